This is an optimization exercise on Yosys and OpenROAD, whose aim is a short achievable clock period and few clock cycles, not a production implementation.
Function was checked by simulation only, so behaviour that the tests miss may differ from the original.
Order is by start time. A run may have started before the one above it ended, and the first run may already hold edits.
Some runs may be left out. An edit can pass the tests and still lose a function that they never use.

[run.sh]
#!/bin/bash
# synth_recipe.tcl (not shown) runs the flow's synth.tcl, then flattens the netlist and writes it again
# the make line also repeats each setting of config.mk as NAME=value (left out here)
make -C /OpenROAD-flow-scripts/flow DESIGN_CONFIG=/design/flow/config.mk WORK_HOME=/design/flow/orfs CLKGATE_MAP_FILE= SYNTH_SCRIPT=/design/flow/synth_recipe.tcl finish
[config.mk]
export PLATFORM = sky130hd
export DESIGN_NAME = rv_core
export DESIGN_NICKNAME = rv_core
export VERILOG_FILES = /design/flow/design.v
export SDC_FILE = /design/flow/constraint.sdc
export NUM_CORES = 4
export LEC_CHECK = 0
export CAP_MARGIN = 30
export CORE_MARGIN = 2
export CORE_UTILIZATION = 40
export SLEW_MARGIN = 30
[constraint.sdc]
create_clock -name core_clock -period 14.5 [get_ports {clk}]
set_input_delay 2.9000 -clock core_clock [delete_from_list [all_inputs] [get_ports {clk}]]
set_output_delay 2.9000 -clock core_clock [all_outputs]
set_load 0.01 [all_outputs]
[design.v]
module muldiv (
    input  logic        clk,
    input  logic        rst,
    input  logic        start,    
    input  logic        hold,     
    input  logic [2:0]  f3,
    input  logic [31:0] a,
    input  logic [31:0] b,
    output logic        idle,
    output logic        done,
    output logic [31:0] res
);
localparam logic [2:0] S_IDLE = 3'd0, S_M2 = 3'd1, S_M3 = 3'd2,
                       S_DN = 3'd3, S_DI = 3'd4, S_DD = 3'd5;
logic [2:0] st;
logic [31:0] ma, mb;
logic        msa, msb, mhi;
logic [47:0] p_lo, p_hi;
logic [32:0] corr;
logic        mhi2;
logic [31:0] da, db;
logic        negq, negr, bz, isrem;
logic [31:0] rr, xx, qq;
logic [33:0] db3;
logic [4:0]  cnt;
assign idle = (st == S_IDLE);
assign done = (st == S_M3) | (st == S_DD);
function automatic [5:0] clz32(input [31:0] v);
    logic [31:0] x;
    logic [4:0]  n;
    begin
        x = v;
        n = 5'd0;
        if (x[31:16] == 16'd0) begin n[4] = 1'b1; x = {x[15:0], 16'd0}; end
        if (x[31:24] == 8'd0)  begin n[3] = 1'b1; x = {x[23:0], 8'd0};  end
        if (x[31:28] == 4'd0)  begin n[2] = 1'b1; x = {x[27:0], 4'd0};  end
        if (x[31:30] == 2'd0)  begin n[1] = 1'b1; x = {x[29:0], 2'd0};  end
        if (x[31] == 1'b0)     n[0] = 1'b1;
        clz32 = (v == 32'd0) ? 6'd32 : {1'b0, n};
    end
endfunction
logic [5:0] ca, cb;
logic       nega;
logic [6:0] nq;
logic       nq_le0;
logic [5:0] n2;
assign nq     = {1'b0, cb} - {1'b0, ca} + 7'd1 + {6'd0, nega};
assign nq_le0 = nq[6] | (nq == 7'd0);
assign n2     = (nq[6:5] != 2'b00) ? 6'd32 : (nq[5:0] + {5'd0, nq[0]});    
logic [33:0] r4;
logic [34:0] t1, t2, t3;
assign r4 = {rr, xx[31:30]};
assign t1 = {1'b0, r4} - {1'b0, {2'b00, db}};
assign t2 = {1'b0, r4} - {1'b0, {1'b0, db, 1'b0}};
assign t3 = {1'b0, r4} - {1'b0, db3};
logic [63:0] prod;
assign prod = {16'd0, p_lo} + {p_hi, 16'd0} - {corr[31:0], 32'd0};
always_comb begin
    if (st == S_M3)
        res = mhi2 ? prod[63:32] : prod[31:0];
    else if (isrem)
        res = negr ? (32'd0 - rr) : rr;
    else if (bz)
        res = 32'hffffffff;
    else
        res = negq ? (32'd0 - qq) : qq;
end
always_ff @(posedge clk) begin
    if (rst) begin
        st <= S_IDLE;
    end else begin
        case (st)
            S_IDLE: if (start) st <= f3[2] ? S_DN : S_M2;
            S_M2:   st <= S_M3;
            S_M3:   if (!hold) st <= S_IDLE;
            S_DN: begin
                if (bz || nq_le0) st <= S_DD;
                else st <= S_DI;
            end
            S_DI:   if (cnt == 5'd1) st <= S_DD;
            S_DD:   if (!hold) st <= S_IDLE;
            default: st <= S_IDLE;
        endcase
    end
end
always_ff @(posedge clk) begin
    case (st)
        S_IDLE: begin
            ma  <= a;
            mb  <= b;
            msa <= (f3[1:0] == 2'b01) | (f3[1:0] == 2'b10);
            msb <= (f3[1:0] == 2'b01);
            mhi <= (f3[1:0] != 2'b00);
            da    <= (!f3[0] && a[31]) ? (32'd0 - a) : a;
            db    <= (!f3[0] && b[31]) ? (32'd0 - b) : b;
            negq  <= !f3[0] && (a[31] ^ b[31]);
            negr  <= !f3[0] && a[31];
            bz    <= (b == 32'd0);
            ca    <= clz32(a ^ {32{!f3[0] & a[31]}});
            cb    <= clz32(b ^ {32{!f3[0] & b[31]}});
            nega  <= !f3[0] & a[31];
            isrem <= f3[1] & f3[2];
        end
        S_M2: begin
            p_lo <= ma * mb[15:0];
            p_hi <= ma * mb[31:16];
            corr <= ((msa & ma[31]) ? {1'b0, mb} : 33'd0) + ((msb & mb[31]) ? {1'b0, ma} : 33'd0);
            mhi2 <= mhi;
        end
        S_DN: begin
            db3 <= {2'b00, db} + {1'b0, db, 1'b0};
            qq  <= 32'd0;
            cnt <= n2[5:1];
            if (bz || nq_le0) begin
                rr <= da;
            end else begin
                rr <= da >> n2;
                xx <= da << (6'd32 - n2);
            end
        end
        S_DI: begin
            xx  <= {xx[29:0], 2'b00};
            cnt <= cnt - 5'd1;
            if (!t3[34]) begin
                rr <= t3[31:0];
                qq <= {qq[29:0], 2'b11};
            end else if (!t2[34]) begin
                rr <= t2[31:0];
                qq <= {qq[29:0], 2'b10};
            end else if (!t1[34]) begin
                rr <= t1[31:0];
                qq <= {qq[29:0], 2'b01};
            end else begin
                rr <= r4[31:0];
                qq <= {qq[29:0], 2'b00};
            end
        end
        default: ;
    endcase
end
endmodule
module rv_core (
    input  logic        clk,
    input  logic        rst,
    output logic [31:0] imem_addr,
    input  logic [31:0] imem_rdata,
    input  logic        imem_resp,
    output logic [31:0] dmem_addr,
    output logic        dmem_read,
    output logic        dmem_write,
    output logic [3:0]  dmem_wmask,
    output logic [31:0] dmem_wdata,
    input  logic [31:0] dmem_rdata,
    input  logic        dmem_resp
);
logic [31:0] fa;               
logic        pv;               
logic [31:0] ppc;              
logic        pp_hit, pp_tk;    
logic [31:0] q_ins [0:3];
logic [31:0] q_pc  [0:3];
logic [3:0]  q_hit, q_tk;
logic [1:0]  q_head, q_tail;
logic [2:0]  q_cnt;
logic        d_redone;         
logic        btb_v   [0:15];
logic [25:0] btb_tag [0:15];
logic [31:0] btb_tgt [0:15];
logic [1:0]  btb_ctr [0:15];
logic        bu_v, bu_tk, bu_jal;
logic [31:0] bu_pc, bu_tgt;
logic        e_v;
logic [31:0] e_pc, e_pc4, e_tgt, e_a, e_b, e_c;
logic [4:0]  e_rd;
logic        e_wen, e_load, e_store, e_br, e_jal, e_jalr, e_md, e_pred;
logic [2:0]  e_f3;
logic        e_fam, e_faw, e_fbm, e_fbw, e_fcm, e_fcw;
logic        e_sub, e_sra;
logic [9:0]  e_rsel;           
logic        m_v, m_wen, m_load, m_store;
logic [4:0]  m_rd;
logic [31:0] m_res, m_wdata;
logic [3:0]  m_wmask;
logic [3:0]  m_bsel, m_ssel;
logic        m_b1hi, m_isb, m_isw;
logic        w_wen;
logic [4:0]  w_rd;
logic [31:0] w_res;
logic [31:0] rf [1:31];
logic md_idle, md_done;
logic [31:0] md_res;
logic mem_wait, md_stall, stall;
assign mem_wait = (m_load | m_store) & ~dmem_resp;
assign md_stall = e_v & e_md & ~md_done;
assign stall    = mem_wait | md_stall;
logic [31:0] xa, xb, xc;
assign xa = e_fam ? m_res : (e_faw ? w_res : e_a);
assign xb = e_fbm ? m_res : (e_fbw ? w_res : e_b);
assign xc = e_fcm ? m_res : (e_fcw ? w_res : e_c);
logic [31:0] sum, sll_r, sr_r;
logic        eq, lt, ltu;
assign sum   = xa + (xb ^ {32{e_sub}}) + {31'd0, e_sub};
assign eq    = (xa == xb);
assign ltu   = (xa < xb);
assign lt    = (xa[31] ^ xb[31]) ? xa[31] : ltu;
assign sll_r = xa << xb[4:0];
logic [32:0] sr_tmp;
assign sr_tmp = $signed({e_sra & xa[31], xa}) >>> xb[4:0];
assign sr_r  = sr_tmp[31:0];
logic [31:0] e_res;
assign e_res = ({32{e_rsel[0]}} & sum)
             | ({32{e_rsel[1]}} & {31'd0, lt})
             | ({32{e_rsel[2]}} & {31'd0, ltu})
             | ({32{e_rsel[3]}} & sll_r)
             | ({32{e_rsel[4]}} & sr_r)
             | ({32{e_rsel[5]}} & (xa ^ xb))
             | ({32{e_rsel[6]}} & (xa | xb))
             | ({32{e_rsel[7]}} & (xa & xb))
             | ({32{e_rsel[8]}} & e_pc4)
             | ({32{e_rsel[9]}} & md_res);
logic taken;
always_comb begin
    case (e_f3)
        3'b000:  taken = eq;
        3'b001:  taken = ~eq;
        3'b100:  taken = lt;
        3'b101:  taken = ~lt;
        3'b110:  taken = ltu;
        default: taken = ~ltu;
    endcase
end
logic        e_red;
logic [31:0] e_rtgt;
assign e_red  = e_v & (e_jalr | (e_br & (taken ^ e_pred)));
assign e_rtgt = e_jalr ? {sum[31:1], 1'b0} : (taken ? e_tgt : e_pc4);
muldiv MD (
    .clk   (clk),
    .rst   (rst),
    .start (e_v & e_md & md_idle),
    .hold  (mem_wait),
    .f3    (e_f3),
    .a     (xa),
    .b     (xb),
    .idle  (md_idle),
    .done  (md_done),
    .res   (md_res)
);
logic [1:0]  lo2;
logic [3:0]  lo_oh;
assign lo2   = xa[1:0] + xb[1:0];
assign lo_oh = 4'b0001 << lo2;
logic [31:0] ins, dpc;
logic        dv, dhit, dtk;
assign ins  = q_ins[q_head];
assign dpc  = q_pc[q_head];
assign dhit = q_hit[q_head];
assign dtk  = q_tk[q_head];
assign dv   = (q_cnt != 3'd0);
logic [6:0] op;
logic [2:0] f3;
logic [4:0] rs1, rs2, rd;
assign op  = ins[6:0];
assign f3  = ins[14:12];
assign rs1 = ins[19:15];
assign rs2 = ins[24:20];
assign rd  = ins[11:7];
logic is_lui, is_auipc, is_jal, is_jalr, is_br, is_load, is_store, is_opi, is_op, is_md, is_alu;
assign is_lui   = (op == 7'b0110111);
assign is_auipc = (op == 7'b0010111);
assign is_jal   = (op == 7'b1101111);
assign is_jalr  = (op == 7'b1100111);
assign is_br    = (op == 7'b1100011);
assign is_load  = (op == 7'b0000011);
assign is_store = (op == 7'b0100011);
assign is_opi   = (op == 7'b0010011);
assign is_op    = (op == 7'b0110011);
assign is_md    = is_op & ins[25];
assign is_alu   = is_opi | (is_op & ~ins[25]);
logic [31:0] imm_i, imm_s, imm_b, imm_u, imm_j;
assign imm_i = {{20{ins[31]}}, ins[31:20]};
assign imm_s = {{20{ins[31]}}, ins[31:25], ins[11:7]};
assign imm_b = {{19{ins[31]}}, ins[31], ins[7], ins[30:25], ins[11:8], 1'b0};
assign imm_u = {ins[31:12], 12'd0};
assign imm_j = {{11{ins[31]}}, ins[31], ins[19:12], ins[20], ins[30:21], 1'b0};
logic use1, use2, d_wen;
assign use1  = ~(is_lui | is_auipc | is_jal) & (rs1 != 5'd0);
assign use2  = (is_op | is_br | is_store) & (rs2 != 5'd0);
assign d_wen = (is_lui | is_auipc | is_jal | is_jalr | is_load | is_opi | is_op) & (rd != 5'd0);
logic [31:0] rv1, rv2;
always_comb begin
    if (w_wen && w_rd == rs1) rv1 = w_res;
    else if (rs1 == 5'd0)     rv1 = 32'd0;
    else                      rv1 = rf[rs1];
    if (w_wen && w_rd == rs2) rv2 = w_res;
    else if (rs2 == 5'd0)     rv2 = 32'd0;
    else                      rv2 = rf[rs2];
end
logic h1e, h1m, h2e, h2m;
assign h1e = e_v & e_wen & (e_rd == rs1);
assign h1m = m_v & m_wen & (m_rd == rs1);
assign h2e = e_v & e_wen & (e_rd == rs2);
assign h2m = m_v & m_wen & (m_rd == rs2);
logic luse;
assign luse = e_v & e_load & e_wen & ((use1 & (e_rd == rs1)) | (use2 & (e_rd == rs2)));
logic        st_tk, fin_pred, d_need, d_red, d_go;
logic [31:0] d_tgt, d_pc4, d_rtgt;
assign st_tk    = ins[31] | (f3 == 3'b001);
assign fin_pred = is_jal | (is_br & (dhit ? dtk : st_tk));
assign d_need   = (is_jal & ~dtk) | (is_br & ~dhit & st_tk) | (~is_jal & ~is_br & dtk);
assign d_tgt    = dpc + (is_jal ? imm_j : imm_b);
assign d_pc4    = dpc + 32'd4;
assign d_rtgt   = (is_jal | is_br) ? d_tgt : d_pc4;
assign d_red    = dv & d_need & ~d_redone & ~e_red;
assign d_go     = dv & ~stall & ~luse & ~e_red;
logic [9:0] d_rsel;
always_comb begin
    d_rsel = 10'd0;
    if (is_md)                 d_rsel[9] = 1'b1;
    else if (is_jal | is_jalr) d_rsel[8] = 1'b1;
    else if (is_alu) begin
        case (f3)
            3'b000: d_rsel[0] = 1'b1;
            3'b010: d_rsel[1] = 1'b1;
            3'b011: d_rsel[2] = 1'b1;
            3'b001: d_rsel[3] = 1'b1;
            3'b101: d_rsel[4] = 1'b1;
            3'b100: d_rsel[5] = 1'b1;
            3'b110: d_rsel[6] = 1'b1;
            default: d_rsel[7] = 1'b1;
        endcase
    end else                   d_rsel[0] = 1'b1;
end
logic [3:0]  f_idx;
logic        f_hit, f_tk;
logic [31:0] f_pred;
assign f_idx  = fa[5:2];
assign f_hit  = btb_v[f_idx] & (btb_tag[f_idx] == fa[31:6]);
assign f_tk   = f_hit & btb_ctr[f_idx][1];
assign f_pred = f_tk ? btb_tgt[f_idx] : fa + 32'd4;
logic enq, refetch, issue;
assign enq     = pv & imem_resp & ~e_red & ~d_red;
assign refetch = pv & ~imem_resp & ~e_red & ~d_red;
assign issue   = ({1'b0, q_cnt} + {3'd0, pv}) <= 4'd2;
assign imem_addr = fa;
always_ff @(posedge clk) begin
    if (rst) begin
        fa <= 32'h40000000;
        pv <= 1'b0;
    end else begin
        if (e_red)        fa <= e_rtgt;
        else if (d_red)   fa <= d_rtgt;
        else if (refetch) fa <= ppc;
        else if (issue)   fa <= f_pred;
        pv <= issue & ~e_red & ~d_red & ~refetch;
    end
    ppc    <= fa;
    pp_hit <= f_hit;
    pp_tk  <= f_tk;
end
always_ff @(posedge clk) begin
    if (rst) begin
        q_cnt    <= 3'd0;
        q_head   <= 2'd0;
        q_tail   <= 2'd0;
        d_redone <= 1'b0;
    end else begin
        if (e_red) begin
            q_cnt  <= 3'd0;
            q_tail <= q_head;
        end else if (d_red) begin
            if (d_go) begin
                q_cnt  <= 3'd0;
                q_head <= q_head + 2'd1;
                q_tail <= q_head + 2'd1;
            end else begin
                q_cnt  <= 3'd1;
                q_tail <= q_head + 2'd1;
            end
        end else begin
            q_cnt  <= q_cnt + {2'd0, enq} - {2'd0, d_go};
            q_head <= q_head + {1'b0, d_go};
            q_tail <= q_tail + {1'b0, enq};
        end
        if (e_red | d_go)  d_redone <= 1'b0;
        else if (d_red)    d_redone <= 1'b1;
    end
end
always_ff @(posedge clk) begin
    if (enq) begin
        q_ins[q_tail] <= imem_rdata;
        q_pc[q_tail]  <= ppc;
        q_hit[q_tail] <= pp_hit;
        q_tk[q_tail]  <= pp_tk;
    end
end
logic [3:0] bu_idx;
logic       bu_hit;
assign bu_idx = bu_pc[5:2];
assign bu_hit = btb_v[bu_idx] & (btb_tag[bu_idx] == bu_pc[31:6]);
always_ff @(posedge clk) begin
    if (rst) begin
        bu_v <= 1'b0;
        for (int k = 0; k < 16; k++) btb_v[k] <= 1'b0;
    end else begin
        bu_v <= e_v & ~stall & (e_br | e_jal);
        if (bu_v) begin
            if (bu_hit) begin
                if (bu_tk) begin
                    if (btb_ctr[bu_idx] != 2'b11) btb_ctr[bu_idx] <= btb_ctr[bu_idx] + 2'd1;
                end else begin
                    if (btb_ctr[bu_idx] != 2'b00) btb_ctr[bu_idx] <= btb_ctr[bu_idx] - 2'd1;
                end
            end else if (bu_tk) begin
                btb_v[bu_idx]   <= 1'b1;
                btb_tag[bu_idx] <= bu_pc[31:6];
                btb_tgt[bu_idx] <= bu_tgt;
                btb_ctr[bu_idx] <= bu_jal ? 2'b11 : 2'b10;
            end
        end
    end
    bu_pc  <= e_pc;
    bu_tgt <= e_tgt;
    bu_tk  <= e_jal | taken;
    bu_jal <= e_jal;
end
always_ff @(posedge clk) begin
    if (rst) begin
        e_v <= 1'b0;
    end else if (!stall) begin
        e_v <= d_go;
    end
    if (!stall) begin
        e_pc    <= dpc;
        e_pc4   <= d_pc4;
        e_tgt   <= d_tgt;
        e_a     <= is_auipc ? dpc : (is_lui ? 32'd0 : rv1);
        e_b     <= (is_op | is_br) ? rv2 :
                   is_store ? imm_s :
                   (is_lui | is_auipc) ? imm_u : imm_i;
        e_c     <= rv2;
        e_rd    <= rd;
        e_wen   <= d_wen;
        e_load  <= is_load;
        e_store <= is_store;
        e_br    <= is_br;
        e_jal   <= is_jal;
        e_jalr  <= is_jalr;
        e_md    <= is_md;
        e_pred  <= fin_pred;
        e_f3    <= f3;
        e_sub   <= is_op & ~ins[25] & ins[30] & (f3 == 3'b000);
        e_sra   <= ins[30];
        e_rsel  <= d_rsel;
        e_fam   <= use1 & h1e;
        e_faw   <= use1 & ~h1e & h1m;
        e_fbm   <= (is_op | is_br) & use2 & h2e;
        e_fbw   <= (is_op | is_br) & use2 & ~h2e & h2m;
        e_fcm   <= is_store & use2 & h2e;
        e_fcw   <= is_store & use2 & ~h2e & h2m;
    end
end
always_ff @(posedge clk) begin
    if (rst) begin
        m_v     <= 1'b0;
        m_load  <= 1'b0;
        m_store <= 1'b0;
    end else if (!stall) begin
        m_v     <= e_v;
        m_load  <= e_v & e_load;
        m_store <= e_v & e_store;
    end
    if (!stall) begin
        m_wen   <= e_wen;
        m_rd    <= e_rd;
        m_res   <= e_res;
        m_wdata <= xc << {lo2, 3'b000};
        case (e_f3[1:0])
            2'b00:   m_wmask <= lo_oh;
            2'b01:   m_wmask <= lo2[1] ? 4'b1100 : 4'b0011;
            default: m_wmask <= 4'b1111;
        endcase
        case (e_f3[1:0])
            2'b00:   m_bsel <= lo_oh;
            2'b01:   m_bsel <= lo2[1] ? 4'b0100 : 4'b0001;
            default: m_bsel <= 4'b0001;
        endcase
        m_b1hi <= (e_f3[1:0] == 2'b01) & lo2[1];
        m_isb  <= (e_f3[1:0] == 2'b00);
        m_isw  <= (e_f3[1:0] == 2'b10);
        if (e_f3[2] || e_f3[1])    m_ssel <= 4'b0000;
        else if (e_f3[0])          m_ssel <= lo2[1] ? 4'b1000 : 4'b0010;
        else                       m_ssel <= lo_oh;
    end
end
assign dmem_addr  = m_res;
assign dmem_read  = m_load;
assign dmem_write = m_store;
assign dmem_wmask = m_wmask;
assign dmem_wdata = m_wdata;
logic [31:0] ld;
logic        lsign;
logic [7:0]  lb0, lb1;
assign lsign = |(m_ssel & {dmem_rdata[31], dmem_rdata[23], dmem_rdata[15], dmem_rdata[7]});
assign lb0   = ({8{m_bsel[0]}} & dmem_rdata[7:0])   | ({8{m_bsel[1]}} & dmem_rdata[15:8])
             | ({8{m_bsel[2]}} & dmem_rdata[23:16]) | ({8{m_bsel[3]}} & dmem_rdata[31:24]);
assign lb1   = m_isb ? {8{lsign}} : (m_b1hi ? dmem_rdata[31:24] : dmem_rdata[15:8]);
assign ld    = {m_isw ? dmem_rdata[31:16] : {16{lsign}}, lb1, lb0};
always_ff @(posedge clk) begin
    if (rst) begin
        w_wen <= 1'b0;
    end else if (!stall) begin
        w_wen <= m_v & m_wen;
    end
    if (!stall) begin
        w_rd  <= m_rd;
        w_res <= m_load ? ld : m_res;
    end
end
always_ff @(posedge clk) begin
    if (rst) begin
        for (int k = 1; k < 32; k++) rf[k] <= 32'd0;
    end else if (w_wen) begin
        rf[w_rd] <= w_res;
    end
end
endmodule
==> impl_metrics.csv, run 1 <==
group,metric,value,unit
run_status,outcome,"complete, no violations",
drt,drt_iter0_drc,19800,
finish,fin_area,0.227,mm^2
setup_path,rrSetupSlack,6550,ps
hold_path,hold_depth,0,
sta,setup_viol_count_final,0,
finish,drive_above_1_share,0.139,
cts,post_cts_resized,0,
synthesis,synth-seq-cells,3170,
cts,clk-insertion-delay-late,1030,ps
floorplanning,initial_core_util,0.402,
sta,rsz0062_at_grt,"false",
synthesis,synth-seq-area-share,0.457,
cts,cts_num_sinks,3170,
setup_path,setup.worst_path.class,"reg -> reg",
floorplanning,die_w,719,um
sta,fin_tns_setup,0,ps
sta,worst_pin_slew,1170,ps
sta,slew_headroom,0.223,
setup_path,worstSetupStartpointType,"flop",
sta,fin_crit_sh,0.548,
synthesis,synth_top_family_by_area,"multiplexers",
setup_path,crit_family,"adder cells",
cts,h-tree-depth,5,
synthesis,yosysWarnings,2,
drt,num_vias,144000,
synthesis,synthArstFlopShare,0,
synthesis,post_synth_most_frequent_cells,"3000 x edfxtp_1, 1500 x and2_1, 1463 x nand2_1",
setup_path,cp_slowest_cell,"edfxtp_1",
synthesis,synth_top_area_share,0.440,
setup_path,worstPathArrival,8640,ps
grt,gr-total-overflow,0,
cts,tritoncts,"built",
hold_path,min_path_type,"reg -> reg",
sta,finalHoldViolations,0,
synthesis,synth_compound_area_frac,0.0838,
finish,fin_cells,23600,
finish,syn2layout_area_growth,10.7,%
setup_path,slowest_delay,780,ps
grt,grt_util_all_layers,0.281,
synthesis,synth_enable_flop_cells,3000,
synthesis,synth_area,0.205,mm^2
synthesis,synth.most_common_cell,"edfxtp_1",
grt,grt_pass1_vias,141000,
cts,cts_made_buffers,354,
hold_path,min_to,"bu_pc[4]",
setup_path,ff2ff_path_depth,24,
sta,skew,93.5,ps
floorplanning,row_count,262,
placement,postPlaceCellArea,0.215,mm^2
drt,viasPerCell,6.11,
placement,gp_congestion,1.07,
setup_path,worstPathMaxFanout,17,
placement,io_buffers,169,
hold_path,min_from,"e_pc[4]",
synthesis,synth_simple_gate_area_frac,0.116,
placement,hpwlAfterDp,498000,um
drt,post_drt_wl_per_cell,31.4,um
setup_path,cp_num_buf_inv,6,
placement,dp.cells,23000,
synthesis,synth_xor_xnor_area_share,0.0264,
sta,period_needed,7950,ps
synthesis,muxShareOfSynthArea,0.143,
grt,grt_antenna_before_repair,72,
finish,nFillCells,46300,
drt,routed_wl,743000,um
cts,clockRootBuffer,"clkbuf_16",
setup_path,crit_top_cell,"fa_1",
synthesis,syn_nets,18400,
setup_path,end_kind,"flop",
cts,post_cts_buffers,0,
synthesis,ys_types,97,
floorplanning,dieArea,0.517,mm^2
finish,fin_nets,18200,
drt,drc,0,
synthesis,synthCells,16700,
grt,grt_pass1_wl,1060000,um
synthesis,yosys-top-cells-area,"edfxtp_1 44%, mux4_2 12%, fa_1 8.4%, and2_1 4.6%, ha_1 4.2%",
cts,hold_buffers,0,
grt,grt_max_degree,145,
setup_path,reg2reg_from,"MD.ma[7]",
setup_path,crit_chain,"buf_4, nand2_1, fa_1, inv_1, fa_1, inv_1, fa_1, inv_1, fa_1, fa_1, inv_1, fa_1, inv_1, ha_1, o21a_1, o211ai_1, nor2_1, o2bb2ai_1, a21oi_1, a31oi_1, a41oi_1, o41ai_1, a221oi_1, xnor2_1",
floorplanning,core-area,0.509,mm^2
setup_path,required,15200,ps
drt,drtPass1Iterations,8,
drt,final_antenna_net_count,0,
cts,clk_pin_slew_worst_paths,60,ps
sta,slew_viol_final,0,
synthesis,synth_top_cell_by_area,"edfxtp_1",
setup_path,r2r_end,"MD.p_hi[47]",
floorplanning,die_h,719,um
synthesis,avgSynthCellArea,12.2,um^2
cts,clock_path_buffers,4,
floorplanning,io_pins,170,
synthesis,synth_adder_area_share,0.126,
synthesis,yosys_most_used_dff,"edfxtp_1",
sta,max_freq,0.126,GHz
job,drv_cap,0,
cells in the final DEF, fill, tap and decap left out, types with 69 or more instances in the layout:
| cell | count |
|---|---|
| and3_1 | 160 |
| nand4_1 | 94 |
| mux2_2 | 83 |
| nand3_1 | 262 |
| buf_4 | 440 |
| a21o_1 | 213 |
| a22oi_1 | 85 |
| inv_1 | 1343 |
| or3_1 | 69 |
| clkinv_1 | 85 |
| nor3_1 | 146 |
| dfxtp_1 | 159 |
| and2_1 | 1495 |
| a31oi_1 | 95 |
| mux2i_1 | 423 |
| xor2_1 | 191 |
| edfxtp_1 | 3000 |
| clkbuf_16 | 360 |
| o21a_1 | 116 |
| nand2b_1 | 87 |
| nand2_1 | 1463 |
| clkdlybuf4s50_1 | 168 |
| o21ai_0 | 498 |
| xnor2_1 | 419 |
| ha_1 | 689 |
| mux4_2 | 1055 |
| o211ai_1 | 119 |
| fa_1 | 862 |
| a21oi_1 | 653 |
| a211oi_1 | 137 |
| clkbuf_1 | 89 |
| nor2_1 | 599 |
logic make-up after synthesis:
group                    count (synthesis)
buffers and inverters                 2528
flip-flops                            3170
multiplexers                          1582
AND/OR/NAND/NOR                       4682
AO/OA/AOI/OAI                         2617
XOR/XNOR                               617
adder cells (fa/ha/maj)               1552
worst reg2reg max path: cells and delay by family, from the launching register on:
kind / cells / cell delay [ps]
simple gates: 2 / 270
xor+xnor: 1 / 160
compound gates: 8 / 2410
flops: 1 / 780
buf+inv: 6 / 660
fa+ha+maj: 7 / 3400
worst max-delay path by stage:
stage,startpoint,end,depth (start not counted)
2_1_floorplan,dmem_resp,q_cnt[2],14
3_3_place_gp,dmem_resp,w_res[26],7
4_1_cts,MD.ma[7],MD.p_hi[47],24
6_report,MD.ma[7],MD.p_hi[47],24
5_1_grt,MD.ma[7],MD.p_hi[47],24
3_5_place_dp,dmem_resp,m_wdata[1],7
layer usage:
layer  vias to the layer above  routed length [um]  global-route usage
li1                      60500                   -                   -
met1                     73700              287000               0.372
met2                      8213              331000               0.429
met3                      1885               76900              0.0659
met4                        54               47900               0.152
met5                         -                 329                   0
cell type report:
type	instances	area, um^2	share of cell area
antenna	25	62.6	0.000276
clock buffer	479	9760	0.0431
clock inverter	176	1630	0.00718
inverter	1374	5170	0.0228
multi-input combinational	11100	103000	0.453
sequential	3170	93500	0.413
tap	6732	8420	0.0372
timing repair buffer	640	5430	0.0240
stage by stage:
step | utilization | hold slack (ps) | worst slack, ps
3_3_place_gp | 0.421 | 329 | 6300
4_1_cts | 0.444 | 343 | 6540
2_1_floorplan | - | 323 | 2730
3_5_place_dp | 0.422 | 333 | 6300
6_report | 0.445 | 346 | 6550
5_1_grt | 0.445 | 362 | 6070
registers in the layout, indices dropped and copies added, names as in the netlist, 34 cells and up, named ones only:
signal	count
btb_tag	416
btb_tgt	512
rf	1024
MD.p_hi	48
q_ins	128
MD.p_lo	48
q_pc	128
MD.db3	34
Testbench counts, summed over its fixed seeds: cycles 9,046.
Power of run 1 is left out: the tool's default activity adds up to more than one toggle a clock period on the data nets, which glitch-free logic cannot reach.
==> run 2, diff against run 1 <==
--- a/design.v
+++ b/design.v
@@ -15,8 +15,7 @@
 logic [2:0] st;
 logic [31:0] ma, mb;
 logic        msa, msb, mhi;
-logic [47:0] p_lo, p_hi;
-logic [32:0] corr;
+logic [63:0] mq [0:3];      
 logic        mhi2;
 logic [31:0] da, db;
 logic        negq, negr, bz, isrem;
@@ -53,8 +52,125 @@
 assign t1 = {1'b0, r4} - {1'b0, {2'b00, db}};
 assign t2 = {1'b0, r4} - {1'b0, {1'b0, db, 1'b0}};
 assign t3 = {1'b0, r4} - {1'b0, db3};
+logic [63:0] pp [0:34];
+logic [31:0] cx, cy;
+assign cx = (msa & ma[31]) ? mb : 32'd0;
+assign cy = (msb & mb[31]) ? ma : 32'd0;
+always_comb begin
+    for (int i = 0; i < 32; i++) pp[i] = mb[i] ? ({32'd0, ma} << i) : 64'd0;
+    pp[32] = {~cx, 32'd0};
+    pp[33] = {~cy, 32'd0};
+    pp[34] = 64'h0000_0002_0000_0000;
+end
+logic [63:0] m2_o [0:3];
+logic [63:0] m2_l0_s0, m2_l0_c0;
+logic [63:0] m2_l0_s1, m2_l0_c1;
+logic [63:0] m2_l0_s2, m2_l0_c2;
+logic [63:0] m2_l0_s3, m2_l0_c3;
+logic [63:0] m2_l0_s4, m2_l0_c4;
+logic [63:0] m2_l0_s5, m2_l0_c5;
+logic [63:0] m2_l0_s6, m2_l0_c6;
+logic [63:0] m2_l0_s7, m2_l0_c7;
+logic [63:0] m2_l0_s8, m2_l0_c8;
+logic [63:0] m2_l0_s9, m2_l0_c9;
+logic [63:0] m2_l0_s10, m2_l0_c10;
+logic [63:0] m2_l1_s0, m2_l1_c0;
+logic [63:0] m2_l1_s1, m2_l1_c1;
+logic [63:0] m2_l1_s2, m2_l1_c2;
+logic [63:0] m2_l1_s3, m2_l1_c3;
+logic [63:0] m2_l1_s4, m2_l1_c4;
+logic [63:0] m2_l1_s5, m2_l1_c5;
+logic [63:0] m2_l1_s6, m2_l1_c6;
+logic [63:0] m2_l1_s7, m2_l1_c7;
+logic [63:0] m2_l2_s0, m2_l2_c0;
+logic [63:0] m2_l2_s1, m2_l2_c1;
+logic [63:0] m2_l2_s2, m2_l2_c2;
+logic [63:0] m2_l2_s3, m2_l2_c3;
+logic [63:0] m2_l2_s4, m2_l2_c4;
+logic [63:0] m2_l3_s0, m2_l3_c0;
+logic [63:0] m2_l3_s1, m2_l3_c1;
+logic [63:0] m2_l3_s2, m2_l3_c2;
+logic [63:0] m2_l4_s0, m2_l4_c0;
+logic [63:0] m2_l4_s1, m2_l4_c1;
+logic [63:0] m2_l5_s0, m2_l5_c0;
+logic [63:0] m2_l5_s1, m2_l5_c1;
+assign m2_l0_s0 = pp[0] ^ pp[1] ^ pp[2];
+assign m2_l0_c0 = ((pp[0] & pp[1]) | (pp[0] & pp[2]) | (pp[1] & pp[2])) << 1;
+assign m2_l0_s1 = pp[3] ^ pp[4] ^ pp[5];
+assign m2_l0_c1 = ((pp[3] & pp[4]) | (pp[3] & pp[5]) | (pp[4] & pp[5])) << 1;
+assign m2_l0_s2 = pp[6] ^ pp[7] ^ pp[8];
+assign m2_l0_c2 = ((pp[6] & pp[7]) | (pp[6] & pp[8]) | (pp[7] & pp[8])) << 1;
+assign m2_l0_s3 = pp[9] ^ pp[10] ^ pp[11];
+assign m2_l0_c3 = ((pp[9] & pp[10]) | (pp[9] & pp[11]) | (pp[10] & pp[11])) << 1;
+assign m2_l0_s4 = pp[12] ^ pp[13] ^ pp[14];
+assign m2_l0_c4 = ((pp[12] & pp[13]) | (pp[12] & pp[14]) | (pp[13] & pp[14])) << 1;
+assign m2_l0_s5 = pp[15] ^ pp[16] ^ pp[17];
+assign m2_l0_c5 = ((pp[15] & pp[16]) | (pp[15] & pp[17]) | (pp[16] & pp[17])) << 1;
+assign m2_l0_s6 = pp[18] ^ pp[19] ^ pp[20];
+assign m2_l0_c6 = ((pp[18] & pp[19]) | (pp[18] & pp[20]) | (pp[19] & pp[20])) << 1;
+assign m2_l0_s7 = pp[21] ^ pp[22] ^ pp[23];
+assign m2_l0_c7 = ((pp[21] & pp[22]) | (pp[21] & pp[23]) | (pp[22] & pp[23])) << 1;
+assign m2_l0_s8 = pp[24] ^ pp[25] ^ pp[26];
+assign m2_l0_c8 = ((pp[24] & pp[25]) | (pp[24] & pp[26]) | (pp[25] & pp[26])) << 1;
+assign m2_l0_s9 = pp[27] ^ pp[28] ^ pp[29];
+assign m2_l0_c9 = ((pp[27] & pp[28]) | (pp[27] & pp[29]) | (pp[28] & pp[29])) << 1;
+assign m2_l0_s10 = pp[30] ^ pp[31] ^ pp[32];
+assign m2_l0_c10 = ((pp[30] & pp[31]) | (pp[30] & pp[32]) | (pp[31] & pp[32])) << 1;
+assign m2_l1_s0 = m2_l0_s0 ^ m2_l0_c0 ^ m2_l0_s1;
+assign m2_l1_c0 = ((m2_l0_s0 & m2_l0_c0) | (m2_l0_s0 & m2_l0_s1) | (m2_l0_c0 & m2_l0_s1)) << 1;
+assign m2_l1_s1 = m2_l0_c1 ^ m2_l0_s2 ^ m2_l0_c2;
+assign m2_l1_c1 = ((m2_l0_c1 & m2_l0_s2) | (m2_l0_c1 & m2_l0_c2) | (m2_l0_s2 & m2_l0_c2)) << 1;
+assign m2_l1_s2 = m2_l0_s3 ^ m2_l0_c3 ^ m2_l0_s4;
+assign m2_l1_c2 = ((m2_l0_s3 & m2_l0_c3) | (m2_l0_s3 & m2_l0_s4) | (m2_l0_c3 & m2_l0_s4)) << 1;
+assign m2_l1_s3 = m2_l0_c4 ^ m2_l0_s5 ^ m2_l0_c5;
+assign m2_l1_c3 = ((m2_l0_c4 & m2_l0_s5) | (m2_l0_c4 & m2_l0_c5) | (m2_l0_s5 & m2_l0_c5)) << 1;
+assign m2_l1_s4 = m2_l0_s6 ^ m2_l0_c6 ^ m2_l0_s7;
+assign m2_l1_c4 = ((m2_l0_s6 & m2_l0_c6) | (m2_l0_s6 & m2_l0_s7) | (m2_l0_c6 & m2_l0_s7)) << 1;
+assign m2_l1_s5 = m2_l0_c7 ^ m2_l0_s8 ^ m2_l0_c8;
+assign m2_l1_c5 = ((m2_l0_c7 & m2_l0_s8) | (m2_l0_c7 & m2_l0_c8) | (m2_l0_s8 & m2_l0_c8)) << 1;
+assign m2_l1_s6 = m2_l0_s9 ^ m2_l0_c9 ^ m2_l0_s10;
+assign m2_l1_c6 = ((m2_l0_s9 & m2_l0_c9) | (m2_l0_s9 & m2_l0_s10) | (m2_l0_c9 & m2_l0_s10)) << 1;
+assign m2_l1_s7 = m2_l0_c10 ^ pp[33] ^ pp[34];
+assign m2_l1_c7 = ((m2_l0_c10 & pp[33]) | (m2_l0_c10 & pp[34]) | (pp[33] & pp[34])) << 1;
+assign m2_l2_s0 = m2_l1_s0 ^ m2_l1_c0 ^ m2_l1_s1;
+assign m2_l2_c0 = ((m2_l1_s0 & m2_l1_c0) | (m2_l1_s0 & m2_l1_s1) | (m2_l1_c0 & m2_l1_s1)) << 1;
+assign m2_l2_s1 = m2_l1_c1 ^ m2_l1_s2 ^ m2_l1_c2;
+assign m2_l2_c1 = ((m2_l1_c1 & m2_l1_s2) | (m2_l1_c1 & m2_l1_c2) | (m2_l1_s2 & m2_l1_c2)) << 1;
+assign m2_l2_s2 = m2_l1_s3 ^ m2_l1_c3 ^ m2_l1_s4;
+assign m2_l2_c2 = ((m2_l1_s3 & m2_l1_c3) | (m2_l1_s3 & m2_l1_s4) | (m2_l1_c3 & m2_l1_s4)) << 1;
+assign m2_l2_s3 = m2_l1_c4 ^ m2_l1_s5 ^ m2_l1_c5;
+assign m2_l2_c3 = ((m2_l1_c4 & m2_l1_s5) | (m2_l1_c4 & m2_l1_c5) | (m2_l1_s5 & m2_l1_c5)) << 1;
+assign m2_l2_s4 = m2_l1_s6 ^ m2_l1_c6 ^ m2_l1_s7;
+assign m2_l2_c4 = ((m2_l1_s6 & m2_l1_c6) | (m2_l1_s6 & m2_l1_s7) | (m2_l1_c6 & m2_l1_s7)) << 1;
+assign m2_l3_s0 = m2_l2_s0 ^ m2_l2_c0 ^ m2_l2_s1;
+assign m2_l3_c0 = ((m2_l2_s0 & m2_l2_c0) | (m2_l2_s0 & m2_l2_s1) | (m2_l2_c0 & m2_l2_s1)) << 1;
+assign m2_l3_s1 = m2_l2_c1 ^ m2_l2_s2 ^ m2_l2_c2;
+assign m2_l3_c1 = ((m2_l2_c1 & m2_l2_s2) | (m2_l2_c1 & m2_l2_c2) | (m2_l2_s2 & m2_l2_c2)) << 1;
+assign m2_l3_s2 = m2_l2_s3 ^ m2_l2_c3 ^ m2_l2_s4;
+assign m2_l3_c2 = ((m2_l2_s3 & m2_l2_c3) | (m2_l2_s3 & m2_l2_s4) | (m2_l2_c3 & m2_l2_s4)) << 1;
+assign m2_l4_s0 = m2_l3_s0 ^ m2_l3_c0 ^ m2_l3_s1;
+assign m2_l4_c0 = ((m2_l3_s0 & m2_l3_c0) | (m2_l3_s0 & m2_l3_s1) | (m2_l3_c0 & m2_l3_s1)) << 1;
+assign m2_l4_s1 = m2_l3_c1 ^ m2_l3_s2 ^ m2_l3_c2;
+assign m2_l4_c1 = ((m2_l3_c1 & m2_l3_s2) | (m2_l3_c1 & m2_l3_c2) | (m2_l3_s2 & m2_l3_c2)) << 1;
+assign m2_l5_s0 = m2_l4_s0 ^ m2_l4_c0 ^ m2_l4_s1;
+assign m2_l5_c0 = ((m2_l4_s0 & m2_l4_c0) | (m2_l4_s0 & m2_l4_s1) | (m2_l4_c0 & m2_l4_s1)) << 1;
+assign m2_l5_s1 = m2_l4_c1 ^ m2_l2_c4 ^ m2_l1_c7;
+assign m2_l5_c1 = ((m2_l4_c1 & m2_l2_c4) | (m2_l4_c1 & m2_l1_c7) | (m2_l2_c4 & m2_l1_c7)) << 1;
+assign m2_o[0] = m2_l5_s0;
+assign m2_o[1] = m2_l5_c0;
+assign m2_o[2] = m2_l5_s1;
+assign m2_o[3] = m2_l5_c1;
+logic [63:0] m3_o [0:1];
+logic [63:0] m3_l0_s0, m3_l0_c0;
+logic [63:0] m3_l1_s0, m3_l1_c0;
+assign m3_l0_s0 = mq[0] ^ mq[1] ^ mq[2];
+assign m3_l0_c0 = ((mq[0] & mq[1]) | (mq[0] & mq[2]) | (mq[1] & mq[2])) << 1;
+assign m3_l1_s0 = m3_l0_s0 ^ m3_l0_c0 ^ mq[3];
+assign m3_l1_c0 = ((m3_l0_s0 & m3_l0_c0) | (m3_l0_s0 & mq[3]) | (m3_l0_c0 & mq[3])) << 1;
+assign m3_o[0] = m3_l1_s0;
+assign m3_o[1] = m3_l1_c0;
 logic [63:0] prod;
-assign prod = {16'd0, p_lo} + {p_hi, 16'd0} - {corr[31:0], 32'd0};
+assign prod = m3_o[0] + m3_o[1];
 always_comb begin
     if (st == S_M3)
         res = mhi2 ? prod[63:32] : prod[31:0];
@@ -102,9 +218,7 @@
             isrem <= f3[1] & f3[2];
         end
         S_M2: begin
-            p_lo <= ma * mb[15:0];
-            p_hi <= ma * mb[31:16];
-            corr <= ((msa & ma[31]) ? {1'b0, mb} : 33'd0) + ((msb & mb[31]) ? {1'b0, ma} : 33'd0);
+            for (int i = 0; i < 4; i++) mq[i] <= m2_o[i];
             mhi2 <= mhi;
         end
         S_DN: begin
@@ -386,7 +500,7 @@
     end
 end
 always_ff @(posedge clk) begin
-    if (enq) begin
+    if (pv & imem_resp) begin
         q_ins[q_tail] <= imem_rdata;
         q_pc[q_tail]  <= ppc;
         q_hit[q_tail] <= pp_hit;
==> flow/run.sh (new file) <==
#!/bin/bash
# Standard ORFS layout (standard.sh, unchanged synthesis), with the
# timing repair steps asked to leave 10 ns of setup slack at the design's
# 14.5 ns clock, so that the layout is optimised for speed.
set -uo pipefail
bash standard.sh SETUP_SLACK_MARGIN=10 finish > make_finish.log 2>&1
status=$?
tail -5 make_finish.log
exit $status
==> standard.sh (new file) <==
#!/bin/bash
# synth_recipe.tcl (not shown) runs the flow's synth.tcl, then flattens the netlist and writes it again
# the make line also repeats each setting of config.mk as NAME=value (left out here)
make -C /OpenROAD-flow-scripts/flow DESIGN_CONFIG=/design/flow/config.mk WORK_HOME=/design/flow/orfs CLKGATE_MAP_FILE= SYNTH_SCRIPT=/design/flow/synth_recipe.tcl "${@:-finish}"
--- a/config.mk
+++ b/config.mk
@@ -5,6 +5,7 @@
 export SDC_FILE = /design/flow/constraint.sdc
 export NUM_CORES = 4
 export LEC_CHECK = 0
+export ABC_CLOCK_PERIOD_IN_PS = 4500
 export CAP_MARGIN = 30
 export CORE_MARGIN = 2
 export CORE_UTILIZATION = 40
removed: run.sh
==> run 2 against run 1 <==
Still clean. Count of clock-buffer cells in the layout fell by 32. Die area is 1.1% lower. Synthesized cell count down 4.0%. First-iteration DRC count fell by 7.1%. Final area grew 5.2%. Highest routed layer unchanged. Sequential cell count up 59. Via count decreased by 0.78%. Global-route usage up 1.9 points. Utilization increased by 2.7 points. Non-clock buffer count up 592. Synthesized area decreased by 1.1%. Wire length up 6.1%.
==> impl_metrics.csv, run 2 <==
group,metric,value,unit
drt,drt_iter0_drc,18400,
finish,syn2layout_area_growth,17.6,%
sta,slew_headroom,0.232,
setup_path,cp_num_buf_inv,5,
placement,hpwlAfterDp,500000,um
drt,viasPerCell,6.08,
setup_path,cp_slowest_cell,"fa_2",
placement,dpl_worst_slack,7710,ps
cts,cts_made_buffers,353,
placement,io_buffers,169,
synthesis,syn_nets,17700,
drt,drtPass1Iterations,8,
placement,gp_congestion,1.03,
finish,drive_above_1_share,0.233,
job,drv_cap,0,
finish,fin_nets,18200,
grt,grt_antenna_before_repair,65,
setup_path,crit_family,"simple AND/OR/NAND/NOR gates",
floorplanning,initial_core_util,0.401,
grt,grt_pass1_wl,1090000,um
placement,postPlaceCellArea,0.213,mm^2
synthesis,avgSynthCellArea,12.6,um^2
synthesis,post_synth_most_frequent_cells,"3059 x edfxtp_1, 1859 x and2_1, 1372 x inv_1",
synthesis,synth-seq-cells,3229,
sta,worst_pin_slew,1140,ps
cts,hold_buffers,0,
floorplanning,io_pins,170,
drt,post_drt_wl_per_cell,33.5,um
finish,largest-register,"rf",
setup_path,worstPathMaxFanout,5,
synthesis,yosys-top-cells-area,"edfxtp_1 45%, mux4_2 12%, fa_1 9.6%, and2_1 5.7%, ha_1 3.6%",
cts,clk-insertion-delay-late,1030,ps
floorplanning,core-area,0.505,mm^2
setup_path,end_kind,"flop",
finish,fin_area,0.238,mm^2
drt,routed_wl,789000,um
setup_path,worstSetupStartpointType,"flop",
sta,setup_ws,9150,ps
sta,slew_viol_final,0,
floorplanning,row_count,261,
sta,finalHoldViolations,0,
sta,fin_crit_sh,0.369,
sta,rsz0062_at_grt,"true",
grt,grt_max_degree,112,
run_status,outcome,"complete, no violations",
synthesis,synthCells,16100,
finish,reg.largest.list,"rf: 1024 flops, btb_tgt: 512 flops, btb_tag: 416 flops",
floorplanning,die_w,716,um
synthesis,yosysWarnings,6,
setup_path,crit_chain,"buf_6, buf_12, mux2_2, mux2i_2, buf_6, ha_4, nor4_4, nand3_2, nor4_4, mux2_4, o32a_1, o211a_1, or3_4, buf_12, nor2_4, nand2_4, ha_4, inv_2, ha_4, fa_2, and3_1",
sta,skew,80.1,ps
cts,clk_pin_slew_worst_paths,70,ps
sta,fin_tns_setup,0,ps
cts,cts_num_sinks,3229,
synthesis,synth_area,0.203,mm^2
synthesis,synth-seq-area-share,0.470,
setup_path,crit_top_cell,"ha_4",
drt,num_vias,143000,
cts,tritoncts,"built",
synthesis,synth_top_cell_by_area,"edfxtp_1",
synthesis,synth_top_area_share,0.454,
grt,grt_util_all_layers,0.300,
synthesis,ys_types,107,
synthesis,yosys_most_used_dff,"edfxtp_1",
setup_path,worstPathArrival,6300,ps
finish,mostFrequentLayoutCell,"edfxtp_1",
drt,drc,0,
drt,final_antenna_net_count,0,
sta,hold_slack,338,ps
synthesis,synthArstFlopShare,0,
sta,max_freq,0.187,GHz
sta,period_needed,5350,ps
floorplanning,die_h,716,um
grt,gr-total-overflow,0,
setup_path,required,15450,ps
setup_path,setup.worst_path.class,"reg -> reg",
cts,clock_path_buffers,4,
synthesis,synth_enable_flop_cells,3059,
floorplanning,dieArea,0.512,mm^2
synthesis,synth.most_common_cell,"edfxtp_1",
hold_path,min_path_type,"reg -> reg",
cts,clockRootBuffer,"clkbuf_16",
cts,h-tree-depth,5,
grt,grt_pass1_vias,140000,
finish,layout_common_cells,"3059 x edfxtp_1, 1831 x and2_1, 1250 x inv_1",
setup_path,slowest_delay,500,ps
finish,largest_reg_flops,1024,
finish,nFillCells,44600,
sta,setup_viol_count_final,0,
==> run 2: metal layers <==
metal | GRT usage | up-vias | routed length (um)
met5 | 0 | - | 238
met4 | 0.186 | 36 | 61000
li1 | - | 58900 | -
met2 | 0.469 | 8158 | 358000
met3 | 0.0630 | 2049 | 77700
met1 | 0.381 | 74200 | 292000
==> run 2: cell families (layout without fill, tap and decap cells) <==
family / Yosys count / after routing / share of synthesized area
flops: 3229 / 3229 / 0.470
fa+ha+maj: 1554 / 1554 / 0.132
xor+xnor: 525 / 525 / 0.0227
simple gates: 4385 / 4394 / 0.112
other cells: 0 / 26 / 0
compound gates: 2409 / 2411 / 0.0765
mux: 1432 / 1438 / 0.137
buf+inv: 2540 / 3288 / 0.0494
==> run 2: final timing paths <==
| path | slack [ps] | cells after the start | end | startpoint |
|---|---|---|---|---|
| max reg2reg | 9150 | 21 | q_cnt[1] | e_faw |
| min reg2reg | 340 | 0 | bu_pc[19] | e_pc[19] |
| max | 9150 | 21 | q_cnt[1] | e_faw |
| min | 340 | 0 | bu_pc[19] | e_pc[19] |
==> run 2: per-stage QoR <==
stage / std cells / util
final: 23600 / 0.472
after CTS: 23300 / 0.462
after floorplan: 16100 / -
after detailed placement: 22200 / 0.421
after global placement: 22200 / 0.421
after global routing: 23600 / 0.472
==> run 2: repair_timing <==
item / in CTS / in global routing
cloned: 56 / 21
setup buffers: 381 / 204
pin swaps: 250 / 350
gates resized for setup: 1552 / 681
setup endpoints to repair: 2809 / 936
==> run 2: cell type report <==
| type | count | area [um^2] | area share |
|---|---|---|---|
| well taps | 6706 | 8390 | 0.0352 |
| clock buffers | 447 | 9500 | 0.0399 |
| flip-flops and latches | 3229 | 95400 | 0.400 |
| clock inverters | 211 | 2230 | 0.00937 |
| repair buffers | 1232 | 13800 | 0.0581 |
| diodes | 26 | 65.1 | 0.000273 |
| inverters | 1398 | 5380 | 0.0226 |
| multi-input cells | 10300 | 103000 | 0.434 |
Testbench counts for the RTL of run 2, summed over its fixed seeds: cycles 9,046.
Power of run 2 is left out for the same reason.
==> run 3, diff against run 2 <==
--- a/design.v
+++ b/design.v
@@ -10,59 +10,22 @@
     output logic        done,
     output logic [31:0] res
 );
-localparam logic [2:0] S_IDLE = 3'd0, S_M2 = 3'd1, S_M3 = 3'd2,
-                       S_DN = 3'd3, S_DI = 3'd4, S_DD = 3'd5;
+localparam logic [2:0] S_IDLE = 3'd0, S_M3 = 3'd1, S_DN = 3'd2, S_DI = 3'd3, S_DD = 3'd4;
 logic [2:0] st;
-logic [31:0] ma, mb;
-logic        msa, msb, mhi;
-logic [63:0] mq [0:3];      
-logic        mhi2;
-logic [31:0] da, db;
-logic        negq, negr, bz, isrem;
-logic [31:0] rr, xx, qq;
-logic [33:0] db3;
-logic [4:0]  cnt;
-assign idle = (st == S_IDLE);
-assign done = (st == S_M3) | (st == S_DD);
-function automatic [5:0] clz32(input [31:0] v);
-    logic [31:0] x;
-    logic [4:0]  n;
-    begin
-        x = v;
-        n = 5'd0;
-        if (x[31:16] == 16'd0) begin n[4] = 1'b1; x = {x[15:0], 16'd0}; end
-        if (x[31:24] == 8'd0)  begin n[3] = 1'b1; x = {x[23:0], 8'd0};  end
-        if (x[31:28] == 4'd0)  begin n[2] = 1'b1; x = {x[27:0], 4'd0};  end
-        if (x[31:30] == 2'd0)  begin n[1] = 1'b1; x = {x[29:0], 2'd0};  end
-        if (x[31] == 1'b0)     n[0] = 1'b1;
-        clz32 = (v == 32'd0) ? 6'd32 : {1'b0, n};
-    end
-endfunction
-logic [5:0] ca, cb;
-logic       nega;
-logic [6:0] nq;
-logic       nq_le0;
-logic [5:0] n2;
-assign nq     = {1'b0, cb} - {1'b0, ca} + 7'd1 + {6'd0, nega};
-assign nq_le0 = nq[6] | (nq == 7'd0);
-assign n2     = (nq[6:5] != 2'b00) ? 6'd32 : (nq[5:0] + {5'd0, nq[0]});    
-logic [33:0] r4;
-logic [34:0] t1, t2, t3;
-assign r4 = {rr, xx[31:30]};
-assign t1 = {1'b0, r4} - {1'b0, {2'b00, db}};
-assign t2 = {1'b0, r4} - {1'b0, {1'b0, db, 1'b0}};
-assign t3 = {1'b0, r4} - {1'b0, db3};
-logic [63:0] pp [0:34];
+logic        sa_m, sb_m;
 logic [31:0] cx, cy;
-assign cx = (msa & ma[31]) ? mb : 32'd0;
-assign cy = (msb & mb[31]) ? ma : 32'd0;
+assign sa_m = (f3[1:0] == 2'b01) | (f3[1:0] == 2'b10);
+assign sb_m = (f3[1:0] == 2'b01);
+assign cx = (sa_m & a[31]) ? b : 32'd0;
+assign cy = (sb_m & b[31]) ? a : 32'd0;
+logic [63:0] pp [0:34];
 always_comb begin
-    for (int i = 0; i < 32; i++) pp[i] = mb[i] ? ({32'd0, ma} << i) : 64'd0;
+    for (int i = 0; i < 32; i++) pp[i] = b[i] ? ({32'd0, a} << i) : 64'd0;
     pp[32] = {~cx, 32'd0};
     pp[33] = {~cy, 32'd0};
     pp[34] = 64'h0000_0002_0000_0000;
 end
-logic [63:0] m2_o [0:3];
+logic [63:0] m2_o [0:5];
 logic [63:0] m2_l0_s0, m2_l0_c0;
 logic [63:0] m2_l0_s1, m2_l0_c1;
 logic [63:0] m2_l0_s2, m2_l0_c2;
@@ -92,8 +55,6 @@
 logic [63:0] m2_l3_s2, m2_l3_c2;
 logic [63:0] m2_l4_s0, m2_l4_c0;
 logic [63:0] m2_l4_s1, m2_l4_c1;
-logic [63:0] m2_l5_s0, m2_l5_c0;
-logic [63:0] m2_l5_s1, m2_l5_c1;
 assign m2_l0_s0 = pp[0] ^ pp[1] ^ pp[2];
 assign m2_l0_c0 = ((pp[0] & pp[1]) | (pp[0] & pp[2]) | (pp[1] & pp[2])) << 1;
 assign m2_l0_s1 = pp[3] ^ pp[4] ^ pp[5];
@@ -152,32 +113,91 @@
 assign m2_l4_c0 = ((m2_l3_s0 & m2_l3_c0) | (m2_l3_s0 & m2_l3_s1) | (m2_l3_c0 & m2_l3_s1)) << 1;
 assign m2_l4_s1 = m2_l3_c1 ^ m2_l3_s2 ^ m2_l3_c2;
 assign m2_l4_c1 = ((m2_l3_c1 & m2_l3_s2) | (m2_l3_c1 & m2_l3_c2) | (m2_l3_s2 & m2_l3_c2)) << 1;
-assign m2_l5_s0 = m2_l4_s0 ^ m2_l4_c0 ^ m2_l4_s1;
-assign m2_l5_c0 = ((m2_l4_s0 & m2_l4_c0) | (m2_l4_s0 & m2_l4_s1) | (m2_l4_c0 & m2_l4_s1)) << 1;
-assign m2_l5_s1 = m2_l4_c1 ^ m2_l2_c4 ^ m2_l1_c7;
-assign m2_l5_c1 = ((m2_l4_c1 & m2_l2_c4) | (m2_l4_c1 & m2_l1_c7) | (m2_l2_c4 & m2_l1_c7)) << 1;
-assign m2_o[0] = m2_l5_s0;
-assign m2_o[1] = m2_l5_c0;
-assign m2_o[2] = m2_l5_s1;
-assign m2_o[3] = m2_l5_c1;
+assign m2_o[0] = m2_l4_s0;
+assign m2_o[1] = m2_l4_c0;
+assign m2_o[2] = m2_l4_s1;
+assign m2_o[3] = m2_l4_c1;
+assign m2_o[4] = m2_l2_c4;
+assign m2_o[5] = m2_l1_c7;
+logic [63:0] mq [0:5];      
+logic        mhi;
 logic [63:0] m3_o [0:1];
 logic [63:0] m3_l0_s0, m3_l0_c0;
+logic [63:0] m3_l0_s1, m3_l0_c1;
 logic [63:0] m3_l1_s0, m3_l1_c0;
+logic [63:0] m3_l2_s0, m3_l2_c0;
 assign m3_l0_s0 = mq[0] ^ mq[1] ^ mq[2];
 assign m3_l0_c0 = ((mq[0] & mq[1]) | (mq[0] & mq[2]) | (mq[1] & mq[2])) << 1;
-assign m3_l1_s0 = m3_l0_s0 ^ m3_l0_c0 ^ mq[3];
-assign m3_l1_c0 = ((m3_l0_s0 & m3_l0_c0) | (m3_l0_s0 & mq[3]) | (m3_l0_c0 & mq[3])) << 1;
-assign m3_o[0] = m3_l1_s0;
-assign m3_o[1] = m3_l1_c0;
+assign m3_l0_s1 = mq[3] ^ mq[4] ^ mq[5];
+assign m3_l0_c1 = ((mq[3] & mq[4]) | (mq[3] & mq[5]) | (mq[4] & mq[5])) << 1;
+assign m3_l1_s0 = m3_l0_s0 ^ m3_l0_c0 ^ m3_l0_s1;
+assign m3_l1_c0 = ((m3_l0_s0 & m3_l0_c0) | (m3_l0_s0 & m3_l0_s1) | (m3_l0_c0 & m3_l0_s1)) << 1;
+assign m3_l2_s0 = m3_l1_s0 ^ m3_l1_c0 ^ m3_l0_c1;
+assign m3_l2_c0 = ((m3_l1_s0 & m3_l1_c0) | (m3_l1_s0 & m3_l0_c1) | (m3_l1_c0 & m3_l0_c1)) << 1;
+assign m3_o[0] = m3_l2_s0;
+assign m3_o[1] = m3_l2_c0;
 logic [63:0] prod;
 assign prod = m3_o[0] + m3_o[1];
+logic [31:0] ma;            
+logic [31:0] da, db;
+logic        negq, negr, bz, isrem;
+logic [31:0] rr, xx, qq;
+logic [33:0] db3;
+logic [4:0]  cnt;
+function automatic [5:0] clz32(input [31:0] v);
+    logic [31:0] x;
+    logic [4:0]  n;
+    begin
+        x = v;
+        n = 5'd0;
+        if (x[31:16] == 16'd0) begin n[4] = 1'b1; x = {x[15:0], 16'd0}; end
+        if (x[31:24] == 8'd0)  begin n[3] = 1'b1; x = {x[23:0], 8'd0};  end
+        if (x[31:28] == 4'd0)  begin n[2] = 1'b1; x = {x[27:0], 4'd0};  end
+        if (x[31:30] == 2'd0)  begin n[1] = 1'b1; x = {x[29:0], 2'd0};  end
+        if (x[31] == 1'b0)     n[0] = 1'b1;
+        clz32 = (v == 32'd0) ? 6'd32 : {1'b0, n};
+    end
+endfunction
+logic [5:0] ca, cb;
+logic       nega;
+logic [6:0] nq;
+logic       nq_le0, dtriv;
+logic [5:0] n2;
+assign nq     = {1'b0, cb} - {1'b0, ca} + 7'd1 + {6'd0, nega};
+assign nq_le0 = nq[6] | (nq == 7'd0);
+assign dtriv  = bz | nq_le0;
+assign n2     = (nq[6:5] != 2'b00) ? 6'd32 : (nq[5:0] + {5'd0, nq[0]});    
+logic [33:0] r4;
+logic [34:0] t1, t2, t3;
+assign r4 = {rr, xx[31:30]};
+assign t1 = {1'b0, r4} - {1'b0, {2'b00, db}};
+assign t2 = {1'b0, r4} - {1'b0, {1'b0, db, 1'b0}};
+assign t3 = {1'b0, r4} - {1'b0, db3};
+logic [31:0] r_n, q_n;
+always_comb begin
+    if (!t3[34]) begin
+        r_n = t3[31:0];
+        q_n = {qq[29:0], 2'b11};
+    end else if (!t2[34]) begin
+        r_n = t2[31:0];
+        q_n = {qq[29:0], 2'b10};
+    end else if (!t1[34]) begin
+        r_n = t1[31:0];
+        q_n = {qq[29:0], 2'b01};
+    end else begin
+        r_n = r4[31:0];
+        q_n = {qq[29:0], 2'b00};
+    end
+end
+assign idle = (st == S_IDLE);
+assign done = (st == S_M3) | (st == S_DN & dtriv) | (st == S_DD);
 always_comb begin
     if (st == S_M3)
-        res = mhi2 ? prod[63:32] : prod[31:0];
+        res = mhi ? prod[63:32] : prod[31:0];
+    else if (st == S_DN)
+        res = isrem ? ma : {32{bz}};
     else if (isrem)
         res = negr ? (32'd0 - rr) : rr;
-    else if (bz)
-        res = 32'hffffffff;
     else
         res = negq ? (32'd0 - qq) : qq;
 end
@@ -186,68 +206,44 @@
         st <= S_IDLE;
     end else begin
         case (st)
-            S_IDLE: if (start) st <= f3[2] ? S_DN : S_M2;
-            S_M2:   st <= S_M3;
+            S_IDLE: if (start) st <= f3[2] ? S_DN : S_M3;
             S_M3:   if (!hold) st <= S_IDLE;
             S_DN: begin
-                if (bz || nq_le0) st <= S_DD;
-                else st <= S_DI;
+                if (!dtriv) st <= S_DI;
+                else if (!hold) st <= S_IDLE;
             end
             S_DI:   if (cnt == 5'd1) st <= S_DD;
-            S_DD:   if (!hold) st <= S_IDLE;
-            default: st <= S_IDLE;
+            default: if (!hold) st <= S_IDLE;
         endcase
     end
 end
 always_ff @(posedge clk) begin
     case (st)
         S_IDLE: begin
-            ma  <= a;
-            mb  <= b;
-            msa <= (f3[1:0] == 2'b01) | (f3[1:0] == 2'b10);
-            msb <= (f3[1:0] == 2'b01);
-            mhi <= (f3[1:0] != 2'b00);
+            for (int i = 0; i < 6; i++) mq[i] <= m2_o[i];
+            mhi   <= (f3[1:0] != 2'b00);
+            ma    <= a;
             da    <= (!f3[0] && a[31]) ? (32'd0 - a) : a;
             db    <= (!f3[0] && b[31]) ? (32'd0 - b) : b;
             negq  <= !f3[0] && (a[31] ^ b[31]);
             negr  <= !f3[0] && a[31];
             bz    <= (b == 32'd0);
+            isrem <= f3[1];
             ca    <= clz32(a ^ {32{!f3[0] & a[31]}});
             cb    <= clz32(b ^ {32{!f3[0] & b[31]}});
             nega  <= !f3[0] & a[31];
-            isrem <= f3[1] & f3[2];
-        end
-        S_M2: begin
-            for (int i = 0; i < 4; i++) mq[i] <= m2_o[i];
-            mhi2 <= mhi;
         end
         S_DN: begin
             db3 <= {2'b00, db} + {1'b0, db, 1'b0};
             qq  <= 32'd0;
             cnt <= n2[5:1];
-            if (bz || nq_le0) begin
-                rr <= da;
-            end else begin
-                rr <= da >> n2;
-                xx <= da << (6'd32 - n2);
-            end
+            {rr, xx} <= {da, 32'd0} >> n2;
         end
         S_DI: begin
             xx  <= {xx[29:0], 2'b00};
             cnt <= cnt - 5'd1;
-            if (!t3[34]) begin
-                rr <= t3[31:0];
-                qq <= {qq[29:0], 2'b11};
-            end else if (!t2[34]) begin
-                rr <= t2[31:0];
-                qq <= {qq[29:0], 2'b10};
-            end else if (!t1[34]) begin
-                rr <= t1[31:0];
-                qq <= {qq[29:0], 2'b01};
-            end else begin
-                rr <= r4[31:0];
-                qq <= {qq[29:0], 2'b00};
-            end
+            rr  <= r_n;
+            qq  <= q_n;
         end
         default: ;
     endcase
@@ -271,6 +267,7 @@
 logic        pv;               
 logic [31:0] ppc;              
 logic        pp_hit, pp_tk;    
+logic [18:0] pp13p, pp13m;     
 logic [31:0] q_ins [0:3];
 logic [31:0] q_pc  [0:3];
 logic [3:0]  q_hit, q_tk;
@@ -284,11 +281,14 @@
 logic        bu_v, bu_tk, bu_jal;
 logic [31:0] bu_pc, bu_tgt;
 logic        e_v;
-logic [31:0] e_pc, e_pc4, e_tgt, e_a, e_b, e_c;
+logic [31:0] e_pc, e_pc4, e_a, e_b, e_c;
 logic [4:0]  e_rd;
 logic        e_wen, e_load, e_store, e_br, e_jal, e_jalr, e_md, e_pred;
 logic [2:0]  e_f3;
-logic        e_fam, e_faw, e_fbm, e_fbw, e_fcm, e_fcw;
+logic        e_fam, e_fbm, e_fcm;
+logic [31:0] e_ma, e_mb;       
+logic        e_fma, e_fmb;
+logic [31:0] e_imm;
 logic        e_sub, e_sra;
 logic [9:0]  e_rsel;           
 logic        m_v, m_wen, m_load, m_store;
@@ -301,6 +301,8 @@
 logic [4:0]  w_rd;
 logic [31:0] w_res;
 logic [31:0] rf [1:31];
+logic rst_r;
+always_ff @(posedge clk) rst_r <= rst;
 logic md_idle, md_done;
 logic [31:0] md_res;
 logic mem_wait, md_stall, stall;
@@ -308,9 +310,12 @@
 assign md_stall = e_v & e_md & ~md_done;
 assign stall    = mem_wait | md_stall;
 logic [31:0] xa, xb, xc;
-assign xa = e_fam ? m_res : (e_faw ? w_res : e_a);
-assign xb = e_fbm ? m_res : (e_fbw ? w_res : e_b);
-assign xc = e_fcm ? m_res : (e_fcw ? w_res : e_c);
+assign xa = e_fam ? m_res : e_a;
+assign xb = e_fbm ? m_res : e_b;
+assign xc = e_fcm ? m_res : e_c;
+logic [31:0] xa_m, xb_m;
+assign xa_m = e_fma ? m_res : e_ma;
+assign xb_m = e_fmb ? m_res : e_mb;
 logic [31:0] sum, sll_r, sr_r;
 logic        eq, lt, ltu;
 assign sum   = xa + (xb ^ {32{e_sub}}) + {31'd0, e_sub};
@@ -344,17 +349,20 @@
     endcase
 end
 logic        e_red;
-logic [31:0] e_rtgt;
-assign e_red  = e_v & (e_jalr | (e_br & (taken ^ e_pred)));
-assign e_rtgt = e_jalr ? {sum[31:1], 1'b0} : (taken ? e_tgt : e_pc4);
+logic [31:0] e_rtgt, e_tgt;
+assign e_tgt  = e_pc + e_imm;
+logic tk;
+assign tk     = e_jal | taken;
+assign e_red  = e_v & (e_jalr | ((e_br | e_jal) & (tk ^ e_pred)));
+assign e_rtgt = e_jalr ? {sum[31:1], 1'b0} : (tk ? e_tgt : e_pc4);
 muldiv MD (
     .clk   (clk),
     .rst   (rst),
     .start (e_v & e_md & md_idle),
     .hold  (mem_wait),
     .f3    (e_f3),
-    .a     (xa),
-    .b     (xb),
+    .a     (xa_m),
+    .b     (xb_m),
     .idle  (md_idle),
     .done  (md_done),
     .res   (md_res)
@@ -365,11 +373,14 @@
 assign lo_oh = 4'b0001 << lo2;
 logic [31:0] ins, dpc;
 logic        dv, dhit, dtk;
-assign ins  = q_ins[q_head];
-assign dpc  = q_pc[q_head];
-assign dhit = q_hit[q_head];
-assign dtk  = q_tk[q_head];
-assign dv   = (q_cnt != 3'd0);
+logic qe, arr;
+assign qe   = (q_cnt == 3'd0);
+assign arr  = pv & imem_resp;
+assign ins  = qe ? imem_rdata : q_ins[q_head];
+assign dpc  = qe ? ppc        : q_pc[q_head];
+assign dhit = qe ? pp_hit     : q_hit[q_head];
+assign dtk  = qe ? pp_tk      : q_tk[q_head];
+assign dv   = ~qe | arr;
 logic [6:0] op;
 logic [2:0] f3;
 logic [4:0] rs1, rs2, rd;
@@ -400,30 +411,44 @@
 assign use1  = ~(is_lui | is_auipc | is_jal) & (rs1 != 5'd0);
 assign use2  = (is_op | is_br | is_store) & (rs2 != 5'd0);
 assign d_wen = (is_lui | is_auipc | is_jal | is_jalr | is_load | is_opi | is_op) & (rd != 5'd0);
+logic h1e, h1m, h2e, h2m;
+assign h1e = e_v & e_wen & (e_rd == rs1);
+assign h1m = m_v & m_wen & (m_rd == rs1);
+assign h2e = e_v & e_wen & (e_rd == rs2);
+assign h2m = m_v & m_wen & (m_rd == rs2);
+logic [31:0] m_fin;
 logic [31:0] rv1, rv2;
 always_comb begin
-    if (w_wen && w_rd == rs1) rv1 = w_res;
+    if (h1m)                  rv1 = m_fin;
+    else if (w_wen && w_rd == rs1) rv1 = w_res;
     else if (rs1 == 5'd0)     rv1 = 32'd0;
     else                      rv1 = rf[rs1];
-    if (w_wen && w_rd == rs2) rv2 = w_res;
+    if (h2m)                  rv2 = m_fin;
+    else if (w_wen && w_rd == rs2) rv2 = w_res;
     else if (rs2 == 5'd0)     rv2 = 32'd0;
     else                      rv2 = rf[rs2];
 end
-logic h1e, h1m, h2e, h2m;
-assign h1e = e_v & e_wen & (e_rd == rs1);
-assign h1m = m_v & m_wen & (m_rd == rs1);
-assign h2e = e_v & e_wen & (e_rd == rs2);
-assign h2m = m_v & m_wen & (m_rd == rs2);
 logic luse;
 assign luse = e_v & e_load & e_wen & ((use1 & (e_rd == rs1)) | (use2 & (e_rd == rs2)));
 logic        st_tk, fin_pred, d_need, d_red, d_go;
 logic [31:0] d_tgt, d_pc4, d_rtgt;
 assign st_tk    = ins[31] | (f3 == 3'b001);
-assign fin_pred = is_jal | (is_br & (dhit ? dtk : st_tk));
-assign d_need   = (is_jal & ~dtk) | (is_br & ~dhit & st_tk) | (~is_jal & ~is_br & dtk);
-assign d_tgt    = dpc + (is_jal ? imm_j : imm_b);
+assign fin_pred = is_jal ? dtk : (is_br & (dhit ? dtk : st_tk));
+assign d_need   = (is_br & ~dhit & st_tk) | (~is_jal & ~is_br & dtk);
+logic [18:0] dh13p, dh13m, qh13p, qh13m;
+logic [31:0] qhpc;
+assign qhpc  = q_pc[q_head];
+assign qh13p = qhpc[31:13] + 19'd1;
+assign qh13m = qhpc[31:13] - 19'd1;
+assign dh13p = qe ? pp13p : qh13p;
+assign dh13m = qe ? pp13m : qh13m;
+logic [13:0] lo_b;
+logic [18:0] hi_b;
+assign lo_b = {1'b0, dpc[12:0]} + {1'b0, imm_b[12:0]};
+assign hi_b = (lo_b[13] & ~ins[31]) ? dh13p : (~lo_b[13] & ins[31]) ? dh13m : dpc[31:13];
+assign d_tgt    = {hi_b, lo_b[12:0]};
 assign d_pc4    = dpc + 32'd4;
-assign d_rtgt   = (is_jal | is_br) ? d_tgt : d_pc4;
+assign d_rtgt   = is_br ? d_tgt : d_pc4;
 assign d_red    = dv & d_need & ~d_redone & ~e_red;
 assign d_go     = dv & ~stall & ~luse & ~e_red;
 logic [9:0] d_rsel;
@@ -452,7 +477,7 @@
 assign f_tk   = f_hit & btb_ctr[f_idx][1];
 assign f_pred = f_tk ? btb_tgt[f_idx] : fa + 32'd4;
 logic enq, refetch, issue;
-assign enq     = pv & imem_resp & ~e_red & ~d_red;
+assign enq     = arr & ~e_red & ~d_red;
 assign refetch = pv & ~imem_resp & ~e_red & ~d_red;
 assign issue   = ({1'b0, q_cnt} + {3'd0, pv}) <= 4'd2;
 assign imem_addr = fa;
@@ -468,6 +493,8 @@
         pv <= issue & ~e_red & ~d_red & ~refetch;
     end
     ppc    <= fa;
+    pp13p  <= fa[31:13] + 19'd1;
+    pp13m  <= fa[31:13] - 19'd1;
     pp_hit <= f_hit;
     pp_tk  <= f_tk;
 end
@@ -482,7 +509,10 @@
             q_cnt  <= 3'd0;
             q_tail <= q_head;
         end else if (d_red) begin
-            if (d_go) begin
+            if (qe) begin
+                q_cnt <= d_go ? 3'd0 : 3'd1;
+                if (!d_go) q_tail <= q_tail + 2'd1;
+            end else if (d_go) begin
                 q_cnt  <= 3'd0;
                 q_head <= q_head + 2'd1;
                 q_tail <= q_head + 2'd1;
@@ -491,9 +521,10 @@
                 q_tail <= q_head + 2'd1;
             end
         end else begin
-            q_cnt  <= q_cnt + {2'd0, enq} - {2'd0, d_go};
-            q_head <= q_head + {1'b0, d_go};
-            q_tail <= q_tail + {1'b0, enq};
+            if (enq & ~d_go)      q_cnt <= q_cnt + 3'd1;
+            else if (~enq & d_go) q_cnt <= q_cnt - 3'd1;
+            q_head <= q_head + {1'b0, d_go & ~qe};
+            q_tail <= q_tail + {1'b0, enq & ~(qe & d_go)};
         end
         if (e_red | d_go)  d_redone <= 1'b0;
         else if (d_red)    d_redone <= 1'b1;
@@ -512,11 +543,18 @@
 assign bu_idx = bu_pc[5:2];
 assign bu_hit = btb_v[bu_idx] & (btb_tag[bu_idx] == bu_pc[31:6]);
 always_ff @(posedge clk) begin
-    if (rst) begin
-        bu_v <= 1'b0;
+    if (rst) bu_v <= 1'b0;
+    else     bu_v <= e_v & ~stall & (e_br | e_jal);
+end
+always_ff @(posedge clk) begin
+    if (rst_r) begin
         for (int k = 0; k < 16; k++) btb_v[k] <= 1'b0;
-    end else begin
-        bu_v <= e_v & ~stall & (e_br | e_jal);
+    end else if (bu_v & ~bu_hit & bu_tk) begin
+        btb_v[bu_idx] <= 1'b1;
+    end
+end
+always_ff @(posedge clk) begin
+    begin
         if (bu_v) begin
             if (bu_hit) begin
                 if (bu_tk) begin
@@ -525,7 +563,6 @@
                     if (btb_ctr[bu_idx] != 2'b00) btb_ctr[bu_idx] <= btb_ctr[bu_idx] - 2'd1;
                 end
             end else if (bu_tk) begin
-                btb_v[bu_idx]   <= 1'b1;
                 btb_tag[bu_idx] <= bu_pc[31:6];
                 btb_tgt[bu_idx] <= bu_tgt;
                 btb_ctr[bu_idx] <= bu_jal ? 2'b11 : 2'b10;
@@ -533,8 +570,8 @@
         end
     end
     bu_pc  <= e_pc;
-    bu_tgt <= e_tgt;
-    bu_tk  <= e_jal | taken;
+    bu_tgt <= e_tgt;    
+    bu_tk  <= tk;
     bu_jal <= e_jal;
 end
 always_ff @(posedge clk) begin
@@ -546,7 +583,6 @@
     if (!stall) begin
         e_pc    <= dpc;
         e_pc4   <= d_pc4;
-        e_tgt   <= d_tgt;
         e_a     <= is_auipc ? dpc : (is_lui ? 32'd0 : rv1);
         e_b     <= (is_op | is_br) ? rv2 :
                    is_store ? imm_s :
@@ -566,11 +602,15 @@
         e_sra   <= ins[30];
         e_rsel  <= d_rsel;
         e_fam   <= use1 & h1e;
-        e_faw   <= use1 & ~h1e & h1m;
         e_fbm   <= (is_op | is_br) & use2 & h2e;
-        e_fbw   <= (is_op | is_br) & use2 & ~h2e & h2m;
         e_fcm   <= is_store & use2 & h2e;
-        e_fcw   <= is_store & use2 & ~h2e & h2m;
+        e_imm   <= is_jal ? imm_j : imm_b;
+    end
+    if (!stall && is_md) begin
+        e_ma    <= rv1;
+        e_mb    <= rv2;
+        e_fma   <= use1 & h1e;
+        e_fmb   <= use2 & h2e;
     end
 end
 always_ff @(posedge clk) begin
@@ -619,6 +659,7 @@
              | ({8{m_bsel[2]}} & dmem_rdata[23:16]) | ({8{m_bsel[3]}} & dmem_rdata[31:24]);
 assign lb1   = m_isb ? {8{lsign}} : (m_b1hi ? dmem_rdata[31:24] : dmem_rdata[15:8]);
 assign ld    = {m_isw ? dmem_rdata[31:16] : {16{lsign}}, lb1, lb0};
+assign m_fin = m_load ? ld : m_res;
 always_ff @(posedge clk) begin
     if (rst) begin
         w_wen <= 1'b0;
@@ -627,11 +668,11 @@
     end
     if (!stall) begin
         w_rd  <= m_rd;
-        w_res <= m_load ? ld : m_res;
+        w_res <= m_fin;
     end
 end
 always_ff @(posedge clk) begin
-    if (rst) begin
+    if (rst_r) begin
         for (int k = 1; k < 32; k++) rf[k] <= 32'd0;
     end else if (w_wen) begin
         rf[w_rd] <= w_res;
==> run 3 against run 2 <==
Via count is 32% higher. Count of clock-buffer cells in the layout increased by 47. Clock skew rose by 35 ps. Sequential cell count increased by 116. Final area is 15% higher. Synthesized cell count grew 21%. Critical path depth grew 1. Utilization up 5.3 points. Synthesized area is 3.6% higher. Cell count increased by 20%. First-iteration DRC count grew 93%.
==> impl_metrics.csv, run 3 <==
group,metric,value,unit
drt,drc,0,
synthesis,synth_top_family_by_area,"simple AND/OR/NAND/NOR gates",
synthesis,post_synth_most_frequent_cells,"3137 x edfxtp_1, 3114 x nand2_1, 1536 x nor2_1",
drt,final_antenna_net_count,0,
setup_path,crit_family,"simple AND/OR/NAND/NOR gates",
sta,setup_viol_count_final,0,
drt,routed_wl,1070000,um
synthesis,yosysWarnings,6,
sta,max_freq,0.189,GHz
grt,grt_util_all_layers,0.375,
synthesis,synth_area,0.210,mm^2
sta,slew_viol_final,0,
hold_path,min_from,"fa[0]",
finish,syn2layout_area_growth,31.0,%
cts,cts_made_buffers,372,
synthesis,synth_compound_area_frac,0.0908,
synthesis,muxShareOfSynthArea,0.0740,
grt,gr-total-overflow,0,
synthesis,synth_xor_xnor_area_share,0.0240,
sta,fin_tns_setup,0,ps
setup_path,reg2reg_from,"e_a[20]",
synthesis,synth_adder_area_share,0.128,
drt,viasPerCell,6.68,
synthesis,ys_types,98,
cts,clock_path_buffers,4,
floorplanning,io_pins,170,
synthesis,yosys-top-cells-area,"edfxtp_1 45%, fa_1 9.3%, nand2_1 5.6%, mux4_2 4.9%, ha_1 3.5%",
sta,rsz0062_at_grt,"true",
placement,io_buffers,169,
cts,clk_pin_slew_worst_paths,70,ps
sta,fin_crit_sh,0.364,
finish,drive_above_1_share,0.276,
synthesis,yosys_most_used_dff,"edfxtp_1",
finish,mostFrequentLayoutCell,"edfxtp_1",
finish,fin_nets,22500,
synthesis,syn_nets,21200,
finish,reg.largest.list,"rf: 1024 flops, btb_tgt: 512 flops, btb_tag: 416 flops",
grt,grt_pass1_vias,172000,
synthesis,synthArstFlopShare,0,
finish,multi_input_area,0.115,mm^2
setup_path,slowest_delay,660,ps
grt,grt_pass1_wl,1390000,um
synthesis,synth-seq-area-share,0.469,
placement,hpwlAfterDp,561000,um
floorplanning,initial_core_util,0.401,
setup_path,worstPathMaxFanout,3,
grt,grt_max_degree,161,
setup_path,cp_num_buf_inv,8,
synthesis,synthCells,19500,
setup_path,worstPathArrival,6210,ps
cts,tritoncts,"built",
sta,worst_pin_slew,1320,ps
finish,layout_common_cells,"3137 x edfxtp_1, 2914 x nand2_1, 1245 x nor2_1",
grt,grt_antenna_before_repair,142,
run_status,outcome,"complete, no violations",
synthesis,synth_simple_gate_area_frac,0.166,
setup_path,cp_slowest_cell,"edfxtp_1",
hold_path,min_path_type,"reg -> reg",
floorplanning,dieArea,0.530,mm^2
sta,period_needed,5280,ps
floorplanning,die_w,728,um
finish,largest_reg_flops,1024,
finish,largest-register,"rf",
finish,nFillCells,43200,
setup_path,setup.worst_path.class,"reg -> reg",
cts,clockRootBuffer,"clkbuf_16",
drt,post_drt_wl_per_cell,37.8,um
setup_path,cp-startpoint,"e_a[20]",
drt,num_vias,189000,
sta,finalHoldViolations,0,
floorplanning,row_count,266,
setup_path,end_kind,"flop",
synthesis,synth_top_area_share,0.449,
synthesis,synth_top_cell_by_area,"edfxtp_1",
synthesis,avgSynthCellArea,10.7,um^2
drt,drt_iter0_drc,35500,
synthesis,synth_enable_flop_cells,3137,
cts,clk-insertion-delay-late,1090,ps
setup_path,required,15430,ps
placement,gp_congestion,1.02,
job,drv_cap,0,
sta,skew,116,ps
cts,cts_num_sinks,3345,
setup_path,crit_top_cell,"buf_6",
cts,h-tree-depth,5,
synthesis,synth-seq-cells,3345,
drt,drtPass1Iterations,20,
floorplanning,die_h,728,um
sta,slew_headroom,0.117,
setup_path,worstSetupStartpointType,"flop",
floorplanning,core-area,0.524,mm^2
setup_path,crit_chain,"mux2i_4, ha_1, nor2_1, nand4_1, or4b_4, nor4_4, nor3_2, o211a_1, or3_4, mux2i_4, buf_4, buf_6, buf_6, buf_6, nand2_8, buf_12, buf_4, buf_4, buf_6, nor3_1, o311ai_1, o31ai_1",
finish,regArea,0.0985,mm^2
synthesis,synth.most_common_cell,"edfxtp_1",
## run 3: cell type report
cell class	instances	area share
multi-input combinational	13600	0.419
clock inverter	195	0.00738
tap	6968	0.0317
inverter	1238	0.0176
timing repair inverter	4	0.000164
timing repair buffer	2381	0.128
antenna	79	0.000719
sequential	3345	0.358
clock buffer	494	0.0371
## run 3: per-layer routing
metal | GRT usage | wire length [um]
met5 | 0.0131 | 3080
met4 | 0.301 | 118000
met3 | 0.183 | 190000
met1 | 0.443 | 343000
met2 | 0.513 | 415000
## run 3: stage by stage
stage	cells	hold slack, ps	setup slack (ps)	utilization	cell area (um^2)
final	28300	380	9220	0.525	275000
after floorplan	19500	355	4460	-	210000
after global placement	25800	366	6120	0.421	220000
after CTS	27700	379	9570	0.501	262000
after global routing	28200	386	9270	0.525	275000
after detailed placement	25800	362	6100	0.421	221000
## run 3: worst register-to-register path, delay by kind of cell, from the launching register on
kind | cells | cell delay [ps]
simple gates | 8 | 1750
buf+inv | 8 | 970
mux | 2 | 810
flops | 1 | 660
compound gates | 3 | 550
fa+ha+maj | 1 | 370
## run 3: logic make-up after synthesis
kind of cell	Yosys count
mux	960
simple gates	7596
fa+ha+maj	1569
buf+inv	2633
flops	3345
xor+xnor	575
compound gates	2847
## run 3: timing repair
action	in CTS	in global routing
hold buffers	0	0
pin swaps	941	941
endpoints found under the setup margin	2119	990
gates resized for setup	3422	1557
setup buffers	886	435
cloned	317	84
## run 3: worst paths after layout
kind | slack [ps] | end | depth (start not counted)
setup / recovery | 9220 | q_tail[1] | 22
setup reg to reg | 9220 | q_tail[1] | 22
hold reg to reg | 380 | ppc[0] | 0
hold / removal | 380 | ppc[0] | 0
Testbench counts for the RTL of run 3, summed over its fixed seeds: cycles 8,428.
Power of run 3 is left out for the same reason.
==> run 4, diff against run 3 <==
--- a/design.v
+++ b/design.v
@@ -10,7 +10,8 @@
     output logic        done,
     output logic [31:0] res
 );
-localparam logic [2:0] S_IDLE = 3'd0, S_M3 = 3'd1, S_DN = 3'd2, S_DI = 3'd3, S_DD = 3'd4;
+localparam logic [2:0] S_IDLE = 3'd0, S_M3 = 3'd1, S_DN = 3'd2, S_DI = 3'd3, S_DD = 3'd4,
+                       S_M2 = 3'd5;
 logic [2:0] st;
 logic        sa_m, sb_m;
 logic [31:0] cx, cy;
@@ -25,7 +26,7 @@
     pp[33] = {~cy, 32'd0};
     pp[34] = 64'h0000_0002_0000_0000;
 end
-logic [63:0] m2_o [0:5];
+logic [63:0] m2_o [0:7];
 logic [63:0] m2_l0_s0, m2_l0_c0;
 logic [63:0] m2_l0_s1, m2_l0_c1;
 logic [63:0] m2_l0_s2, m2_l0_c2;
@@ -53,8 +54,6 @@
 logic [63:0] m2_l3_s0, m2_l3_c0;
 logic [63:0] m2_l3_s1, m2_l3_c1;
 logic [63:0] m2_l3_s2, m2_l3_c2;
-logic [63:0] m2_l4_s0, m2_l4_c0;
-logic [63:0] m2_l4_s1, m2_l4_c1;
 assign m2_l0_s0 = pp[0] ^ pp[1] ^ pp[2];
 assign m2_l0_c0 = ((pp[0] & pp[1]) | (pp[0] & pp[2]) | (pp[1] & pp[2])) << 1;
 assign m2_l0_s1 = pp[3] ^ pp[4] ^ pp[5];
@@ -109,35 +108,40 @@
 assign m2_l3_c1 = ((m2_l2_c1 & m2_l2_s2) | (m2_l2_c1 & m2_l2_c2) | (m2_l2_s2 & m2_l2_c2)) << 1;
 assign m2_l3_s2 = m2_l2_s3 ^ m2_l2_c3 ^ m2_l2_s4;
 assign m2_l3_c2 = ((m2_l2_s3 & m2_l2_c3) | (m2_l2_s3 & m2_l2_s4) | (m2_l2_c3 & m2_l2_s4)) << 1;
-assign m2_l4_s0 = m2_l3_s0 ^ m2_l3_c0 ^ m2_l3_s1;
-assign m2_l4_c0 = ((m2_l3_s0 & m2_l3_c0) | (m2_l3_s0 & m2_l3_s1) | (m2_l3_c0 & m2_l3_s1)) << 1;
-assign m2_l4_s1 = m2_l3_c1 ^ m2_l3_s2 ^ m2_l3_c2;
-assign m2_l4_c1 = ((m2_l3_c1 & m2_l3_s2) | (m2_l3_c1 & m2_l3_c2) | (m2_l3_s2 & m2_l3_c2)) << 1;
-assign m2_o[0] = m2_l4_s0;
-assign m2_o[1] = m2_l4_c0;
-assign m2_o[2] = m2_l4_s1;
-assign m2_o[3] = m2_l4_c1;
-assign m2_o[4] = m2_l2_c4;
-assign m2_o[5] = m2_l1_c7;
-logic [63:0] mq [0:5];      
+assign m2_o[0] = m2_l3_s0;
+assign m2_o[1] = m2_l3_c0;
+assign m2_o[2] = m2_l3_s1;
+assign m2_o[3] = m2_l3_c1;
+assign m2_o[4] = m2_l3_s2;
+assign m2_o[5] = m2_l3_c2;
+assign m2_o[6] = m2_l2_c4;
+assign m2_o[7] = m2_l1_c7;
+logic [63:0] mq [0:7];      
 logic        mhi;
 logic [63:0] m3_o [0:1];
 logic [63:0] m3_l0_s0, m3_l0_c0;
 logic [63:0] m3_l0_s1, m3_l0_c1;
 logic [63:0] m3_l1_s0, m3_l1_c0;
+logic [63:0] m3_l1_s1, m3_l1_c1;
 logic [63:0] m3_l2_s0, m3_l2_c0;
+logic [63:0] m3_l3_s0, m3_l3_c0;
 assign m3_l0_s0 = mq[0] ^ mq[1] ^ mq[2];
 assign m3_l0_c0 = ((mq[0] & mq[1]) | (mq[0] & mq[2]) | (mq[1] & mq[2])) << 1;
 assign m3_l0_s1 = mq[3] ^ mq[4] ^ mq[5];
 assign m3_l0_c1 = ((mq[3] & mq[4]) | (mq[3] & mq[5]) | (mq[4] & mq[5])) << 1;
 assign m3_l1_s0 = m3_l0_s0 ^ m3_l0_c0 ^ m3_l0_s1;
 assign m3_l1_c0 = ((m3_l0_s0 & m3_l0_c0) | (m3_l0_s0 & m3_l0_s1) | (m3_l0_c0 & m3_l0_s1)) << 1;
-assign m3_l2_s0 = m3_l1_s0 ^ m3_l1_c0 ^ m3_l0_c1;
-assign m3_l2_c0 = ((m3_l1_s0 & m3_l1_c0) | (m3_l1_s0 & m3_l0_c1) | (m3_l1_c0 & m3_l0_c1)) << 1;
-assign m3_o[0] = m3_l2_s0;
-assign m3_o[1] = m3_l2_c0;
+assign m3_l1_s1 = m3_l0_c1 ^ mq[6] ^ mq[7];
+assign m3_l1_c1 = ((m3_l0_c1 & mq[6]) | (m3_l0_c1 & mq[7]) | (mq[6] & mq[7])) << 1;
+assign m3_l2_s0 = m3_l1_s0 ^ m3_l1_c0 ^ m3_l1_s1;
+assign m3_l2_c0 = ((m3_l1_s0 & m3_l1_c0) | (m3_l1_s0 & m3_l1_s1) | (m3_l1_c0 & m3_l1_s1)) << 1;
+assign m3_l3_s0 = m3_l2_s0 ^ m3_l2_c0 ^ m3_l1_c1;
+assign m3_l3_c0 = ((m3_l2_s0 & m3_l2_c0) | (m3_l2_s0 & m3_l1_c1) | (m3_l2_c0 & m3_l1_c1)) << 1;
+assign m3_o[0] = m3_l3_s0;
+assign m3_o[1] = m3_l3_c0;
+logic [63:0] ms, mc;        
 logic [63:0] prod;
-assign prod = m3_o[0] + m3_o[1];
+assign prod = ms + mc;
 logic [31:0] ma;            
 logic [31:0] da, db;
 logic        negq, negr, bz, isrem;
@@ -206,7 +210,8 @@
         st <= S_IDLE;
     end else begin
         case (st)
-            S_IDLE: if (start) st <= f3[2] ? S_DN : S_M3;
+            S_IDLE: if (start) st <= f3[2] ? S_DN : S_M2;
+            S_M2:   st <= S_M3;
             S_M3:   if (!hold) st <= S_IDLE;
             S_DN: begin
                 if (!dtriv) st <= S_DI;
@@ -220,7 +225,7 @@
 always_ff @(posedge clk) begin
     case (st)
         S_IDLE: begin
-            for (int i = 0; i < 6; i++) mq[i] <= m2_o[i];
+            for (int i = 0; i < 8; i++) mq[i] <= m2_o[i];
             mhi   <= (f3[1:0] != 2'b00);
             ma    <= a;
             da    <= (!f3[0] && a[31]) ? (32'd0 - a) : a;
@@ -233,6 +238,10 @@
             cb    <= clz32(b ^ {32{!f3[0] & b[31]}});
             nega  <= !f3[0] & a[31];
         end
+        S_M2: begin
+            ms <= m3_o[0];
+            mc <= m3_o[1];
+        end
         S_DN: begin
             db3 <= {2'b00, db} + {1'b0, db, 1'b0};
             qq  <= 32'd0;
@@ -294,6 +303,7 @@
 logic        m_v, m_wen, m_load, m_store;
 logic [4:0]  m_rd;
 logic [31:0] m_res, m_wdata;
+logic [31:0] m_addr;           
 logic [3:0]  m_wmask;
 logic [3:0]  m_bsel, m_ssel;
 logic        m_b1hi, m_isb, m_isw;
@@ -498,38 +508,28 @@
     pp_hit <= f_hit;
     pp_tk  <= f_tk;
 end
+logic       q_adv;
+assign q_adv = dv & ~stall & ~luse & ~qe;       
 always_ff @(posedge clk) begin
     if (rst) begin
         q_cnt    <= 3'd0;
         q_head   <= 2'd0;
-        q_tail   <= 2'd0;
         d_redone <= 1'b0;
     end else begin
-        if (e_red) begin
-            q_cnt  <= 3'd0;
-            q_tail <= q_head;
-        end else if (d_red) begin
-            if (qe) begin
-                q_cnt <= d_go ? 3'd0 : 3'd1;
-                if (!d_go) q_tail <= q_tail + 2'd1;
-            end else if (d_go) begin
-                q_cnt  <= 3'd0;
-                q_head <= q_head + 2'd1;
-                q_tail <= q_head + 2'd1;
-            end else begin
-                q_cnt  <= 3'd1;
-                q_tail <= q_head + 2'd1;
-            end
-        end else begin
-            if (enq & ~d_go)      q_cnt <= q_cnt + 3'd1;
-            else if (~enq & d_go) q_cnt <= q_cnt - 3'd1;
-            q_head <= q_head + {1'b0, d_go & ~qe};
-            q_tail <= q_tail + {1'b0, enq & ~(qe & d_go)};
-        end
+        if (q_adv) q_head <= q_head + 2'd1;
+        if (e_red)
+            q_cnt <= 3'd0;
+        else if (d_red)
+            q_cnt <= d_go ? 3'd0 : 3'd1;        
+        else if (enq & ~d_go)
+            q_cnt <= q_cnt + 3'd1;
+        else if (~enq & d_go)
+            q_cnt <= q_cnt - 3'd1;
         if (e_red | d_go)  d_redone <= 1'b0;
         else if (d_red)    d_redone <= 1'b1;
     end
 end
+assign q_tail = q_head + q_cnt[1:0];
 always_ff @(posedge clk) begin
     if (pv & imem_resp) begin
         q_ins[q_tail] <= imem_rdata;
@@ -623,6 +623,7 @@
         m_load  <= e_v & e_load;
         m_store <= e_v & e_store;
     end
+    if (!stall && e_v && (e_load || e_store)) m_addr <= sum;
     if (!stall) begin
         m_wen   <= e_wen;
         m_rd    <= e_rd;
@@ -646,7 +647,7 @@
         else                       m_ssel <= lo_oh;
     end
 end
-assign dmem_addr  = m_res;
+assign dmem_addr  = m_addr;
 assign dmem_read  = m_load;
 assign dmem_write = m_store;
 assign dmem_wmask = m_wmask;
==> flow/run.sh (replaced) <==
#!/bin/bash
# Standard ORFS layout (standard.sh, unchanged synthesis), with the
# timing repair steps asked to leave 10 ns of setup slack at the design's
# 14.5 ns clock, so that the layout is optimised for speed, and free to
# resize cells across footprints.
set -uo pipefail
bash standard.sh SETUP_SLACK_MARGIN=10 MATCH_CELL_FOOTPRINT=0 finish > make_finish.log 2>&1
status=$?
tail -5 make_finish.log
exit $status
==> run 4 against run 3 <==
Critical path type is now in -> reg. Global-route usage is 2.8 points lower. Sequential cell count is 207 higher. Clock skew is 16 ps higher. Critical endpoint is now e_b[14].
==> impl_metrics.csv, run 4 <==
group,metric,value,unit
synthesis,syn_nets,21000,
cts,clk-insertion-delay-late,1090,ps
synthesis,avgSynthCellArea,11.3,um^2
cts,clk_pin_slew_worst_paths,60,ps
synthesis,yosysWarnings,6,
floorplanning,io_pins,170,
floorplanning,core-area,0.541,mm^2
finish,syn2layout_area_growth,21.7,%
synthesis,synth_top_area_share,0.462,
drt,drt_iter0_drc,30200,
cts,h-tree-depth,5,
finish,fin_nets,21700,
setup_path,worstSetupStartpointType,"input port",
synthesis,yosys_most_used_dff,"edfxtp_1",
setup_path,worstPathArrival,5930,ps
finish,mostFrequentLayoutCell,"edfxtp_1",
synthesis,synth_top_cell_by_area,"edfxtp_1",
synthesis,muxShareOfSynthArea,0.0921,
synthesis,synth_top_family_by_area,"simple AND/OR/NAND/NOR gates",
sta,fin_tns_setup,0,ps
synthesis,synth_adder_area_share,0.124,
sta,fin_crit_sh,0.355,
synthesis,synth_enable_flop_cells,3346,
finish,nFillCells,47500,
sta,worst_pin_slew,1330,ps
setup_path,setup.worst_path.class,"in -> reg",
synthesis,synth_area,0.218,mm^2
hold_path,hold_depth,0,
setup_path,required,15290,ps
grt,grt_max_degree,169,
grt,grt_util_all_layers,0.347,
drt,drtPass1Iterations,15,
setup_path,worstPathMaxFanout,7,
floorplanning,initial_core_util,0.402,
placement,postPlaceCellArea,0.229,mm^2
synthesis,synth_compound_area_frac,0.0868,
synthesis,synthCells,19300,
cts,clockRootBuffer,"clkbuf_16",
sta,slew_viol_final,0,
synthesis,post_synth_most_frequent_cells,"3346 x edfxtp_1, 2588 x nand2_1, 1462 x nor2_1",
grt,grt_antenna_before_repair,104,
sta,slew_headroom,0.113,
sta,setup_viol_count_final,0,
sta,finalHoldViolations,0,
placement,hpwlAfterDp,579000,um
job,drv_cap,0,
finish,fin_area,0.265,mm^2
drt,drc,0,
sta,period_needed,5150,ps
drt,post_drt_wl_per_cell,35.8,um
floorplanning,die_h,742,um
finish,drive_above_1_share,0.205,
sta,max_freq,0.194,GHz
finish,largest_reg_flops,1024,
grt,grt_pass1_wl,1340000,um
grt,grt_pass1_vias,166000,
drt,final_antenna_net_count,0,
sta,skew,131,ps
floorplanning,row_count,270,
setup_path,ff2ff_path_depth,20,
cts,cts_num_sinks,3552,
grt,gr-total-overflow,0,
synthesis,ys_types,100,
sta,hold_slack,366,ps
finish,layout_common_cells,"3346 x edfxtp_1, 2492 x nand2_1, 1403 x nor2_1",
placement,gp_congestion,1.02,
synthesis,synth-seq-area-share,0.481,
cts,hold_buffers,0,
synthesis,synth-seq-cells,3552,
cts,tritoncts,"built",
synthesis,synth_simple_gate_area_frac,0.144,
floorplanning,dieArea,0.550,mm^2
finish,reg.largest.list,"rf: 1024 flops, btb_tgt: 512 flops, btb_tag: 416 flops",
placement,dp.cells,25800,
finish,largest-register,"rf",
synthesis,synthArstFlopShare,0,
sta,rsz0062_at_grt,"true",
run_status,outcome,"complete, no violations",
synthesis,synth_xor_xnor_area_share,0.0234,
finish,fin_cells,27700,
cts,cts_made_buffers,396,
hold_path,min_path_type,"reg -> reg",
drt,routed_wl,992000,um
drt,num_vias,177000,
floorplanning,die_w,742,um
synthesis,synth.most_common_cell,"edfxtp_1",
setup_path,end_kind,"flop",
placement,io_buffers,169,
cts,clock_path_buffers,4,
synthesis,yosys-top-cells-area,"edfxtp_1 46%, fa_1 9.0%, mux4_2 5.7%, nand2_1 4.5%, ha_1 3.4%",
drt,viasPerCell,6.40,
run 4: changes by cell type in the layout (fill, tap and decap cells not counted), sizes merged, moves of 96 or more:
cell | previous run | this run
a21oi | 709 | 581
and3 | 425 | 329
buf | 2169 | 1432
clkbuf | 572 | 714
edfxtp | 3137 | 3346
inv | 1234 | 1426
mux2i | 400 | 677
nand2 | 3116 | 2588
nand3 | 709 | 609
nor3 | 287 | 172
run 4: through the flow:
| stage | util | setup WS, ps |
|---|---|---|
| 2_1_floorplan | - | 7270 |
| 5_1_grt | 0.489 | 9370 |
| 3_5_place_dp | 0.423 | 6120 |
| 6_report | 0.489 | 9350 |
| 3_3_place_gp | 0.422 | 5850 |
| 4_1_cts | 0.478 | 9580 |
run 4: repair_timing:
| item | in CTS | in global routing |
|---|---|---|
| cloned | 225 | 30 |
| pin swaps | 347 | 281 |
| setup buffers | 595 | 221 |
| gates resized for setup | 1957 | 678 |
| endpoints found under the hold margin | 0 | 0 |
| setup endpoints to repair | 2171 | 1091 |
run 4: cell type report:
type                       count  area, um^2  share of cell area
clock inverter               235        2660              0.0101
antenna                       53         133            0.000501
multi-input combinational  13000      111000               0.419
inverter                    1457        5690              0.0215
clock buffer                 497       10700              0.0403
tap                         7208        9020              0.0341
timing repair inverter         2        16.3           0.0000614
sequential                  3552      105000               0.396
timing repair buffer        1698       20800              0.0785
run 4: layer usage:
| metal | vias to the layer above | track usage | part of all wire |
|---|---|---|---|
| met1 | 88100 | 0.436 | 0.35 |
| met5 | - | 0.0169 | 0.0021 |
| met2 | 14700 | 0.481 | 0.40 |
| met3 | 3906 | 0.133 | 0.15 |
| met4 | 66 | 0.259 | 0.097 |
| li1 | 70500 | - | - |
run 4: cell families (layout without fill, tap and decap cells):
family | after synthesis | count (layout)
AND/OR/NAND/NOR | 6744 | 6768
flip-flops | 3552 | 3552
buffers and inverters | 2816 | 3889
XOR/XNOR | 581 | 581
multiplexers | 1305 | 1314
other | 0 | 53
adder cells (fa/ha/maj) | 1568 | 1568
AO/OA/AOI/OAI | 2753 | 2759
run 4: path summary, 6_finish.rpt:
check                                     from      end  slack, ps
worst max register to register           e_fbm   fa[24]       9540
worst min-delay path                     fa[0]   ppc[0]        370
worst max-delay path            imem_rdata[20]  e_b[14]       9350
worst min register to register           fa[0]   ppc[0]        370
run 4: critical path, cell delays in order:
cell	delay (ps)
buf_8	70
nor4b_4	320
a21oi_4	60
buf_12	200
clkbuf_16	200
buf_16	150
nand2_2	60
and3_4	180
a311oi_4	40
o311ai_4	450
buf_4	190
o31ai_2	60
a22oi_2	490
mux2i_2	190
a221o_1	320
Testbench counts for the RTL of run 4, summed over its fixed seeds: cycles 8,551.
Power of run 4 is not shown: the default activity estimate is doubtful for this run.
==> run 5, diff against run 4 <==
--- a/design.v
+++ b/design.v
@@ -307,9 +307,6 @@
 logic [3:0]  m_wmask;
 logic [3:0]  m_bsel, m_ssel;
 logic        m_b1hi, m_isb, m_isw;
-logic        w_wen;
-logic [4:0]  w_rd;
-logic [31:0] w_res;
 logic [31:0] rf [1:31];
 logic rst_r;
 always_ff @(posedge clk) rst_r <= rst;
@@ -359,12 +356,11 @@
     endcase
 end
 logic        e_red;
-logic [31:0] e_rtgt, e_tgt;
+logic [31:0] e_tgt;
 assign e_tgt  = e_pc + e_imm;
 logic tk;
 assign tk     = e_jal | taken;
 assign e_red  = e_v & (e_jalr | ((e_br | e_jal) & (tk ^ e_pred)));
-assign e_rtgt = e_jalr ? {sum[31:1], 1'b0} : (tk ? e_tgt : e_pc4);
 muldiv MD (
     .clk   (clk),
     .rst   (rst),
@@ -430,18 +426,16 @@
 logic [31:0] rv1, rv2;
 always_comb begin
     if (h1m)                  rv1 = m_fin;
-    else if (w_wen && w_rd == rs1) rv1 = w_res;
     else if (rs1 == 5'd0)     rv1 = 32'd0;
     else                      rv1 = rf[rs1];
     if (h2m)                  rv2 = m_fin;
-    else if (w_wen && w_rd == rs2) rv2 = w_res;
     else if (rs2 == 5'd0)     rv2 = 32'd0;
     else                      rv2 = rf[rs2];
 end
 logic luse;
 assign luse = e_v & e_load & e_wen & ((use1 & (e_rd == rs1)) | (use2 & (e_rd == rs2)));
 logic        st_tk, fin_pred, d_need, d_red, d_go;
-logic [31:0] d_tgt, d_pc4, d_rtgt;
+logic [31:0] d_tgt, d_pc4;
 assign st_tk    = ins[31] | (f3 == 3'b001);
 assign fin_pred = is_jal ? dtk : (is_br & (dhit ? dtk : st_tk));
 assign d_need   = (is_br & ~dhit & st_tk) | (~is_jal & ~is_br & dtk);
@@ -458,7 +452,6 @@
 assign hi_b = (lo_b[13] & ~ins[31]) ? dh13p : (~lo_b[13] & ins[31]) ? dh13m : dpc[31:13];
 assign d_tgt    = {hi_b, lo_b[12:0]};
 assign d_pc4    = dpc + 32'd4;
-assign d_rtgt   = is_br ? d_tgt : d_pc4;
 assign d_red    = dv & d_need & ~d_redone & ~e_red;
 assign d_go     = dv & ~stall & ~luse & ~e_red;
 logic [9:0] d_rsel;
@@ -491,15 +484,30 @@
 assign refetch = pv & ~imem_resp & ~e_red & ~d_red;
 assign issue   = ({1'b0, q_cnt} + {3'd0, pv}) <= 4'd2;
 assign imem_addr = fa;
+logic s_ej, s_et, s_ep, s_db, s_dp, s_rf, s_is, s_hd;
+assign s_ej = e_red & e_jalr;
+assign s_et = e_red & ~e_jalr & tk;
+assign s_ep = e_red & ~e_jalr & ~tk;
+assign s_db = ~e_red & d_red & is_br;
+assign s_dp = ~e_red & d_red & ~is_br;
+assign s_rf = refetch;
+assign s_is = ~e_red & ~d_red & ~refetch & issue;
+assign s_hd = ~e_red & ~d_red & ~refetch & ~issue;
+logic [31:0] fa_n;
+assign fa_n = ({32{s_ej}} & {sum[31:1], 1'b0})
+            | ({32{s_et}} & e_tgt)
+            | ({32{s_ep}} & e_pc4)
+            | ({32{s_db}} & d_tgt)
+            | ({32{s_dp}} & d_pc4)
+            | ({32{s_rf}} & ppc)
+            | ({32{s_is}} & f_pred)
+            | ({32{s_hd}} & fa);
 always_ff @(posedge clk) begin
     if (rst) begin
         fa <= 32'h40000000;
         pv <= 1'b0;
     end else begin
-        if (e_red)        fa <= e_rtgt;
-        else if (d_red)   fa <= d_rtgt;
-        else if (refetch) fa <= ppc;
-        else if (issue)   fa <= f_pred;
+        fa <= fa_n;
         pv <= issue & ~e_red & ~d_red & ~refetch;
     end
     ppc    <= fa;
@@ -661,22 +669,13 @@
 assign lb1   = m_isb ? {8{lsign}} : (m_b1hi ? dmem_rdata[31:24] : dmem_rdata[15:8]);
 assign ld    = {m_isw ? dmem_rdata[31:16] : {16{lsign}}, lb1, lb0};
 assign m_fin = m_load ? ld : m_res;
-always_ff @(posedge clk) begin
-    if (rst) begin
-        w_wen <= 1'b0;
-    end else if (!stall) begin
-        w_wen <= m_v & m_wen;
-    end
-    if (!stall) begin
-        w_rd  <= m_rd;
-        w_res <= m_fin;
-    end
-end
+logic rf_we;
+assign rf_we = m_v & m_wen & ~(m_load & ~dmem_resp);
 always_ff @(posedge clk) begin
     if (rst_r) begin
         for (int k = 1; k < 32; k++) rf[k] <= 32'd0;
-    end else if (w_wen) begin
-        rf[w_rd] <= w_res;
+    end else if (rf_we) begin
+        rf[m_rd] <= m_fin;
     end
 end
 endmodule
==> run 5 against run 4 <==
Still clean on timing, DRC and antenna. Sequential share of layout area is essentially flat. Via count is 1.1% higher. Global-route usage shrank 0.82 points. Worst hold slack improved by 56 ps. Non-clock buffer count grew 34.
==> impl_metrics.csv, run 5 <==
group,metric,value,unit
run_status,outcome,"complete, no violations",
setup_path,cp_num_buf_inv,2,
finish,syn2layout_area_growth,23.2,%
synthesis,synth.most_common_cell,"edfxtp_1",
synthesis,synthArstFlopShare,0,
cts,clockRootBuffer,"clkbuf_16",
grt,grt_util_all_layers,0.339,
placement,hpwlAfterDp,549000,um
floorplanning,io_pins,170,
setup_path,crit_family,"compound AO/OA/AOI/OAI gates",
placement,gp_congestion,1.02,
synthesis,synthCells,19600,
floorplanning,core-area,0.528,mm^2
floorplanning,initial_core_util,0.402,
grt,grt_antenna_before_repair,100,
sta,fin_tns_setup,0,ps
finish,reg.largest.list,"rf: 1024 flops, btb_tgt: 512 flops, btb_tag: 416 flops",
finish,drive_above_1_share,0.199,
setup_path,worstPathArrival,6080,ps
sta,slew_viol_final,0,
cts,clk-insertion-delay-late,1080,ps
job,drv_cap,0,
grt,grt_max_degree,138,
sta,finalHoldViolations,0,
hold_path,min_path_type,"reg -> reg",
grt,grt_pass1_vias,164000,
setup_path,end_kind,"flop",
drt,viasPerCell,6.46,
floorplanning,row_count,267,
synthesis,synth_top_area_share,0.468,
sta,fin_crit_sh,0.357,
placement,io_buffers,169,
cts,hold_buffers,0,
cts,clock_path_buffers,4,
setup_path,cp_slowest_cell,"a222oi_1",
sta,slew_headroom,0.176,
synthesis,yosys_most_used_dff,"edfxtp_1",
sta,skew,86.4,ps
drt,drt_iter0_drc,30400,
synthesis,ys_types,103,
cts,h-tree-depth,5,
setup_path,setup.worst_path.class,"reg -> reg",
synthesis,synth_enable_flop_cells,3309,
finish,mostFrequentLayoutCell,"edfxtp_1",
cts,tritoncts,"built",
sta,rsz0062_at_grt,"true",
hold_path,hold_depth,0,
synthesis,yosysWarnings,6,
drt,routed_wl,988000,um
cts,cts_made_buffers,390,
cts,cts_num_sinks,3510,
synthesis,post_synth_most_frequent_cells,"3309 x edfxtp_1, 3091 x nand2_1, 2436 x nor2_1",
drt,final_antenna_net_count,0,
setup_path,worstPathMaxFanout,8,
drt,post_drt_wl_per_cell,35.6,um
drt,num_vias,179000,
setup_path,slowest_delay,800,ps
setup_path,required,15410,ps
cts,clk_pin_slew_worst_paths,70,ps
finish,layout_common_cells,"3309 x edfxtp_1, 3014 x nand2_1, 2367 x nor2_1",
grt,grt_pass1_wl,1290000,um
setup_path,ff2ff_path_depth,15,
setup_path,worstSetupStartpointType,"flop",
floorplanning,die_w,732,um
finish,fin_nets,22000,
sta,max_freq,0.193,GHz
floorplanning,dieArea,0.536,mm^2
drt,drc,0,
grt,gr-total-overflow,0,
synthesis,yosys-top-cells-area,"edfxtp_1 47%, fa_1 9.2%, nand2_1 5.5%, mux4_2 5.1%, nor2_1 4.3%",
synthesis,synth_area,0.212,mm^2
synthesis,synth-seq-cells,3510,
drt,drtPass1Iterations,9,
setup_path,cp_num_cells,15,
synthesis,avgSynthCellArea,10.8,um^2
finish,largest-register,"rf",
sta,setup_viol_count_final,0,
setup_path,crit_chain,"mux2i_1, buf_4, ha_1, nor4_2, nand4_1, nor3_2, mux2i_1, nand2_2, a2bb2oi_4, a2111oi_4, buf_4, o31a_4, a222oi_1, and3_1, a31oi_1",
synthesis,synth-seq-area-share,0.487,
sta,period_needed,5170,ps
floorplanning,die_h,732,um
sta,worst_pin_slew,1240,ps
synthesis,synth_top_cell_by_area,"edfxtp_1",
finish,largest_reg_flops,1024,
synthesis,syn_nets,21200,
==> run 5: metal layers <==
| metal | vias to the layer above | share of wire | global-route usage |
|---|---|---|---|
| met4 | 62 | 0.097 | 0.241 |
| li1 | 71000 | - | - |
| met5 | - | 0.00051 | 0 |
| met1 | 88700 | 0.34 | 0.426 |
| met3 | 4170 | 0.15 | 0.115 |
| met2 | 15300 | 0.41 | 0.487 |
==> run 5: final timing paths <==
path                    start        to  slack [ps]
setup reg to reg    m_res[10]    fa[16]        9330
hold / removal    MD.mq[0][1]  MD.ms[1]         420
hold reg to reg   MD.mq[0][1]  MD.ms[1]         420
setup / recovery    m_res[10]    fa[16]        9330
==> run 5: stage by stage <==
step / utilization / cell area (um^2) / std cells / hold WS [ps] / worst slack [ps]
floorplan: - / 212000 / 19600 / 355 / 3020
global placement: 0.422 / 223000 / 25900 / 404 / 6780
detailed placement: 0.422 / 223000 / 25900 / 410 / 6680
CTS: 0.476 / 251000 / 27300 / 422 / 9630
global route: 0.495 / 261000 / 27700 / 432 / 9390
finish: 0.495 / 262000 / 27800 / 422 / 9330
==> run 5: kinds of logic (layout without fill, tap and decap cells) <==
logic type,after synthesis,after routing,synth area share
other,0,56,0
buffers and inverters,2881,3940,0.0527
and+or+nand+nor,7290,7332,0.146
DFF,3510,3510,0.487
muxes,881,881,0.0708
AOI/OAI and AO/OA,2918,2923,0.0931
adders and majority gates,1568,1568,0.127
xor gates and xnor gates,561,561,0.0231
==> run 5: area by class of cell <==
cell class,count,area (um^2)
Fill cell,46200,267000
Multi-Input combinational cell,13300,107000
Sequential cell,3510,104000
Timing Repair Buffer,1732,23300
Clock buffer,483,10300
Tap cell,6994,8750
Inverter,1482,5690
Clock inverter,243,2690
Antenna cell,56,140
==> run 5: what timing repair did <==
item                                    in CTS  in global routing
pin swaps                                  209                396
cloned                                     237                121
setup buffers                              450                316
endpoints found under the setup margin    3765               1790
gates resized for setup                   1967                994
==> run 5: worst register-to-register path, delay by kind of cell (launching register included) <==
kind | cells | cell delay (ps)
AOI/OAI and AO/OA | 5 | 1780
and+or+nand+nor | 5 | 1290
DFF | 1 | 780
muxes | 2 | 460
buffers and inverters | 2 | 400
adders and majority gates | 1 | 340
Testbench counts for the RTL of run 5, summed over its fixed seeds: cycles 8,551.
Power of run 5 is not shown: the default activity estimate is doubtful for this run.
==> run 6, diff against run 5 <==
--- a/design.v
+++ b/design.v
@@ -295,6 +295,7 @@
 logic        e_wen, e_load, e_store, e_br, e_jal, e_jalr, e_md, e_pred;
 logic [2:0]  e_f3;
 logic        e_fam, e_fbm, e_fcm;
+logic        e_fac, e_fbc;     
 logic [31:0] e_ma, e_mb;       
 logic        e_fma, e_fmb;
 logic [31:0] e_imm;
@@ -326,9 +327,15 @@
 logic [31:0] sum, sll_r, sr_r;
 logic        eq, lt, ltu;
 assign sum   = xa + (xb ^ {32{e_sub}}) + {31'd0, e_sub};
-assign eq    = (xa == xb);
 assign ltu   = (xa < xb);
 assign lt    = (xa[31] ^ xb[31]) ? xa[31] : ltu;
+logic [31:0] xa_c, xb_c;
+logic        eq_c, lt_c, ltu_c;
+assign xa_c  = e_fac ? m_res : e_a;
+assign xb_c  = e_fbc ? m_res : e_b;
+assign eq    = (xa_c == xb_c);
+assign ltu_c = (xa_c < xb_c);
+assign lt_c  = (xa_c[31] ^ xb_c[31]) ? xa_c[31] : ltu_c;
 assign sll_r = xa << xb[4:0];
 logic [32:0] sr_tmp;
 assign sr_tmp = $signed({e_sra & xa[31], xa}) >>> xb[4:0];
@@ -349,10 +356,10 @@
     case (e_f3)
         3'b000:  taken = eq;
         3'b001:  taken = ~eq;
-        3'b100:  taken = lt;
-        3'b101:  taken = ~lt;
-        3'b110:  taken = ltu;
-        default: taken = ~ltu;
+        3'b100:  taken = lt_c;
+        3'b101:  taken = ~lt_c;
+        3'b110:  taken = ltu_c;
+        default: taken = ~ltu_c;
     endcase
 end
 logic        e_red;
@@ -382,7 +389,9 @@
 logic qe, arr;
 assign qe   = (q_cnt == 3'd0);
 assign arr  = pv & imem_resp;
-assign ins  = qe ? imem_rdata : q_ins[q_head];
+logic [31:0] qh_ins;
+assign qh_ins = q_ins[q_head];
+assign ins  = qe ? imem_rdata : qh_ins;
 assign dpc  = qe ? ppc        : q_pc[q_head];
 assign dhit = qe ? pp_hit     : q_hit[q_head];
 assign dtk  = qe ? pp_tk      : q_tk[q_head];
@@ -424,14 +433,18 @@
 assign h2m = m_v & m_wen & (m_rd == rs2);
 logic [31:0] m_fin;
 logic [31:0] rv1, rv2;
-always_comb begin
-    if (h1m)                  rv1 = m_fin;
-    else if (rs1 == 5'd0)     rv1 = 32'd0;
-    else                      rv1 = rf[rs1];
-    if (h2m)                  rv2 = m_fin;
-    else if (rs2 == 5'd0)     rv2 = 32'd0;
-    else                      rv2 = rf[rs2];
-end
+logic [4:0]  rs1_a, rs2_a, rs1_q, rs2_q;
+logic [31:0] rf1_a, rf2_a, rf1_q, rf2_q;
+assign rs1_a  = imem_rdata[19:15];
+assign rs2_a  = imem_rdata[24:20];
+assign rs1_q  = qh_ins[19:15];
+assign rs2_q  = qh_ins[24:20];
+assign rf1_a  = (rs1_a == 5'd0) ? 32'd0 : rf[rs1_a];
+assign rf2_a  = (rs2_a == 5'd0) ? 32'd0 : rf[rs2_a];
+assign rf1_q  = (rs1_q == 5'd0) ? 32'd0 : rf[rs1_q];
+assign rf2_q  = (rs2_q == 5'd0) ? 32'd0 : rf[rs2_q];
+assign rv1 = h1m ? m_fin : (qe ? rf1_a : rf1_q);
+assign rv2 = h2m ? m_fin : (qe ? rf2_a : rf2_q);
 logic luse;
 assign luse = e_v & e_load & e_wen & ((use1 & (e_rd == rs1)) | (use2 & (e_rd == rs2)));
 logic        st_tk, fin_pred, d_need, d_red, d_go;
@@ -548,8 +561,11 @@
 end
 logic [3:0] bu_idx;
 logic       bu_hit;
+logic [3:0] e_bidx;
+logic       e_bhit;
+assign e_bidx = e_pc[5:2];
+assign e_bhit = btb_v[e_bidx] & (btb_tag[e_bidx] == e_pc[31:6]);
 assign bu_idx = bu_pc[5:2];
-assign bu_hit = btb_v[bu_idx] & (btb_tag[bu_idx] == bu_pc[31:6]);
 always_ff @(posedge clk) begin
     if (rst) bu_v <= 1'b0;
     else     bu_v <= e_v & ~stall & (e_br | e_jal);
@@ -578,6 +594,7 @@
         end
     end
     bu_pc  <= e_pc;
+    bu_hit <= e_bhit;
     bu_tgt <= e_tgt;    
     bu_tk  <= tk;
     bu_jal <= e_jal;
@@ -610,6 +627,8 @@
         e_sra   <= ins[30];
         e_rsel  <= d_rsel;
         e_fam   <= use1 & h1e;
+        e_fac   <= is_br & use1 & h1e;
+        e_fbc   <= is_br & use2 & h2e;
         e_fbm   <= (is_op | is_br) & use2 & h2e;
         e_fcm   <= is_store & use2 & h2e;
         e_imm   <= is_jal ? imm_j : imm_b;
==> run 6 against run 5 <==
Critical path depth is 5 higher. Register-to-register slack better by 90 ps. Final area is 3.3% higher. Setup slack better by 85 ps.
==> impl_metrics.csv, run 6 <==
group,metric,value,unit
drt,num_vias,174000,
synthesis,synth-seq-cells,3517,
sta,period_needed,5090,ps
synthesis,syn_nets,19900,
sta,finalHoldViolations,0,
finish,fin_nets,20400,
drt,post_drt_wl_per_cell,35.8,um
grt,grt_util_all_layers,0.321,
cts,clock_path_buffers,4,
cts,clk-insertion-delay-late,1100,ps
sta,worst_pin_slew,1190,ps
setup_path,reg2reg_from,"e_fac",
cts,tritoncts,"built",
setup_path,worstPathMaxFanout,7,
setup_path,r2r_end,"fa[18]",
synthesis,muxShareOfSynthArea,0.193,
finish,layout_common_cells,"3311 x edfxtp_1, 2473 x nor2_1, 1553 x mux4_2",
sta,fin_crit_sh,0.351,
setup_path,required,15450,ps
floorplanning,die_w,758,um
job,drv_cap,0,
synthesis,synth.most_common_cell,"edfxtp_1",
synthesis,yosysWarnings,6,
setup_path,rrSetupSlack,9410,ps
floorplanning,dieArea,0.575,mm^2
drt,viasPerCell,6.51,
synthesis,yosys_most_used_dff,"edfxtp_1",
synthesis,synthCells,18200,
synthesis,yosys-top-cells-area,"edfxtp_1 44%, mux4_2 15%, fa_1 8.6%, nor2_1 4.2%, ha_1 3.4%",
setup_path,setup.worst_path.class,"reg -> reg",
synthesis,synth_simple_gate_area_frac,0.0876,
grt,grt_pass1_vias,165000,
drt,drtPass1Iterations,9,
synthesis,synth-seq-area-share,0.455,
placement,gp_congestion,1.01,
drt,drt_iter0_drc,29100,
drt,drc,0,
synthesis,ys_types,103,
setup_path,worstSetupStartpointType,"flop",
sta,max_freq,0.197,GHz
synthesis,synth_top_cell_by_area,"edfxtp_1",
setup_path,ff2ff_path_depth,20,
cts,cts_num_sinks,3517,
synthesis,synth_compound_area_frac,0.0754,
floorplanning,die_h,758,um
floorplanning,io_pins,170,
cts,hold_buffers,0,
sta,rsz0062_at_grt,"true",
cts,h-tree-depth,5,
placement,io_buffers,169,
placement,hpwlAfterDp,597000,um
floorplanning,core-area,0.568,mm^2
floorplanning,row_count,277,
synthesis,post_synth_most_frequent_cells,"3311 x edfxtp_1, 2520 x nor2_1, 1559 x mux4_2",
finish,reg.largest.list,"rf: 1024 flops, btb_tgt: 512 flops, btb_tag: 416 flops",
synthesis,synth_adder_area_share,0.120,
sta,skew,107,ps
sta,setup_viol_count_final,0,
hold_path,min_path_type,"reg -> reg",
sta,slew_headroom,0.206,
synthesis,synth_top_area_share,0.437,
grt,grt_max_degree,167,
synthesis,synth_xor_xnor_area_share,0.0209,
synthesis,synthArstFlopShare,0,
run_status,outcome,"complete, no violations",
sta,fin_tns_setup,0,ps
synthesis,synth_enable_flop_cells,3311,
finish,nFillCells,49400,
synthesis,synth_top_family_by_area,"multiplexers",
sta,slew_viol_final,0,
setup_path,cp-startpoint,"e_fac",
finish,syn2layout_area_growth,18.7,%
grt,gr-total-overflow,0,
finish,mostFrequentLayoutCell,"edfxtp_1",
finish,largest_reg_flops,1024,
setup_path,worstPathArrival,6040,ps
finish,largest-register,"rf",
cts,cts_made_buffers,399,
drt,final_antenna_net_count,0,
setup_path,crit_end,"fa[18]",
synthesis,avgSynthCellArea,12.5,um^2
cts,clockRootBuffer,"clkbuf_16",
grt,grt_antenna_before_repair,72,
drt,routed_wl,956000,um
cts,clk_pin_slew_worst_paths,70,ps
finish,drive_above_1_share,0.241,
synthesis,synth_area,0.228,mm^2
setup_path,end_kind,"flop",
grt,grt_pass1_wl,1300000,um
floorplanning,initial_core_util,0.401,
-- run 6: how the worst min path moves through the flow --
stage,slack (ps),cells past startpoint,endpoint,from
finish,420,0,MD.ms[3],MD.mq[0][3]
global route,430,0,MD.ms[1],MD.mq[0][1]
CTS,420,0,MD.ms[1],MD.mq[0][1]
detailed placement,410,0,MD.ms[1],MD.mq[0][1]
global placement,400,0,MD.ms[2],MD.mq[0][2]
floorplan,370,0,bu_tgt[0],e_pc[0]
-- run 6: metal layers --
| metal | track usage | wire (um) |
|---|---|---|
| met3 | 0.108 | 134000 |
| met2 | 0.467 | 405000 |
| met4 | 0.228 | 86500 |
| met1 | 0.400 | 329000 |
| met5 | 0.00117 | 644 |
-- run 6: repair_timing --
item / CTS / global route
setup endpoints to repair: 3137 / 1472
gates resized for setup: 1430 / 430
buffers inserted: 423 / 202
gates cloned: 128 / 42
pin swaps: 121 / 135
-- run 6: area by class of cell --
class | count | area [um^2] | share of cell area
antenna | 39 | 97.6 | 0.000361
clock inverter | 272 | 3060 | 0.0113
sequential | 3517 | 104000 | 0.384
tap | 7533 | 9430 | 0.0349
timing repair buffer | 1430 | 18100 | 0.0670
clock buffer | 476 | 10600 | 0.0391
inverter | 1494 | 5790 | 0.0214
timing repair inverter | 1 | 7.51 | 0.0000278
multi-input combinational | 11900 | 119000 | 0.442
-- run 6: logic make-up (layout without fill, tap and decap cells) --
logic type,count (synthesis),in the layout
compound gates,2627,2628
xor+xnor,543,543
fa+ha+maj,1601,1601
buf+inv,2834,3673
flops,3517,3517
mux,2416,2417
other cells,0,39
simple gates,4692,4726
-- run 6: per-stage QoR --
step           setup slack (ps)  cells  cell area [um^2]  hold WS (ps)  utilization
2_1_floorplan              5650  18200            230000           370            -
4_1_cts                    9390  26400            265000           421        0.467
5_1_grt                    9340  26600            270000           427        0.476
6_report                   9410  26700            270000           423        0.476
3_3_place_gp               7200  25100            240000           402        0.422
3_5_place_dp               7210  25100            240000           406        0.423
-- run 6: critical path: stages, from the launching register on --
cell and delay [ps]:
edfxtp_1 450, buf_4 180, buf_12 140, mux2i_4 270
inv_1 80, ha_2 430, nand3_1 150, nor3_2 420
nand4_1 210, mux2_4 350, o31ai_4 290, a31oi_2 160
buf_6 190, mux2_4 350, nor4_4 370, buf_12 170
and3_4 290, buf_12 140, a21o_1 100, a22oi_1 60
a21oi_1 170
Testbench counts for the RTL of run 6, summed over its fixed seeds: cycles 8,551.
Power of run 6 is not shown: the default activity estimate is doubtful for this run.
==> run 7, diff against run 6 <==
--- a/design.v
+++ b/design.v
@@ -330,7 +330,7 @@
 assign ltu   = (xa < xb);
 assign lt    = (xa[31] ^ xb[31]) ? xa[31] : ltu;
 logic [31:0] xa_c, xb_c;
-logic        eq_c, lt_c, ltu_c;
+logic        lt_c, ltu_c;
 assign xa_c  = e_fac ? m_res : e_a;
 assign xb_c  = e_fbc ? m_res : e_b;
 assign eq    = (xa_c == xb_c);
@@ -448,22 +448,26 @@
 logic luse;
 assign luse = e_v & e_load & e_wen & ((use1 & (e_rd == rs1)) | (use2 & (e_rd == rs2)));
 logic        st_tk, fin_pred, d_need, d_red, d_go;
-logic [31:0] d_tgt, d_pc4;
+logic [31:0] d_pc4;
 assign st_tk    = ins[31] | (f3 == 3'b001);
 assign fin_pred = is_jal ? dtk : (is_br & (dhit ? dtk : st_tk));
 assign d_need   = (is_br & ~dhit & st_tk) | (~is_jal & ~is_br & dtk);
-logic [18:0] dh13p, dh13m, qh13p, qh13m;
 logic [31:0] qhpc;
 assign qhpc  = q_pc[q_head];
+logic [12:0] ib_a, ib_q;
+assign ib_a = {imem_rdata[31], imem_rdata[7], imem_rdata[30:25], imem_rdata[11:8], 1'b0};
+assign ib_q = {qh_ins[31], qh_ins[7], qh_ins[30:25], qh_ins[11:8], 1'b0};
+logic [13:0] lo_a, lo_q;
+logic [18:0] hi_a, hi_q, qh13p, qh13m;
 assign qh13p = qhpc[31:13] + 19'd1;
 assign qh13m = qhpc[31:13] - 19'd1;
-assign dh13p = qe ? pp13p : qh13p;
-assign dh13m = qe ? pp13m : qh13m;
-logic [13:0] lo_b;
-logic [18:0] hi_b;
-assign lo_b = {1'b0, dpc[12:0]} + {1'b0, imm_b[12:0]};
-assign hi_b = (lo_b[13] & ~ins[31]) ? dh13p : (~lo_b[13] & ins[31]) ? dh13m : dpc[31:13];
-assign d_tgt    = {hi_b, lo_b[12:0]};
+assign lo_a = {1'b0, ppc[12:0]}  + {1'b0, ib_a};
+assign lo_q = {1'b0, qhpc[12:0]} + {1'b0, ib_q};
+assign hi_a = (lo_a[13] & ~imem_rdata[31]) ? pp13p : (~lo_a[13] & imem_rdata[31]) ? pp13m : ppc[31:13];
+assign hi_q = (lo_q[13] & ~qh_ins[31])     ? qh13p : (~lo_q[13] & qh_ins[31])     ? qh13m : qhpc[31:13];
+logic [31:0] tgt_a, tgt_q;
+assign tgt_a = {hi_a, lo_a[12:0]};
+assign tgt_q = {hi_q, lo_q[12:0]};
 assign d_pc4    = dpc + 32'd4;
 assign d_red    = dv & d_need & ~d_redone & ~e_red;
 assign d_go     = dv & ~stall & ~luse & ~e_red;
@@ -497,12 +501,14 @@
 assign refetch = pv & ~imem_resp & ~e_red & ~d_red;
 assign issue   = ({1'b0, q_cnt} + {3'd0, pv}) <= 4'd2;
 assign imem_addr = fa;
-logic s_ej, s_et, s_ep, s_db, s_dp, s_rf, s_is, s_hd;
+logic s_ej, s_et, s_ep, s_db, s_dba, s_dbq, s_dp, s_rf, s_is, s_hd;
 assign s_ej = e_red & e_jalr;
 assign s_et = e_red & ~e_jalr & tk;
 assign s_ep = e_red & ~e_jalr & ~tk;
 assign s_db = ~e_red & d_red & is_br;
 assign s_dp = ~e_red & d_red & ~is_br;
+assign s_dba = s_db & qe;
+assign s_dbq = s_db & ~qe;
 assign s_rf = refetch;
 assign s_is = ~e_red & ~d_red & ~refetch & issue;
 assign s_hd = ~e_red & ~d_red & ~refetch & ~issue;
@@ -510,7 +516,8 @@
 assign fa_n = ({32{s_ej}} & {sum[31:1], 1'b0})
             | ({32{s_et}} & e_tgt)
             | ({32{s_ep}} & e_pc4)
-            | ({32{s_db}} & d_tgt)
+            | ({32{s_dba}} & tgt_a)
+            | ({32{s_dbq}} & tgt_q)
             | ({32{s_dp}} & d_pc4)
             | ({32{s_rf}} & ppc)
             | ({32{s_is}} & f_pred)
==> run 7 against run 6 <==
First-iteration DRC count down 4.1%. Critical path depth down 2. Clock skew up 29 ps. Largest cell class unchanged. Highest routed layer unchanged.
==> impl_metrics.csv, run 7 <==
group,metric,value,unit
run_status,outcome,"complete, no violations",
floorplanning,die_w,758,um
cts,clock_path_buffers,4,
grt,grt_pass1_vias,165000,
sta,slew_headroom,0.191,
drt,post_drt_wl_per_cell,36.6,um
synthesis,synth_area,0.228,mm^2
grt,grt_max_degree,149,
setup_path,crit_chain,"buf_8, ha_4, fa_2, a21oi_2, nor2_2, o21a_1, o41ai_4, o21ai_2, o41a_4, buf_12, buf_8, buf_6, mux2_2, nand2_2, o21ai_2, a22oi_1, o21ai_1, o31a_1",
grt,grt_util_all_layers,0.326,
cts,hold_buffers,0,
grt,gr-usage-met1,0.404,
floorplanning,dieArea,0.575,mm^2
drt,drc,0,
synthesis,yosysWarnings,6,
finish,fin_nets,20300,
grt,grt_use_met3,0.110,
synthesis,synth_top_family_by_area,"multiplexers",
synthesis,synthArstFlopShare,0,
setup_path,end_kind,"flop",
setup_path,worstPathArrival,6050,ps
sta,finalHoldViolations,0,
synthesis,yosys_most_used_dff,"edfxtp_1",
synthesis,post_synth_most_frequent_cells,"3311 x edfxtp_1, 2523 x nor2_1, 1595 x mux4_2",
synthesis,synth_xor_xnor_area_share,0.0207,
sta,setup_viol_count_final,0,
setup_path,worstSetupStartpointType,"input port",
hold_path,min_path_type,"reg -> reg",
finish,drive_above_1_share,0.251,
sta,hold_slack,415,ps
synthesis,synthCells,18000,
synthesis,synth_adder_area_share,0.121,
synthesis,synth_enable_flop_cells,3311,
sta,worst_pin_slew,1200,ps
finish,nFillCells,49600,
synthesis,muxShareOfSynthArea,0.196,
placement,dpl_worst_slack,6790,ps
cts,cts_num_sinks,3517,
floorplanning,row_count,277,
sta,skew,135,ps
cts,h-tree-depth,5,
sta,fin_tns_setup,0,ps
grt,use_met2,0.480,
drt,routed_wl,972000,um
placement,gp_congestion,1.03,
floorplanning,io_pins,170,
setup_path,required,15390,ps
grt,grt_pass1_wl,1310000,um
synthesis,synth_simple_gate_area_frac,0.0862,
floorplanning,die_h,758,um
drt,viasPerCell,6.57,
sta,period_needed,5160,ps
finish,reg.largest.list,"rf: 1024 flops, btb_tgt: 512 flops, btb_tag: 416 flops",
cts,clk_pin_slew_worst_paths,70,ps
placement,hpwlAfterDp,613000,um
drt,drtPass1Iterations,10,
grt,gr-total-overflow,0,
cts,clockRootBuffer,"clkbuf_16",
synthesis,syn_nets,19700,
cts,clk-insertion-delay-late,1100,ps
drt,drt_iter0_drc,27900,
cts,cts_made_buffers,392,
synthesis,ys_types,123,
setup_path,setup.worst_path.class,"in -> reg",
finish,layout_common_cells,"3311 x edfxtp_1, 2448 x nor2_1, 1594 x mux4_2",
placement,io_buffers,169,
finish,syn2layout_area_growth,18.4,%
finish,largest_reg_flops,1024,
grt,grt_antenna_before_repair,88,
setup_path,cp_num_buf_inv,4,
synthesis,synth.most_common_cell,"edfxtp_1",
sta,max_freq,0.194,GHz
synthesis,synth_compound_area_frac,0.0731,
floorplanning,core-area,0.568,mm^2
setup_path,worstPathMaxFanout,6,
setup_path,crit_family,"compound AO/OA/AOI/OAI gates",
drt,num_vias,174000,
synthesis,synth-seq-cells,3517,
synthesis,avgSynthCellArea,12.6,um^2
finish,mostFrequentLayoutCell,"edfxtp_1",
setup_path,cp_slowest_cell,"fa_2",
sta,rsz0062_at_grt,"true",
setup_path,slowest_delay,390,ps
synthesis,synth-seq-area-share,0.455,
floorplanning,initial_core_util,0.401,
sta,fin_crit_sh,0.356,
sta,setup_ws,9340,ps
drt,final_antenna_net_count,0,
sta,slew_viol_final,0,
synthesis,yosys-top-cells-area,"edfxtp_1 44%, mux4_2 16%, fa_1 8.6%, nor2_1 4.2%, ha_1 3.5%",
cts,tritoncts,"built",
finish,largest-register,"rf",
synthesis,synth_top_cell_by_area,"edfxtp_1",
synthesis,synth_top_area_share,0.437,
grt,top_usage_layer,"met2",
job,drv_cap,0,
-- run 7: changes by cell type after synthesis, moves of 34 or more --
| cell | previous run | this run |
|---|---|---|
| buf_1 | 195 | 240 |
| a31oi_1 | 144 | 108 |
| clkbuf_1 | 967 | 932 |
| o21ai_1 | 22 | 75 |
| o22ai_1 | 125 | 91 |
| mux2_2 | 136 | 170 |
| nand2_1 | 1151 | 991 |
| mux4_2 | 1559 | 1595 |
| o21ai_0 | 525 | 430 |
| buf_2 | 156 | 118 |
| mux2i_1 | 719 | 665 |
| nor3_1 | 148 | 187 |
-- run 7: metrics by stage --
stage | cell area [um^2] | std cells | util
3_3_place_gp | 239000 | 24900 | 0.422
5_1_grt | 269000 | 26500 | 0.474
3_5_place_dp | 240000 | 24900 | 0.422
2_1_floorplan | 228000 | 18000 | -
6_report | 269000 | 26500 | 0.475
4_1_cts | 264000 | 26200 | 0.464
-- run 7: metal layers --
layer	wire length, um	vias up
met2	416000	14300
met3	139000	3708
met4	87000	44
met1	330000	88400
met5	343	-
li1	-	68000
-- run 7: path summary, 6_finish.rpt --
kind | slack (ps) | end | depth (start not counted) | startpoint
max | 9340 | fa[27] | 18 | imem_rdata[8]
min | 410 | MD.ms[2] | 0 | MD.mq[0][2]
max reg2reg | 9360 | fa[22] | 14 | q_cnt[2]
min reg2reg | 410 | MD.ms[2] | 0 | MD.mq[0][2]
-- run 7: worst reg2reg max path: stages, from the launching register on --
cell and delay, ps:
dfxtp_1 420, nor3_4 530, buf_8 440, nand2_1 150, nand2_1 210, ha_1 370, a21boi_1 280, and2_1 220
nand3_1 500, nor2_2 500, nand3_1 210, xnor2_1 220, a222oi_1 360, nand3_1 230, o31a_1 350
-- run 7: what timing repair did --
item	in CTS	in global routing
gates cloned	100	37
pin swaps	189	208
resized for setup	1519	586
setup buffers	426	243
endpoints found under the setup margin	3148	1194
-- run 7: cell type report --
cell class,count,area [um^2],area share
antenna,70,175,0.000650
tap,7533,9430,0.0350
clock buffer,480,10400,0.0388
multi-input combinational,11700,120000,0.445
sequential,3517,104000,0.385
clock inverter,246,2630,0.00975
inverter,1494,5780,0.0215
timing repair buffer,1483,17300,0.0644
-- run 7: cells by family (layout without fill, tap and decap cells) --
kind of cell | after synthesis | count (layout)
and+or+nand+nor | 4574 | 4584
buffers and inverters | 2813 | 3703
DFF | 3517 | 3517
muxes | 2438 | 2447
other | 0 | 70
adders and majority gates | 1616 | 1616
xor gates and xnor gates | 539 | 539
AOI/OAI and AO/OA | 2516 | 2521
Testbench counts for the RTL of run 7, summed over its fixed seeds: cycles 8,551.
Power of run 7 is not shown: the default activity estimate is doubtful for this run.

==> separate check: timing with driven ports <==
The results above use ideal ports. As a check the final layouts listed here were re-extracted and re-timed, cells and wires unchanged. Step 1, drivers: a clkbuf_16 drives clk and a buf_2 each remaining input, both assumed. Step 2 moves the port delays by t, midway between the first and last clock arrival at a register: inputs arrive t later, outputs are due t later. That takes back most of the time a late clock gives input paths. Three values: ideal ports, drivers, drivers and shift; two values: the first two.
run	t, ns	slack for setup (ns)	hold WS [ns]
run 1	1.102	6.555 / 6.555 / 6.337	0.346 / 0.346 / 0.346
run 2	1.111	9.147 / 9.147 / 8.440	0.338 / 0.338 / 0.338
run 3	1.165	9.219 / 9.219 / 8.211	0.380 / 0.380 / 0.380
run 4	1.167	9.352 / 9.344 / 8.209	0.366 / 0.366 / 0.366
run 5	1.171	9.326 / 9.326 / 8.314	0.422 / 0.422 / 0.422
run 6	1.169	9.411 / 9.389 / 8.220	0.423 / 0.423 / 0.423
run 7	1.192	9.338 / 9.278 / 8.085	0.415 / 0.415 / 0.415
After both steps every run listed still meets setup and hold. For run 7, which loses most, drivers alone change the setup slack by -0.060 ns; drivers and shift together by -1.253 ns.
